Source: an optimization exercise on an open RTL-to-GDS flow (aim: small area, a short achievable clock period and few clock cycles). Production flows keep margins and buffers that such runs may drop. Where RTL was checked, it was by simulation tests only, not by an equivalence proof against the original. Order is by start time. A run may have started before the one above it ended, and the first run may already hold edits. The series may have gaps, and a smaller design here may also do less where the tests do not look. No functional check of the RTL was part of run 2. Power and IR drop assume default switching activity.

===== flow/run.sh =====
#!/bin/bash
# synth_recipe.tcl (not shown) runs the flow's synth.tcl, then flattens the netlist and writes it again
# the make line also repeats each setting of config.mk as NAME=value (left out here)
make -C /OpenROAD-flow-scripts/flow DESIGN_CONFIG=/design/flow/config.mk WORK_HOME=/design/flow/orfs CLKGATE_MAP_FILE= SYNTH_SCRIPT=/design/flow/synth_recipe.tcl finish

===== flow/config.mk =====
export PLATFORM = sky130hd
export DESIGN_NAME = MU0
export DESIGN_NICKNAME = MU0
export VERILOG_FILES = /design/flow/design.v
export SDC_FILE = /design/flow/constraint.sdc
export NUM_CORES = 8
export LEC_CHECK = 0
export CAP_MARGIN = 20
export CORE_MARGIN = 2
export CORE_UTILIZATION = 40
export SLEW_MARGIN = 20

===== flow/constraint.sdc =====
create_clock -name core_clock -period 9.0 [get_ports {Clk}]
set_input_delay 1.8000 -clock core_clock [delete_from_list [all_inputs] [get_ports {Clk}]]
set_output_delay 1.8000 -clock core_clock [all_outputs]
set_load 0.01 [all_outputs]

===== flow/design.v =====
`timescale 1ns / 10ps
module BUF (output O, input I);
assign O = I;
endmodule
module INV (output O, input I);
assign O = ~I;
endmodule
module GND (output G);
assign G = 1'b0;
endmodule
module AND2 (output O, input I0, I1);
assign O = I0 & I1;
endmodule
module AND2B1 (output O, input I0, I1);
assign O = ~I0 & I1;
endmodule
module AND3 (output O, input I0, I1, I2);
assign O = I0 & I1 & I2;
endmodule
module AND3B1 (output O, input I0, I1, I2);
assign O = ~I0 & I1 & I2;
endmodule
module AND3B2 (output O, input I0, I1, I2);
assign O = ~I0 & ~I1 & I2;
endmodule
module AND4 (output O, input I0, I1, I2, I3);
assign O = I0 & I1 & I2 & I3;
endmodule
module AND4B1 (output O, input I0, I1, I2, I3);
assign O = ~I0 & I1 & I2 & I3;
endmodule
module AND4B2 (output O, input I0, I1, I2, I3);
assign O = ~I0 & ~I1 & I2 & I3;
endmodule
module AND4B3 (output O, input I0, I1, I2, I3);
assign O = ~I0 & ~I1 & ~I2 & I3;
endmodule
module OR2 (output O, input I0, I1);
assign O = I0 | I1;
endmodule
module OR2B1 (output O, input I0, I1);
assign O = ~I0 | I1;
endmodule
module OR3 (output O, input I0, I1, I2);
assign O = I0 | I1 | I2;
endmodule
module OR4 (output O, input I0, I1, I2, I3);
assign O = I0 | I1 | I2 | I3;
endmodule
module NOR4 (output O, input I0, I1, I2, I3);
assign O = ~(I0 | I1 | I2 | I3);
endmodule
module XOR2 (output O, input I0, I1);
assign O = I0 ^ I1;
endmodule
module FDC (output reg Q, input C, CLR, D);
always @(posedge C or posedge CLR)
  if (CLR) Q <= 1'b0;
  else     Q <= D;
endmodule
module FDCE (output reg Q, input C, CE, CLR, D);
always @(posedge C or posedge CLR)
  if (CLR)     Q <= 1'b0;
  else if (CE) Q <= D;
endmodule
`timescale 1ns / 10ps 
module mux_3_1 ( Q, A, B, C, sel );
output  Q;
input  A, B, C;
input [1:0]  sel;
AND3B1  I2 ( .O(net10), .I2(B), .I1(sel[0]), .I0(sel[1]));
AND3B1  I1 ( .O(net11), .I2(C), .I1(sel[1]), .I0(sel[0]));
AND3B2  I3 ( .O(net12), .I2(A), .I1(sel[1]), .I0(sel[0]));
AND3  I0 ( .O(net13), .I2(sel[1]), .I1(sel[0]), .I0(C));
OR4  I4 ( .O(Q), .I3(net12), .I2(net10), .I1(net11), .I0(net13));
endmodule
`timescale 1ns / 10ps 
module decoder_3_8 ( Q_0, Q_1, Q_2, Q_3, Q_4, Q_5, Q_6, Q_7,
     En, F );
input  En;
output  Q_0, Q_1, Q_2, Q_3, Q_4, Q_5, Q_6, Q_7;
wire [0:7]  Q;
assign {Q_0, Q_1, Q_2, Q_3, Q_4, Q_5, Q_6, Q_7} = Q;
input [2:0]  F;
AND4B3  I4 ( .I0(F[2]), .I1(F[1]), .I2(F[0]), .I3(En), .O(Q[0]));
AND4B1  I1 ( .I0(F[0]), .I1(F[2]), .I2(F[1]), .I3(En), .O(Q[6]));
AND4B1  I2 ( .I0(F[1]), .I1(F[2]), .I2(F[0]), .I3(En), .O(Q[5]));
AND4B1  I7 ( .I0(F[2]), .I1(F[1]), .I2(F[0]), .I3(En), .O(Q[3]));
AND4  I0 ( .I0(F[2]), .I1(F[1]), .I2(F[0]), .I3(En), .O(Q[7]));
AND4B2  I3 ( .I0(F[1]), .I1(F[0]), .I2(F[2]), .I3(En), .O(Q[4]));
AND4B2  I5 ( .I0(F[2]), .I1(F[1]), .I2(F[0]), .I3(En), .O(Q[1]));
AND4B2  I6 ( .I0(F[2]), .I1(F[0]), .I2(F[1]), .I3(En), .O(Q[2]));
endmodule
`timescale 1ns / 10ps 
module MU0_control ( Acc_En, Halted, IR_En, M, PC_En, Rd, Wr, X_sel,
     Y_sel, addr_sel, fetch, Clk, F, N, Reset, Z );
output  Acc_En, Halted, IR_En, PC_En, Rd, Wr, X_sel, Y_sel, addr_sel,
     fetch;
input  Clk, N, Reset, Z;
output [1:0]  M;
input [3:0]  F;
decoder_3_8 I2 ( lda, sta, add, sub, jmp, jge, jne, stp, addr_sel,
     F[2:0]);
BUF  I10 ( .I(F[2]), .O(Y_sel));
BUF  I8 ( .I(stp), .O(Halted));
FDC  I0 ( .C(Clk), .CLR(Reset), .Q(addr_sel), .D(net110));
AND2  I12 ( .I0(net120), .I1(addr_sel), .O(M[0]));
AND2  I9 ( .I0(net103), .I1(addr_sel), .O(Acc_En));
AND2  I4 ( .I0(sta), .I1(addr_sel), .O(Wr));
INV  I3 ( .I(addr_sel), .O(X_sel));
INV  I11 ( .I(addr_sel), .O(IR_En));
INV  I5 ( .I(addr_sel), .O(fetch));
AND2B1  I15 ( .I0(Z), .I1(jne), .O(net123));
AND2B1  I17 ( .I0(N), .I1(jge), .O(net126));
OR4  I16 ( .I0(net123), .I1(net126), .I2(jmp), .I3(fetch), .O(PC_En));
OR2B1  I14 ( .I0(addr_sel), .I1(sub), .O(M[1]));
OR2B1  I1 ( .I0(addr_sel), .I1(stp), .O(net110));
OR2B1  I6 ( .I0(addr_sel), .I1(net103), .O(Rd));
OR2  I13 ( .I0(sub), .I1(add), .O(net120));
OR3  I7 ( .I0(add), .I1(sub), .I2(lda), .O(net103));
endmodule
`timescale 1ns / 10ps 
module fulladder ( cout, s, a, b, cin );
output  cout, s;
input  a, b, cin;
XOR2  I5 ( .O(s), .I1(cin), .I0(net12));
XOR2  I3 ( .O(net12), .I1(b), .I0(a));
AND2  I7 ( .O(net15), .I1(b), .I0(a));
AND2  I6 ( .O(net14), .I1(cin), .I0(net12));
OR2  I8 ( .O(cout), .I1(net14), .I0(net15));
endmodule
`timescale 1ns / 10ps 
module adder_4bit ( cout, s, a, b, cin );
output  cout;
input  cin;
output [3:0]  s;
input [3:0]  a;
input [3:0]  b;
fulladder I3 ( cout, s[3], a[3], b[3], net03);
fulladder I2 ( net03, s[2], a[2], b[2], net04);
fulladder I1 ( net04, s[1], a[1], b[1], net8);
fulladder I0 ( net8, s[0], a[0], b[0], cin);
endmodule
`timescale 1ns / 10ps 
module adder_16bit ( cout, s, a, b, cin );
output  cout;
input  cin;
output [15:0]  s;
input [15:0]  b;
input [15:0]  a;
adder_4bit I3 ( cout, s[15:12], a[15:12], b[15:12], net8);
adder_4bit I2 ( net8, s[11:8], a[11:8], b[11:8], net9);
adder_4bit I1 ( net9, s[7:4], a[7:4], b[7:4], net10);
adder_4bit I0 ( net10, s[3:0], a[3:0], b[3:0], cin);
endmodule
`timescale 1ns / 10ps 
module MU0_ALU ( Q, M, X, Y );
output [15:0]  Q;
input [15:0]  Y;
input [15:0]  X;
input [1:0]  M;
wire  [0:15]  net6;
wire  [0:15]  net15;
wire  [0:15]  net9;
wire  [0:15]  net18;
AND2B1  I3[15:0] ( .O(net9[0:15]), .I0(Y[15:0]), .I1(net12));
adder_16bit I8 ( net018, Q[15:0], net18[0:15], net6[0:15], M[1]);
OR2  I4[15:0] ( .O(net6[0:15]), .I0(net15[0:15]), .I1(net9[0:15]));
OR2  I5 ( .I0(M[1]), .I1(M[0]), .O(net3));
AND2  I1[15:0] ( .O(net18[0:15]), .I0(net3), .I1(X[15:0]));
AND2  I2[15:0] ( .O(net15[0:15]), .I0(net1), .I1(Y[15:0]));
AND2  I7 ( .I0(M[1]), .I1(M[0]), .O(net12));
INV  I6 ( .I(M[1]), .O(net1));
endmodule
`timescale 1ns / 10ps 
module MU0_conditions ( N, Z, Acc );
output  N, Z;
input [15:0]  Acc;
OR4  I0 ( .I0(Acc[15]), .I1(Acc[14]), .I2(Acc[13]), .I3(Acc[12]),
     .O(net26));
OR4  I1 ( .I0(Acc[11]), .I1(Acc[10]), .I2(Acc[9]), .I3(Acc[8]),
     .O(net21));
OR4  I2 ( .I0(Acc[7]), .I1(Acc[6]), .I2(Acc[5]), .I3(Acc[4]),
     .O(net16));
OR4  I3 ( .I0(Acc[3]), .I1(Acc[2]), .I2(Acc[1]), .I3(Acc[0]),
     .O(net11));
BUF  I5 ( .I(Acc[15]), .O(N));
NOR4  I4 ( .I0(net26), .I1(net21), .I2(net16), .I3(net11), .O(Z));
endmodule
`timescale 1ns / 10ps
module mux_2to1_12bit ( output reg [11:0] q,
			input [11:0] a,
			input [11:0] b,
			input sel );
always @ (*)
begin
    case(sel)
        1'b0:    q = a;
	1'b1:    q = b;
        default: q = 12'bX;
    endcase
end
endmodule
`timescale 1ns / 10ps
module mux_2to1_16bit ( output reg [15:0] q,
			input [15:0] a,
			input [15:0] b,
			input sel);
always @ (*)
begin
    case (sel)
        1'b0: q = a;
        1'b1: q = b;
	default: q = 16'bX;
    endcase
end
endmodule
`timescale 1ns / 10ps 
module MU0_datapath ( Acc, Addr, Dout, F, N, PC, Z, Acc_En, Clk, Din,
     IR_En, M, PC_En, Reset, X_sel, Y_sel, addr_sel );
output  N, Z;
input  Acc_En, Clk, IR_En, PC_En, Reset, X_sel, Y_sel, addr_sel;
output [15:0]  Dout;
output [11:0]  Addr;
output [3:0]  F;
output [15:0]  PC;
output [15:0]  Acc;
input [15:0]  Din;
input [1:0]  M;
wire  [15:0]  Y;
wire  [15:0]  ALU;
wire  [15:0]  IR;
BUF  I8[3:0] ( .O(F[3:0]), .I(IR[15:12]));
MU0_ALU I0 ( ALU[15:0], M[1:0], Dout[15:0], Y[15:0]);
MU0_conditions I7 ( N, Z, Acc[15:0]);
mux_2to1_12bit I12 ( Addr[11:0], PC[11:0], IR[11:0], addr_sel);
GND  I11[3:0] ( .G(PC[15:12]));
mux_2to1_16bit I14 ( Y[15:0], Din[15:0], IR[15:0], Y_sel);
mux_2to1_16bit I13 ( Dout[15:0], Acc[15:0], PC[15:0], X_sel);
FDCE  I15[15:0] ( .Q(IR[15:0]), .C(Clk), .CE(IR_En), .CLR(Reset),
     .D(Din[15:0]));
FDCE  I16[11:0] ( .Q(PC[11:0]), .C(Clk), .CE(PC_En), .CLR(Reset),
     .D(ALU[11:0]));
FDCE  I18[15:0] ( .Q(Acc[15:0]), .C(Clk), .CE(Acc_En), .CLR(Reset),
     .D(ALU[15:0]));
endmodule
`timescale 1ns / 10ps 
module MU0 ( Addr, Dout, Halted, Rd, Wr, cc, fetch, regC, Clk, Din,
     Reset, srcC );
output  Halted, Rd, Wr, fetch;
input  Clk, Reset;
output [11:0]  Addr;
output [1:0]  cc;
output [15:0]  Dout;
output [15:0]  regC;
input [15:0]  Din;
input [1:0]  srcC;
wire  [15:0]  flags;
wire  [0:15]  net028;
wire  [0:1]  net34;
wire  [0:3]  net35;
wire  [0:15]  net027;
mux_3_1 I9[15:0] ( regC[15:0], net028[0:15], net027[0:15], flags[15:0],
     srcC[1:0]);
MU0_control I0 ( net26, Halted, net25, net34[0:1], net24, Rd, Wr,
     net28, net27, net29, fetch, Clk, net35[0:3], cc[1], Reset, cc[0]);
MU0_datapath I1 ( net028[0:15], Addr[11:0], Dout[15:0], net35[0:3],
     cc[1], net027[0:15], cc[0], net26, Clk, Din[15:0], net25,
     net34[0:1], net24, Reset, net28, net27, net29);
GND  I6[15:2] ( .G(flags[15:2]));
BUF  I8 ( .O(flags[0]), .I(cc[0]));
BUF  I7 ( .O(flags[1]), .I(cc[1]));
endmodule

==> key figures, run 1 <==
Status
  • Status: timing/DRC/antenna clean

Run
  • Maxcap violations: 0

Setup path
  • Crit path launch type: input pin
  • Worst setup EP type: flop
  • Worst-path fanout max: 3
  • Setup Crit Path Kind: in2reg
  • Data arrival, critical path: 8950 ps
  • Req. time, crit path: just over 9000 ps

Routing
  • DR vias: 2,473
  • DRC: 0
  • DR vias/cell: 5.02
  • DRT Pass-1 Iters: 4
  • Final wirelength: between 7 and 8 mm
  • Wire per inst: 16.1 um
  • Antenna Violating Nets Remaining: 0
  • Iteration-0 DRC Markers: about 110

Power
  • Clock share of power: 0.087
  • Sequential share of power: 0.225
  • Pwr dens: 470 mW/mm^2
  • VDD IR max: ~0.19 mV
  • Switching power: 0.000797 W
  • Leak pwr: between 1.5 and 2 nW
  • Design internal power: 0.00104 W
  • Total power: 0.00184 W
  • Sw Share: 0.433
  • Logic gate share of total power: 0.687

Logic synthesis
  • Top FF cell, synth: dfrtp_1
  • Post-synth top area cell: dfrtp_1
  • Synth top area share: 0.337
  • Sequential area share after synthesis: 0.337
  • Synth Register Bits: between 40 and 50
  • Synth Area in Compound Gates: 0.102
  • Most frequent cells after synthesis: 69 x nand2_1, 44 x dfrtp_1, 35 x buf_4
  • Syn_nets: 397
  • Post-synthesis adder-cell area fraction: 0.0919
  • Yosys cell types: 31
  • Post-Synth Simple-Gate Area: 0.156
  • Syn Std Cell Area: 0.00327 mm^2
  • Synthesis Warnings: 44
  • Top cells by area, synth: dfrtp_1 34%, fa_1 9.2%, buf_4 8.0%
  • Async SR Flop Fraction: 1.00
  • Count of flip-flops with a built-in enable after synthesis: 0
  • Synth Area in XOR/XNOR: 0.0375
  • Mux contribution to synthesized area: 0.146
  • Main combinational cell family by area after synthesis: simple AND/OR/NAND/NOR gates
  • Cell count after synthesis: between 300 and 400
  • Avg Inst Size Synth: 9.02 um^2
  • Count leader, synth: nand2_1

Final layout
  • Synth-to-layout area growth: 19.8%
  • Fillers: between 700 and 800
  • Share of layout cells above drive strength 1: 0.130
  • Post-layout util: 0.501
  • ANT cells: 0
  • Final nets: ~430

Timing
  • Layout Skew: between 10 and 15 ps
  • Tcrit/Tclk final: 0.971
  • Setup TNS: 0 ps
  • Max-slew violations: 0
  • Setup violators final: 0
  • Minimum clock period: about 8700 ps
  • Tightest Pin Transition: ~900 ps
  • Fmax: about 110 MHz
  • Hold Fails Final Rpt: 0
  • Max_slew headroom: 0.400

Worst hold path
  • Hold crit path type: reg2reg

Global route
  • Grt ovf: 0
  • Largest net degree at the start of global routing: 50
  • Gr usage total: 0.191
  • Initial antenna violation count: 0
  • First-pass GRT wire length: ~13 mm
  • Via count of the first global-routing pass: around 2,500

Floorplanning
  • Die area: slightly below 0.009 mm^2
  • Core ar.: 0.00781 mm^2
  • Die width: around 94 um
  • I/O pins: 70
  • Initial Util: 0.418
  • Std cell rows: 32
  • Die Ht: between 90 and 100 um

Clock network
  • Worst-Skew Late Latency: slightly above 300 ps
  • Clock Sinks: 44
  • Cts bufs inserted: 5
  • Root Driver: clkbuf_8
  • Htree depth: 2
  • Register clock-pin slew on the reported worst setup and hold paths: around 100 ps
  • CTS tree: done
  • Clock Tree Buf Depth: 2

Placed design
  • Buffers on Ports: between 60 and 70
  • Placer Congestion: 0.829
  • DP HPWL: between 5 and 6 mm
## cell usage in the layout (no fill, tap or decap), types with 13 or more instances in the layout
cell type	netlist	layout
mux2_2	18	18
nand2_1	69	69
clkdlybuf4s50_1	0	69
fa_1	15	13
mux2i_1	14	14
inv_1	19	19
nor2_1	27	27
xnor2_1	14	13
a21oi_1	16	16
dfrtp_1	44	44
o21ai_0	23	22
## state kept, by name, summed over array words and instances (netlist names)
register / cells
I1.I15.Q: 15
I1.I18.Q: 16
I0.I0.Q: 1
I1.I16.Q: 12
## final timing paths
kind | start | end | slack [ps] | depth (start not counted)
min in group asynchronous | Reset | I1.I16[6].Q | 1940 | 3
worst min register to register | I1.I15[10].Q | I1.I15[10].Q | 510 | 2
worst max-delay path | Din[0] | I1.I18[15].Q | 260 | 25
max in group asynchronous | Reset | I1.I15[13].Q | 6670 | 3
worst min-delay path | I1.I15[10].Q | I1.I15[10].Q | 510 | 2
worst max register to register | I1.I15[13].Q | I1.I18[15].Q | 1460 | 22
## critical path, stage by stage
cell	delay (ps)
clkdlybuf4s50_1	450
inv_1	50
xnor2_1	130
o21ai_0	90
nand2_1	110
fa_1	170
inv_1	50
fa_2	360
fa_1	400
fa_1	390
fa_1	390
fa_1	390
fa_1	390
fa_1	390
fa_1	400
fa_1	390
fa_1	420
fa_2	370
fa_1	390
fa_1	390
fa_1	410
xnor2_2	190
buf_4	150
nand2_1	60
o221ai_1	220
## what timing repair did
action	in CTS	in global routing
hold buffers	0	0
resized for setup	0	4
endpoints found under the setup margin	0	1
hold endpoints to repair	0	0
setup buffers	0	0
## layer usage
metal / wire length [um] / part of all wire / global-route usage
met1: 3910 / 0.49 / 0.297
met2: 3570 / 0.45 / 0.280
met3: 348 / 0.044 / 0.0271
met4: 105 / 0.013 / 0.0471
met5: 0 / 0 / 0
## cell type report
class / count / area (um^2) / share of cell area
flip-flops and latches: 44 / 1100 / 0.281
clock buffers: 5 / 68.8 / 0.0176
clock inverters: 3 / 46.3 / 0.0118
multi-input cells: 244 / 1760 / 0.449
inverters: 19 / 71.3 / 0.0182
well taps: 102 / 128 / 0.0326
repair buffers: 76 / 743 / 0.190
## cell families (layout without fill, tap and decap cells)
group                      count (synthesis)  in the layout
and+or+nand+nor                          119            119
buffers and inverters                     74            103
AOI/OAI and AO/OA                         55             55
DFF                                       44             44
muxes                                     41             41
adders and majority gates                 15             15
xor gates and xnor gates                  14             14
## through the flow
step           setup slack (ps)  hold WS, ps  area, um^2  instances
6_report                    264          513        3920        493
5_1_grt                   -8.02          547        3920        493
4_1_cts                     140          517        3900        493
3_5_place_dp               -173          492        3790        485
3_3_place_gp              -86.3          485        3790        485
2_1_floorplan               650          469        3270        362
## power groups by stage
stage / clock [W] / combinational (W) / sequential [W]
2_1_floorplan: 0 / 0.000922 / 0.000372
3_3_place_gp: 0 / 0.00122 / 0.000414
3_5_place_dp: 0 / 0.00125 / 0.000418
4_1_cts: 0.000164 / 0.00126 / 0.000414
5_1_grt: 0.000169 / 0.00139 / 0.000433
6_report: 0.000161 / 0.00127 / 0.000415
Testbench counts, summed over its fixed seeds: cycles 54,166.
==> run 2: changes to the inputs <==
==> flow/design.v (replaced) <==
`timescale 1ns / 10ps
module MU0 ( Addr, Dout, Halted, Rd, Wr, cc, fetch, regC, Clk, Din,
     Reset, srcC );
output  Halted, Rd, Wr, fetch;
input  Clk, Reset;
output [11:0]  Addr;
output [1:0]  cc;
output [15:0]  Dout;
output [15:0]  regC;
input [15:0]  Din;
input [1:0]  srcC;
reg  [15:0] acc;      
reg  [11:0] a;        
reg  [11:0] p;        
reg         ex_rd;    
reg         ex_wr;    
reg         ex_sub;   
reg         ex_lda;   
reg         halt;
wire n = acc[15];
wire z = ~|acc;
wire fet = ~(ex_rd | ex_wr | halt);
wire [2:0] op = Din[14:12];
wire mem_op = ~op[2];
wire taken = op[2] & ~(op[1] & op[0]) &
             (~(op[1] | op[0]) | (op[0] & ~n) | (op[1] & ~z));
wire load_s = fet & (mem_op | taken);
wire [11:0] a_inc = a + {11'd0, ~halt};
always @(posedge Clk or posedge Reset)
  if (Reset) begin
    a <= 12'd0;
    ex_rd <= 1'b0;
    ex_wr <= 1'b0;
    ex_sub <= 1'b0;
    ex_lda <= 1'b0;
    halt <= 1'b0;
  end else begin
    a <= load_s ? Din[11:0] : (ex_rd | ex_wr) ? p : a_inc;
    ex_rd <= fet & mem_op & ~(~op[1] & op[0]);
    ex_wr <= fet & mem_op & ~op[1] & op[0];
    ex_sub <= fet & mem_op & op[1] & op[0];
    ex_lda <= fet & mem_op & ~op[1] & ~op[0];
    halt <= halt | (fet & (&op));
  end
always @(posedge Clk)
  p <= a_inc;
wire [15:0] x = ex_lda ? 16'd0 : acc;
wire [15:0] y = (Din ^ {16{ex_sub}}) & {16{ex_rd}};
always @(posedge Clk or posedge Reset)
  if (Reset) acc <= 16'd0;
  else       acc <= x + y + {15'd0, ex_sub};
assign Addr = a;
assign Dout = acc;
assign Rd = ~ex_wr;
assign Wr = ex_wr;
assign fetch = fet;
assign Halted = halt;
assign cc = {n, z};
assign regC = srcC[1] ? {14'd0, n, z} : srcC[0] ? {4'd0, a} : acc;
endmodule
==> run 2 against run 1 <==
  * Core utilization grew 2.7 points
  * Still clean on timing, DRC and antenna
  * Clock-buffer cell count unchanged
  * Clock skew about the same
  * Synthesized area shrank 6.8%
  * Highest routed layer unchanged
  * Die area down 6.5%
  * Total power shrank 45%
  * Non-clock buffer count decreased by 6
  * Cell area shrank 1.1%
  * Synthesized cell count decreased by 7.5%
==> key figures, run 2 <==
Final layout
  • Post-layout util: 0.528
  • Largest register FFs: 16
  • Most flop-heavy register: acc
  • Highest-count cells in the layout ignoring fill and taps: 69 x clkdlybuf4s50_1, 33 x nand2_1, 33 x dfrtp_1, 30 x xor2_1, 23 x mux2i_1
  • Commonest non-fill, non-tap cell in the layout: clkdlybuf4s50_1
  • Synth-to-layout area growth: 27.1%
  • Share of layout cells above drive strength 1: 0.0453
  • Final nets: 434
  • Biggest regs: acc x16, a x12, p x12
  • ANT cells: 0

Routing
  • Wire per inst: between 15 and 20 um
  • Antenna Violating Nets Remaining: 0
  • DRT Pass-1 Iters: 4
  • DRC: 0
  • DR vias/cell: around 5.1
  • DR vias: about 2,500
  • Final wirelength: roughly 8 mm
  • Iteration-0 DRC Markers: 92

Global route
  • Via count of the first global-routing pass: between 2,000 and 3,000
  • Gr usage total: 0.206
  • Initial antenna violation count: 0
  • Largest net degree at the start of global routing: 34
  • First-pass GRT wire length: 13.5 mm
  • Grt ovf: 0

Logic synthesis
  • Sequential area share after synthesis: 0.350
  • Syn_nets: ~370
  • Cell count after synthesis: around 340
  • Most frequent cells after synthesis: 33 x dfrtp_1, 33 x nand2_1, 30 x xor2_1
  • Syn Std Cell Area: just over 0.003 mm^2
  • Count of flip-flops with a built-in enable after synthesis: 0
  • Avg Inst Size Synth: approximately 9 um^2
  • Synthesis Warnings: 1
  • Synth top area share: 0.271
  • Top FF cell, synth: dfrtp_1
  • Top cells by area, synth: dfrtp_1 27%, xor2_1 8.6%, dfxtp_1 7.9%
  • Yosys cell types: 46
  • Synth Register Bits: between 40 and 50
  • Post-synth top area cell: dfrtp_1
  • Async SR Flop Fraction: 0.733

Timing
  • Layout Skew: between 10 and 15 ps
  • RSZ-0062 raised after global routing: false
  • Setup TNS: 0 ps
  • Minimum clock period: between 5000 and 6000 ps
  • Hold_ws: ~510 ps
  • Hold Fails Final Rpt: 0
  • Max-slew violations: 0
  • Fmax: ~180 MHz
  • Tcrit/Tclk final: 0.630
  • Max_slew headroom: 0.420
  • Setup violators final: 0
  • Tightest Pin Transition: 869 ps

Setup path
  • Crit path launch type: input pin
  • Req. time, crit path: slightly above 7000 ps
  • Worst-path fanout max: 13
  • Setup Crit Path Kind: in2out
  • Data arrival, critical path: just under 4000 ps
  • Worst setup EP type: output port

Clock network
  • Clock Sinks: 45
  • CTS tree: done
  • Clock Tree Buf Depth: 2
  • Register clock-pin slew on the reported worst setup and hold paths: approximately 90 ps
  • Cts bufs inserted: 5
  • Root Driver: clkbuf_8
  • Post-cts sizing count: 0
  • Worst-Skew Late Latency: 310 ps
  • Setup repair bufs after CTS: 0
  • CTS Hold Bufs: 0
  • Htree depth: 2

Placed design
  • Buffers on Ports: 69
  • Placer Congestion: approximately 0.86
  • DP HPWL: about 6.3 mm

Power
  • Total power: around 0.001 W
  • Pwr dens: between 200 and 300 mW/mm^2
  • VDD IR max: between 0.1 and 0.15 mV
  • Leak pwr: ~1.8 nW

Floorplanning
  • Core ar.: roughly 0.0073 mm^2
  • Die area: about 0.0083 mm^2
  • Die width: between 90 and 100 um
  • Initial Util: 0.415
  • Die Ht: ~90 um
  • I/O pins: 70
  • Std cell rows: 31

Worst hold path
  • Hold crit path type: reg2reg

Run
  • Maxcap violations: 0

Status
  • Status: timing/DRC/antenna clean
==> run 2: cell types whose count changed in the layout (fill, tap and decap cells not counted), sizes merged, moves of 13 or more <==
cell and delta:
nand2 -36, mux2 -27, fa -13, ha +16
xor2 +30
==> run 2: cell type report <==
type | count | area [um^2]
timing repair buffer | 70 | 698
clock buffer | 5 | 68.8
clock inverter | 3 | 25.0
multi-input combinational | 264 | 1850
fill | 695 | 3460
sequential | 45 | 1070
inverter | 10 | 37.5
tap | 99 | 124
==> run 2: per-stage QoR <==
step / setup slack [ps] / instance area (um^2) / instances
after detailed placement: 3380 / 3780 / 488
after CTS: 3380 / 3870 / 496
after global placement: 3410 / 3780 / 488
final: 3330 / 3870 / 496
after global routing: 3320 / 3870 / 496
after floorplan: 4670 / 3050 / 335
==> run 2: kinds of logic after synthesis <==
| kind of cell | Yosys count | share of synthesized area |
|---|---|---|
| flops | 45 | 0.350 |
| mux | 23 | 0.0756 |
| buf+inv | 26 | 0.0419 |
| simple gates | 128 | 0.225 |
| xor+xnor | 40 | 0.115 |
| compound gates | 55 | 0.113 |
| fa+ha+maj | 18 | 0.0789 |
==> run 2: critical path: stages <==
cell	delay, ps
clkdlybuf4s50_1	810
nor2_1	540
and2_1	190
clkdlybuf4s50_1	530
==> run 2: final timing paths <==
kind                       depth (start not counted)  slack [ps]     from        to
min in group asynchronous                          3        1890    Reset      a[2]
hold reg to reg                                    2         510     p[9]      a[9]
hold / removal                                     2         510     p[9]      a[9]
max in group asynchronous                          3        6780    Reset   acc[10]
setup / recovery                                   4        3330  srcC[0]  regC[13]
setup reg to reg                                   9        5810   ex_sub   acc[12]
==> run 2: layer usage <==
layer / vias up / global-route usage / part of all wire
li1: 1265 / - / -
met2: 57 / 0.335 / 0.47
met1: 1214 / 0.280 / 0.47
met3: 11 / 0.0332 / 0.033
met5: - / 0 / 0
met4: 0 / 0.0694 / 0.023
==> run 2: power by group <==
part           internal (W)  switching (W)
clock             0.0000562      0.0000793
sequential         0.000291       0.000107
combinational      0.000264       0.000209
==> run 3: changes to the inputs <==
==> flow/design.v (replaced) <==
`timescale 1ns / 10ps
module MU0 ( Addr, Dout, Halted, Rd, Wr, cc, fetch, regC, Clk, Din,
     Reset, srcC );
output  Halted, Rd, Wr, fetch;
input  Clk, Reset;
output [11:0]  Addr;
output [1:0]  cc;
output [15:0]  Dout;
output [15:0]  regC;
input [15:0]  Din;
input [1:0]  srcC;
reg  [15:0] ir;       
reg  [15:0] acc;      
reg  [11:0] pc;       
reg         dec;      
reg         pend;     
reg         sub;      
reg         lda;      
reg         halt;
wire n = acc[15];
wire z = ~|acc;
wire [2:0] op = ir[14:12];
wire mem_op = ~op[2];
wire is_sta = mem_op & ~op[1] & op[0];
wire is_jmp = op[2] & ~(op[1] & op[0]);
wire is_stp = &op;
wire taken = is_jmp & (~(op[1] | op[0]) | (op[0] & ~n) | (op[1] & ~z));
wire halted = halt | (dec & is_stp);
wire fet = ~halt & (~dec | is_jmp);
wire use_s = dec & (mem_op | taken);
assign Addr = use_s ? ir[11:0] : pc;
wire [11:0] ic;
assign ic[0] = Addr[0];
genvar j;
generate for (j = 1; j < 12; j = j + 1) begin : inc
  assign ic[j] = ic[j-1] & Addr[j];
end endgenerate
always @(posedge Clk)
  ir <= Din;
always @(posedge Clk or posedge Reset)
  if (Reset) begin
    pc <= 12'd0;
    dec <= 1'b0;
    pend <= 1'b0;
    sub <= 1'b0;
    lda <= 1'b0;
    halt <= 1'b0;
  end else begin
    if (fet) pc <= Addr ^ {ic[10:0], 1'b1};
    dec <= fet;
    pend <= dec & mem_op & ~is_sta;
    sub <= dec & mem_op & op[1] & op[0];
    lda <= dec & mem_op & ~op[1] & ~op[0];
    halt <= halted;
  end
wire [15:0] x = acc & {16{~lda}};
wire [15:0] y = (ir ^ {16{sub}}) & {16{pend}};
wire [16:0] c;
wire [15:0] g = x & y;
wire [15:0] p = x ^ y;
assign c[0] = sub;
genvar i;
generate for (i = 0; i < 16; i = i + 1) begin : add
  assign c[i+1] = g[i] | (p[i] & c[i]);
end endgenerate
always @(posedge Clk or posedge Reset)
  if (Reset) acc <= 16'd0;
  else       acc <= p ^ c[15:0];
assign Dout = acc;
assign Wr = dec & is_sta;
assign Rd = ~Wr;
assign fetch = fet;
assign Halted = halted;
assign cc = {n, z};
assign regC = srcC[1] ? {14'd0, n, z} : srcC[0] ? {4'd0, pc} : acc;
endmodule
==> flow/flow/run.sh (new file) <==
#!/bin/bash
# Layout flow: the standard flow (standard.sh) with
#  - synthesis mapped by flow/abc.script (area-oriented ABC mapping) and no
#    full/half-adder cell extraction,
#  - sky130_fd_sc_hd__buf_1 as the port buffer cell, sized up by repair,
#  - repair_timing aiming at a setup margin of SETUP_MARGIN ns.
# The whole make output goes to flow.log in the work folder; ORFS's own
# per-step logs are under orfs/logs/.
set -euo pipefail
W=$(pwd)
F=$W/flow
export MY_ABC_SCRIPT=$F/abc.script
export MY_ABC_DONTUSE="sky130_fd_sc_hd__maj3_1 sky130_fd_sc_hd__maj3_2 sky130_fd_sc_hd__maj3_4"
bash "$W/standard.sh" \
  SYNTH_SCRIPT="$F/synth.tcl" \
  ADDER_MAP_FILE= \
  SETUP_SLACK_MARGIN=4.5 \
  "BUFFER_PORTS_ARGS=-buffer_cell sky130_fd_sc_hd__buf_1" \
  finish > "$W/flow.log" 2>&1
==> flow/flow/abc.script (new file) <==
strash
dch
map -D 3000
topo
stime -c
==> flow/flow/synth.tcl (new file) <==
proc synth {args} { yosys synth -nofsm -noshare {*}$args }
proc abc {args} {
  set i [lsearch $args -script]
  if {$i >= 0} { set args [lreplace $args $i [expr {$i+1}] -script $::env(MY_ABC_SCRIPT)] }
  if {[info exists ::env(MY_ABC_DONTUSE)]} {
    foreach c $::env(MY_ABC_DONTUSE) { lappend args -dont_use $c }
  }
  yosys abc {*}$args
}
source $::env(SCRIPTS_DIR)/synth.tcl
# left out here: clear keep_hierarchy, flatten, clean up, hide names made inside functions, write 1_2_yosys.v
==> flow/standard.sh (new file) <==
#!/bin/bash
# synth_recipe.tcl (not shown) runs the flow's synth.tcl, then flattens the netlist and writes it again
# the make line also repeats each setting of config.mk as NAME=value (left out here)
make -C /OpenROAD-flow-scripts/flow DESIGN_CONFIG=/design/flow/config.mk WORK_HOME=/design/flow/orfs CLKGATE_MAP_FILE= SYNTH_SCRIPT=/design/flow/synth_recipe.tcl "${@:-finish}"
removed: flow/run.sh
==> run 3 against run 2 <==
  * Still clean on timing, DRC and antenna
  * Clock skew fell by 5.5 ps
  * Die area fell by 12%
  * Total power shrank 3.7%
  * Wire length down 15%
  * Synthesized area shrank 13%
  * Sequential share of layout area increased by 8.1 points
  * Clock-buffer cell count is 3 higher
  * Sequential power decreased by 7.5%
  * Via count decreased by 0.16%
  * Maximum frequency increased by 27%
  * Critical endpoint is now regC[0]
  * Highest routed layer unchanged
==> key figures, run 3 <==
Status
  • Status: timing/DRC/antenna clean

Setup path
  • Worst setup EP type: output port
  • Crit path launch type: input pin
  • Worst-path fanout max: 17
  • Req. time, crit path: just over 7000 ps
  • R2R cell count: 26
  • Data arrival, critical path: between 2000 and 3000 ps
  • R2R Path Start: lda
  • Setup Crit Path Kind: in2out
  • CP startpoint: srcC[0]
  • R2R Path End: acc[15]
  • R2R setup slack: 4880 ps

Placed design
  • Inst Count DP: about 510
  • Buffers on Ports: a little under 70
  • DP HPWL: roughly 5.2 mm
  • Placer Congestion: approximately 0.84

Power
  • Logic gate share of total power: 0.482
  • Total power: just under 0.001 W
  • Pwr dens: roughly 300 mW/mm^2
  • Sequential share of power: 0.379
  • Leak pwr: 1.25 nW
  • Clock share of power: 0.138
  • VDD IR max: between 0.1 and 0.15 mV
  • Design internal power: roughly 0.00052 W
  • Sw Share: 0.462
  • Switching power: around 0.00045 W

Routing
  • Final wirelength: around 7.0 mm
  • Antenna Violating Nets Remaining: 0
  • Wire per inst: roughly 13 um
  • DR vias: between 2,000 and 3,000
  • DRT Pass-1 Iters: 4
  • DRC: 0
  • DR vias/cell: 4.89
  • Iteration-0 DRC Markers: 78

Worst hold path
  • Hold crit path type: reg2reg
  • Worst Hold End: sub
  • Hold path cells: 1
  • HP Start: ir[14]

Clock network
  • CTS tree: done
  • Root Driver: clkbuf_8
  • Register clock-pin slew on the reported worst setup and hold paths: roughly 90 ps
  • Worst-Skew Late Latency: around 300 ps
  • Clock Sinks: 49
  • Clock Tree Buf Depth: 2
  • CTS Hold Bufs: 0
  • Cts bufs inserted: 5
  • Htree depth: 2

Final layout
  • Synth-to-layout area growth: 21.8%
  • Share of layout cells above drive strength 1: 0.0926
  • Final nets: ~460
  • Biggest regs: acc x16, ir x16, pc x12
  • Commonest non-fill, non-tap cell in the layout: buf_1
  • Highest-count cells in the layout ignoring fill and taps: 66 x buf_1, 62 x clkinv_1, 48 x nor2_1, 39 x nand2_1, 36 x o21ai_0
  • ANT cells: 0
  • Fillers: between 600 and 700
  • Post-Layout Cell Count: 520

Timing
  • Hold_ws: 446 ps
  • Fmax: roughly 220 MHz
  • Layout Skew: roughly 7.4 ps
  • Max-slew violations: 0
  • Setup violators final: 0
  • RSZ-0062 raised after global routing: false
  • Tcrit/Tclk final: 0.495
  • Tightest Pin Transition: about 460 ps
  • Hold Fails Final Rpt: 0
  • Setup TNS: 0 ps
  • Max_slew headroom: 0.696
  • Minimum clock period: 4460 ps

Floorplanning
  • Std cell rows: 29
  • Die Ht: about 86 um
  • Core ar.: 0.00639 mm^2
  • Die area: approximately 0.0073 mm^2
  • Die width: 85.5 um
  • I/O pins: 70
  • Initial Util: 0.416

Logic synthesis
  • Count of flip-flops with a built-in enable after synthesis: 0
  • Synth Register Bits: 49
  • Cell count after synthesis: approximately 360
  • Synthesis Warnings: 1
  • Syn_nets: 382
  • Post-synth top area cell: dfrtp_1
  • Top cells by area, synth: dfrtp_1 31%, dfxtp_1 12%, o21ai_0 9.8%
  • Top FF cell, synth: dfrtp_1
  • Avg Inst Size Synth: 7.34 um^2
  • Count leader, synth: clkinv_1
  • Synth top area share: 0.311
  • Sequential area share after synthesis: 0.431
  • Syn Std Cell Area: about 0.0027 mm^2
  • Most frequent cells after synthesis: 65 x clkinv_1, 52 x nor2_1, 52 x o21ai_0
  • Async SR Flop Fraction: 0.673
  • Yosys cell types: 21

Global route
  • Gr usage total: 0.193
  • Grt ovf: 0
  • Largest net degree at the start of global routing: 34
  • First-pass GRT wire length: around 11 mm
  • Via count of the first global-routing pass: 2,255
  • Initial antenna violation count: 0

Run
  • Maxcap violations: 0
==> run 3: critical path, cell delays in order <==
cell and delay (ps):
buf_6 160, clkinv_4 120, o21ai_1 190, a21oi_1 80
a21oi_2 150, clkbuf_2 160
==> run 3: timing repair <==
action / 4_1_cts / 5_1_grt
pin swaps: 0 / 5
resized for setup: 23 / 28
setup buffers: 0 / 5
setup endpoints to repair: 26 / 17
==> run 3: layout make-up <==
class	count	area, um^2	share of cell area
Tap cell	77	96.3	0.0298
Multi-Input combinational cell	245	1320	0.407
Timing Repair Buffer	76	322	0.0993
Inverter	65	256	0.0792
Clock buffer	8	90.1	0.0278
Sequential cell	49	1150	0.357
==> run 3: kinds of logic after synthesis <==
group | share of synthesized area
AND/OR/NAND/NOR | 0.181
AO/OA/AOI/OAI | 0.202
buffers and inverters | 0.100
flip-flops | 0.431
XOR/XNOR | 0.0856
==> run 3: layer usage <==
layer  up-vias  track usage  share of wire  wire (um)
li1       1352            -              -          -
met3         5       0.0423          0.060        420
met2        52        0.290           0.44       3080
met5         -            0              0          0
met1      1134        0.285           0.49       3420
met4         0       0.0433         0.0076         53
==> run 3: how the worst max path moves through the flow <==
stage                   end  cells after the start
floorplan           regC[0]                      4
global placement    regC[0]                      6
detailed placement  regC[0]                      6
CTS                 regC[0]                      6
global route        acc[15]                     29
finish              regC[0]                      6
==> run 3: power groups by stage <==
| stage | combinational (W) | clock, W | sequential, W |
|---|---|---|---|
| after global placement | 0.000436 | 0 | 0.000365 |
| final | 0.000468 | 0.000134 | 0.000368 |
| after detailed placement | 0.000445 | 0 | 0.000364 |
| after CTS | 0.000453 | 0.000140 | 0.000363 |
| after floorplan | 0.000310 | 0 | 0.000359 |
| after global routing | 0.000534 | 0.000148 | 0.000377 |
==> run 3: per-stage QoR <==
stage          instance area (um^2)  setup slack, ps  utilization
2_1_floorplan                  2660             4780            -
3_3_place_gp                   3010             3750        0.472
3_5_place_dp                   3010             3660        0.472
4_1_cts                        3140             4480        0.491
5_1_grt                        3240             4460        0.507
6_report                       3240             4540        0.507
Testbench counts for the RTL of run 3, summed over its fixed seeds: cycles 48,860.
==> run 4: changes to the inputs <==
--- a/flow/design.v
+++ b/flow/design.v
@@ -17,8 +17,8 @@
 reg         sub;      
 reg         lda;      
 reg         halt;
+reg         z;        
 wire n = acc[15];
-wire z = ~|acc;
 wire [2:0] op = ir[14:12];
 wire mem_op = ~op[2];
 wire is_sta = mem_op & ~op[1] & op[0];
@@ -35,8 +35,9 @@
 generate for (j = 1; j < 12; j = j + 1) begin : inc
   assign ic[j] = ic[j-1] & Addr[j];
 end endgenerate
+wire inv_d = dec & mem_op & op[1] & op[0];
 always @(posedge Clk)
-  ir <= Din;
+  ir <= Din ^ {16{inv_d}};
 always @(posedge Clk or posedge Reset)
   if (Reset) begin
     pc <= 12'd0;
@@ -49,12 +50,12 @@
     if (fet) pc <= Addr ^ {ic[10:0], 1'b1};
     dec <= fet;
     pend <= dec & mem_op & ~is_sta;
-    sub <= dec & mem_op & op[1] & op[0];
+    sub <= inv_d;
     lda <= dec & mem_op & ~op[1] & ~op[0];
     halt <= halted;
   end
 wire [15:0] x = acc & {16{~lda}};
-wire [15:0] y = (ir ^ {16{sub}}) & {16{pend}};
+wire [15:0] y = ir & {16{pend}};
 wire [16:0] c;
 wire [15:0] g = x & y;
 wire [15:0] p = x ^ y;
@@ -63,14 +64,28 @@
 generate for (i = 0; i < 16; i = i + 1) begin : add
   assign c[i+1] = g[i] | (p[i] & c[i]);
 end endgenerate
+wire [15:0] sum = p ^ c[15:0];
+wire zero = ~|sum;
 always @(posedge Clk or posedge Reset)
   if (Reset) acc <= 16'd0;
-  else       acc <= p ^ c[15:0];
+  else       acc <= sum;
+always @(posedge Clk or posedge Reset)
+  if (Reset) z <= 1'b1;
+  else       z <= zero;
 assign Dout = acc;
 assign Wr = dec & is_sta;
 assign Rd = ~Wr;
 assign fetch = fet;
 assign Halted = halted;
 assign cc = {n, z};
-assign regC = srcC[1] ? {14'd0, n, z} : srcC[0] ? {4'd0, pc} : acc;
+MU0_regc rc (.regC(regC), .acc(acc), .pc(pc), .n(n), .z(z), .srcC(srcC));
 endmodule
+module MU0_regc (regC, acc, pc, n, z, srcC);
+output [15:0] regC;
+input  [15:0] acc;
+input  [11:0] pc;
+input         n, z;
+input  [1:0]  srcC;
+wire [15:0] m = srcC[0] ? {4'd0, pc} : acc;
+assign regC = srcC[1] ? {14'd0, n, z} : m;
+endmodule
==> flow/flow/run.sh (replaced) <==
#!/bin/bash
# Layout flow: the standard flow (standard.sh) with
#  - synthesis mapped by flow/abc.script (area-oriented ABC mapping), no
#    full/half-adder cell extraction, and the regC multiplexer (MU0_regc)
#    mapped on its own before the design is flattened,
#  - sky130_fd_sc_hd__buf_1 as the port buffer cell, sized up by repair,
#  - repair_timing aiming at a setup margin of SETUP_MARGIN ns.
# The whole make output goes to flow.log in the work folder; ORFS's own
# per-step logs are under orfs/logs/.
set -euo pipefail
W=$(pwd)
F=$W/flow
export MY_ABC_SCRIPT=$F/abc.script
export MY_ABC_DONTUSE="sky130_fd_sc_hd__maj3_1 sky130_fd_sc_hd__maj3_2 sky130_fd_sc_hd__maj3_4"
bash "$W/standard.sh" \
  SYNTH_SCRIPT="$F/synth.tcl" \
  ADDER_MAP_FILE= \
  SYNTH_KEEP_MODULES=MU0_regc \
  SETUP_SLACK_MARGIN=4.7 \
  "BUFFER_PORTS_ARGS=-buffer_cell sky130_fd_sc_hd__buf_1" \
  finish > "$W/flow.log" 2>&1
==> flow/flow/abc.script (replaced) <==
strash
&get -n
&dch -f
&nf -D 3000
&put
topo
stime -c
==> run 4 against run 3 <==
  * Still clean
  * Synthesized area shrank 2.5%
  * Total power grew 12%
  * Worst setup slack gained 190 ps
  * Maximum frequency grew 4.4%
  * Cell area shrank 2.7%
==> key figures, run 4 <==
Status
  • Status: timing/DRC/antenna clean

Clock network
  • Clock Tree Buf Depth: 2
  • Root Driver: clkbuf_8
  • Worst-Skew Late Latency: slightly above 300 ps
  • Cts bufs inserted: 5
  • CTS tree: done
  • Htree depth: 2
  • Register clock-pin slew on the reported worst setup and hold paths: around 90 ps
  • Clock Sinks: 50

Logic synthesis
  • Async SR Flop Fraction: 0.680
  • Mux contribution to synthesized area: 0.0960
  • Post-Synth Simple-Gate Area: 0.164
  • Top cells by area, synth: dfrtp_1 32%, dfxtp_1 12%, xnor2_1 9.5%
  • Syn Std Cell Area: 0.00259 mm^2
  • Avg Inst Size Synth: just under 10 um^2
  • Post-synthesis adder-cell area fraction: 0
  • Synth Area in XOR/XNOR: 0.145
  • Synthesis Warnings: 1
  • Post-synth top area cell: dfrtp_1
  • Synth Area in Compound Gates: 0.119
  • Yosys cell types: 29
  • Sequential area share after synthesis: 0.452
  • Main combinational cell family by area after synthesis: simple AND/OR/NAND/NOR gates
  • Synth top area share: 0.319
  • Syn_nets: 288
  • Most frequent cells after synthesis: 33 x dfrtp_1, 33 x nor2_1, 28 x xnor2_1
  • Cell count after synthesis: about 270
  • Count of flip-flops with a built-in enable after synthesis: 0
  • Synth Register Bits: 50
  • Top FF cell, synth: dfrtp_1

Placed design
  • Inst Count DP: a little over 400
  • Placer Congestion: 0.797
  • Setup WS pre-CTS: ~4000 ps
  • DP HPWL: ~4.4 mm
  • Placed Area: a little under 0.003 mm^2
  • Buffers on Ports: a little under 70

Routing
  • Highest metal used: met4
  • DR vias: about 2,200
  • Final wirelength: 6.13 mm
  • WL met2: ~2.9 mm
  • DRT Pass-1 Iters: 4
  • Met3 wire length: a little over 300 um
  • Antenna Violating Nets Remaining: 0
  • DR vias/cell: 5.12
  • DRC: 0
  • Iteration-0 DRC Markers: 74
  • M1 WL: between 2 and 3 mm
  • Wire per inst: between 10 and 15 um

Timing
  • Max_slew headroom: 0.594
  • Max-slew violations: 0
  • Minimum clock period: roughly 4300 ps
  • Setup TNS: 0 ps
  • Fmax: 234 MHz
  • Hold Fails Final Rpt: 0
  • Tightest Pin Transition: just over 600 ps
  • Tcrit/Tclk final: 0.474
  • Layout Skew: roughly 6.7 ps
  • Final Worst Setup Slack: roughly 4700 ps
  • RSZ-0062 raised after global routing: true
  • Setup violators final: 0

Power
  • Clock share of power: 0.175
  • Design internal power: 0.000627 W
  • Switching power: 0.000458 W
  • Sw Share: 0.422
  • Logic gate share of total power: 0.469
  • VDD IR max: 0.139 mV
  • Pwr dens: around 340 mW/mm^2
  • Sequential share of power: 0.356
  • Leak pwr: approximately 1.2 nW

Final layout
  • Multi-input gate area: around 0.0014 mm^2
  • Commonest non-fill, non-tap cell in the layout: buf_1
  • Biggest regs: acc x16, ir x16, pc x12
  • Synth-to-layout area growth: 21.5%
  • Share of layout cells above drive strength 1: 0.0688
  • Cell area after layout: ~0.0031 mm^2
  • Register area: roughly 0.0012 mm^2
  • Highest-count cells in the layout ignoring fill and taps: 67 x buf_1, 32 x nor2_1, 31 x dfrtp_1, 28 x xnor2_1, 21 x a21oi_1
  • Final nets: roughly 370
  • ANT cells: 0
  • Post-layout util: 0.499
  • Fillers: 650
  • Post-Layout Cell Count: approximately 430

Setup path
  • Req. time, crit path: approximately 7200 ps
  • Highest-delay cell along the critical path: o21ai_0
  • Worst setup EP type: output port
  • Crit path launch type: input pin
  • CP top delay family: buffers and inverters
  • Cell chain of the critical path: buf_6 > mux2i_1 > o21ai_0 > buf_1
  • Data arrival, critical path: roughly 2500 ps
  • CP peak stage delay: around 200 ps
  • Setup Crit Path Kind: in2out
  • Worst Path Buf+Inv: 2
  • Worst-path fanout max: 13

Floorplanning
  • Core ar.: ~0.0063 mm^2
  • Std cell rows: 29
  • Initial Util: 0.411
  • Die width: approximately 85 um
  • Die area: 0.00714 mm^2
  • Die Ht: 84.5 um
  • I/O pins: 70

Global route
  • Via count of the first global-routing pass: between 2,000 and 2,500
  • First-pass GRT wire length: about 9.9 mm
  • Initial antenna violation count: 0
  • Largest net degree at the start of global routing: 35
  • Grt ovf: 0
  • Gr usage total: 0.176

Run
  • Maxcap violations: 0

Worst hold path
  • Hold crit path type: reg2reg
[run 4: cell types whose count changed after synthesis, moves of 7 or more]
cell and delta:
clkinv_1 -55, o21ai_0 -41, xnor2_1 +24, nand2_1 -21
nor2_1 -19, mux2i_1 +17, a21oi_1 -14, nor3_1 -11
a22o_1 +7, mux2_1 +7, xor2_1 -7
[run 4: routing by layer]
layer | global-route usage | vias to the layer above
li1 | - | 1102
met1 | 0.231 | 1018
met2 | 0.286 | 53
met3 | 0.0374 | 10
met4 | 0.0678 | 0
met5 | 0 | -
[run 4: cells by family after synthesis]
kind of cell,Yosys count
AOI/OAI and AO/OA,51
xor gates and xnor gates,43
buffers and inverters,13
DFF,50
muxes,24
and+or+nand+nor,87
[run 4: metrics by stage]
| step | hold WS, ps | total power [W] |
|---|---|---|
| 2_1_floorplan | 460 | 0.000739 |
| 3_3_place_gp | 499 | 0.000886 |
| 6_report | 521 | 0.00108 |
| 3_5_place_dp | 504 | 0.000893 |
| 5_1_grt | 541 | 0.00117 |
| 4_1_cts | 526 | 0.00109 |
[run 4: path summary, 6_finish.rpt]
path                         start  endpoint  slack, ps  depth (start not counted)
hold reg to reg               halt      halt        520                          1
hold / removal                halt      halt        520                          1
max in group asynchronous    Reset      pend       7110                          3
min in group asynchronous    Reset   acc[12]       1550                          3
setup reg to reg               lda         z       5030                         16
setup / recovery           srcC[0]   regC[1]       4730                          4
[run 4: timing repair]
| item | 4_1_cts | 5_1_grt |
|---|---|---|
| gates cloned | 0 | 1 |
| endpoints found under the setup margin | 19 | 9 |
| setup buffers | 1 | 1 |
| resized for setup | 15 | 8 |
| hold buffers | 0 | 0 |
| pin swaps | 0 | 1 |
[run 4: power groups by stage]
stage	logic [W]	clock network, W	registers, W
finish	0.000509	0.000190	0.000386
global placement	0.000495	0	0.000391
CTS	0.000510	0.000193	0.000386
detailed placement	0.000501	0	0.000393
global route	0.000571	0.000204	0.000398
floorplan	0.000356	0	0.000383
[run 4: per-module statistics from Yosys, one instance, submodules excluded]
module	flip-flops and latches	cell area, um^2
MU0_regc	0	204
MU0	50	2390
[run 4: final cells by class]
cell class | instances | area share
clock buffers | 5 | 0.0219
clock inverters | 3 | 0.0219
inverters | 10 | 0.0135
multi-input cells | 205 | 0.437
flip-flops and latches | 50 | 0.374
well taps | 77 | 0.0306
repair buffers | 75 | 0.100
repair inverters | 1 | 0.00159
Testbench counts for the RTL of run 4, summed over its fixed seeds: cycles 48,860.
==> run 5: changes to the inputs <==
--- a/flow/design.v
+++ b/flow/design.v
@@ -44,16 +44,17 @@
     dec <= 1'b0;
     pend <= 1'b0;
     sub <= 1'b0;
-    lda <= 1'b0;
     halt <= 1'b0;
   end else begin
     if (fet) pc <= Addr ^ {ic[10:0], 1'b1};
     dec <= fet;
     pend <= dec & mem_op & ~is_sta;
     sub <= inv_d;
-    lda <= dec & mem_op & ~op[1] & ~op[0];
     halt <= halted;
   end
+always @(posedge Clk or posedge Reset)
+  if (Reset) lda <= 1'b1;
+  else       lda <= dec & mem_op & ~op[1] & ~op[0];
 wire [15:0] x = acc & {16{~lda}};
 wire [15:0] y = ir & {16{pend}};
 wire [16:0] c;
@@ -66,12 +67,10 @@
 end endgenerate
 wire [15:0] sum = p ^ c[15:0];
 wire zero = ~|sum;
-always @(posedge Clk or posedge Reset)
-  if (Reset) acc <= 16'd0;
-  else       acc <= sum;
-always @(posedge Clk or posedge Reset)
-  if (Reset) z <= 1'b1;
-  else       z <= zero;
+always @(posedge Clk) begin
+  acc <= sum;
+  z <= zero;
+end
 assign Dout = acc;
 assign Wr = dec & is_sta;
 assign Rd = ~Wr;
--- a/flow/flow/run.sh
+++ b/flow/flow/run.sh
@@ -4,7 +4,8 @@
 #    full/half-adder cell extraction, and the regC multiplexer (MU0_regc)
 #    mapped on its own before the design is flattened,
 #  - sky130_fd_sc_hd__buf_1 as the port buffer cell, sized up by repair,
-#  - repair_timing aiming at a setup margin of SETUP_MARGIN ns.
+#  - repair_timing aiming at a setup slack of 4.75 ns (a period of 4.25 ns),
+#  - 60% core utilization.
 # The whole make output goes to flow.log in the work folder; ORFS's own
 # per-step logs are under orfs/logs/.
 set -euo pipefail
@@ -16,6 +17,7 @@
   SYNTH_SCRIPT="$F/synth.tcl" \
   ADDER_MAP_FILE= \
   SYNTH_KEEP_MODULES=MU0_regc \
-  SETUP_SLACK_MARGIN=4.7 \
+  CORE_UTILIZATION=60 \
+  SETUP_SLACK_MARGIN=4.75 \
   "BUFFER_PORTS_ARGS=-buffer_cell sky130_fd_sc_hd__buf_1" \
   finish > "$W/flow.log" 2>&1
==> run 5 against run 4 <==
  * Via count increased by 3.0%
  * Wire length down 4.2%
  * Global-route usage up 8.5 points
  * Synthesized area fell by 3.3%
  * Critical endpoint is now regC[13]
  * Largest power group unchanged
==> key figures, run 5 <==
Global route
  • Gr usage total: 0.261
  • Via count of the first global-routing pass: roughly 1,900
  • Largest net degree at the start of global routing: 27
  • Grt ovf: 0
  • First-pass GRT wire length: a little under 9 mm
  • Initial antenna violation count: 0

Clock network
  • Cts bufs inserted: 5
  • Clock Tree Buf Depth: 2
  • CTS tree: done
  • Clock Sinks: 50
  • Register clock-pin slew on the reported worst setup and hold paths: around 100 ps
  • Htree depth: 2
  • Worst-Skew Late Latency: 310 ps
  • CTS Hold Bufs: 0
  • Root Driver: clkbuf_8

Floorplanning
  • Die area: 0.00471 mm^2
  • Initial Util: 0.627
  • Std cell rows: 23
  • Die width: between 60 and 70 um
  • Core ar.: ~0.004 mm^2
  • Die Ht: ~70 um
  • I/O pins: 70

Power
  • Design internal power: about 0.00064 W
  • Clock share of power: 0.177
  • Sw Share: 0.419
  • VDD IR max: 0.174 mV
  • Logic gate share of total power: 0.476
  • Pwr dens: about 360 mW/mm^2
  • Leak pwr: between 1 and 1.5 nW
  • Total power: around 0.0011 W
  • Sequential share of power: 0.348
  • Switching power: roughly 0.00046 W

Timing
  • Setup TNS: 0 ps
  • Layout Skew: ~12 ps
  • Max-slew violations: 0
  • Hold Fails Final Rpt: 0
  • Setup violators final: 0
  • Max_slew headroom: 0.544
  • Fmax: about 240 MHz
  • Tcrit/Tclk final: 0.468
  • Final Worst Setup Slack: 4790 ps
  • Minimum clock period: roughly 4200 ps
  • Tightest Pin Transition: 679 ps
  • RSZ-0062 raised after global routing: false

Placed design
  • DP HPWL: around 3.9 mm
  • Setup WS pre-CTS: 4150 ps
  • Placer Congestion: about 0.86
  • Buffers on Ports: 69

Logic synthesis
  • Most frequent cells after synthesis: 33 x dfxtp_1, 33 x nor2_1, 27 x xnor2_1
  • Top cells by area, synth: dfxtp_1 26%, dfrtp_1 16%, xnor2_1 9.4%
  • Avg Inst Size Synth: a little over 9 um^2
  • Async SR Flop Fraction: 0.340
  • Sequential area share after synthesis: 0.434
  • Synth Register Bits: 50
  • Syn_nets: 288
  • Post-synth top area cell: dfxtp_1
  • Yosys cell types: 29
  • Top FF cell, synth: dfxtp_1
  • Cell count after synthesis: 268
  • Syn Std Cell Area: 0.00251 mm^2
  • Count of flip-flops with a built-in enable after synthesis: 0
  • Synth top area share: 0.264
  • Synthesis Warnings: 1

Setup path
  • CP top delay family: buffers and inverters
  • Worst Path Buf+Inv: 2
  • WP depth: 4
  • Setup Crit Path Kind: in2out
  • Cell chain of the critical path: buf_4 > nor2_4 > and2_0 > buf_1
  • R2R cell count: 16
  • Worst setup EP type: output port
  • Req. time, crit path: around 7000 ps
  • Data arrival, critical path: between 2000 and 2500 ps
  • Worst-path fanout max: 15
  • Crit path launch type: input pin
  • CP peak stage delay: about 180 ps
  • Highest-delay cell along the critical path: buf_4

Final layout
  • Biggest regs: acc x16, ir x16, pc x12
  • Highest-count cells in the layout ignoring fill and taps: 65 x buf_1, 33 x dfxtp_1, 32 x nor2_1, 27 x xnor2_1, 19 x nand2_1
  • Final nets: 370
  • ANT cells: 0
  • Post-layout util: 0.774
  • Synth-to-layout area growth: 23.5%
  • Commonest non-fill, non-tap cell in the layout: buf_1
  • Fillers: 282
  • Share of layout cells above drive strength 1: 0.0997

Routing
  • Final wirelength: between 5 and 6 mm
  • Wire per inst: approximately 15 um
  • Antenna Violating Nets Remaining: 0
  • DRC: 0
  • DR vias/cell: approximately 5.6
  • DRT Pass-1 Iters: 5
  • DR vias: between 2,000 and 2,500
  • Iteration-0 DRC Markers: approximately 140

Status
  • Status: timing/DRC/antenna clean

Run
  • Maxcap violations: 0

Worst hold path
  • Hold path cells: 1
  • Hold crit path type: reg2reg
-- run 5: cell count changes after synthesis, sizes merged --
cell   change
dfrtp     -17
and3       -1
xor2       +1
xnor2      -1
dfxtp     +17
nand3      +1
-- run 5: power by group through the flow --
stage / clock network, W / logic, W / registers [W]
after detailed placement: 0 / 0.000494 / 0.000388
after global routing: 0.000207 / 0.000588 / 0.000393
after global placement: 0 / 0.000485 / 0.000386
after CTS: 0.000198 / 0.000510 / 0.000381
final: 0.000195 / 0.000525 / 0.000383
after floorplan: 0 / 0.000353 / 0.000385
-- run 5: cell families after synthesis --
| logic type | count (synthesis) | share of synthesized area |
|---|---|---|
| xor+xnor | 43 | 0.150 |
| simple gates | 87 | 0.169 |
| mux | 24 | 0.0994 |
| buf+inv | 13 | 0.0240 |
| compound gates | 51 | 0.123 |
| flops | 50 | 0.434 |
-- run 5: final timing paths --
path | from | endpoint | slack, ps
worst max-delay path | srcC[1] | regC[13] | 4790
worst min-delay path | sub | acc[0] | 530
worst max register to register | lda | z | 5050
worst min register to register | sub | acc[0] | 530
max in group asynchronous | Reset | pend | 7160
min in group asynchronous | Reset | pc[2] | 1470
-- run 5: what timing repair did --
item	4_1_cts	5_1_grt
gates resized for setup	18	15
setup endpoints to repair	20	7
hold endpoints to repair	0	0
setup buffers	6	1
pin swaps	6	2
-- run 5: layout make-up --
class,instances,area (um^2),share of cell area
Clock buffer,6,82.6,0.0267
Clock inverter,2,60.1,0.0194
Tap cell,50,62.6,0.0202
Multi-Input combinational cell,205,1410,0.454
Sequential cell,50,1090,0.352
Timing Repair Buffer,78,344,0.111
Inverter,10,50.0,0.0162
-- run 5: metrics by stage --
step                cell area (um^2)  instances  hold slack, ps
detailed placement              2830        386             491
CTS                             3050        400             510
global route                    3100        401             559
global placement                2830        386             487
finish                          3100        401             532
floorplan                       2510        268             465
-- run 5: Yosys stat by module (local to each module, per instance) --
module / cells / area (um^2)
MU0_regc: 31 / 204
MU0: 237 / 2300
-- run 5: metal layers --
metal  part of all wire  routed length, um  global-route usage  up-vias
met4             0.0095                 56              0.0900        0
li1                   -                  -                   -     1097
met3              0.061                360              0.0617        7
met5                  0                  0                   0        -
met1               0.44               2610               0.334     1064
met2               0.49               2850               0.429       80
Testbench counts for the RTL of run 5, summed over its fixed seeds: cycles 48,860.
==> run 6: changes to the inputs <==
--- a/flow/flow/run.sh
+++ b/flow/flow/run.sh
@@ -5,7 +5,8 @@
 #    mapped on its own before the design is flattened,
 #  - sky130_fd_sc_hd__buf_1 as the port buffer cell, sized up by repair,
 #  - repair_timing aiming at a setup slack of 4.75 ns (a period of 4.25 ns),
-#  - 60% core utilization.
+#  - 60% core utilization,
+#  - clock tree synthesis without dummy load cells.
 # The whole make output goes to flow.log in the work folder; ORFS's own
 # per-step logs are under orfs/logs/.
 set -euo pipefail
@@ -18,6 +19,7 @@
   ADDER_MAP_FILE= \
   SYNTH_KEEP_MODULES=MU0_regc \
   CORE_UTILIZATION=60 \
+  "CTS_ARGS=-sink_clustering_enable -repair_clock_nets -dont_use_dummy_load" \
   SETUP_SLACK_MARGIN=4.75 \
   "BUFFER_PORTS_ARGS=-buffer_cell sky130_fd_sc_hd__buf_1" \
   finish > "$W/flow.log" 2>&1
==> run 6 against run 5 <==
  * Still clean
  * Cell area down 2.7%
  * Combinational power is 0.8% lower
  * Via count shrank 1.2%
  * Synthesized area unchanged
  * Clock-buffer cell count decreased by 1
  * Sequential share of layout area up 1.0 points
  * Hold slack got worse by 1.2 ps
  * Maximum frequency increased by 0.26%
  * Sequential power about the same
  * First-iteration DRC count is 13% lower
  * Largest cell class unchanged
==> key figures, run 6 <==
Global route
  • Grt ovf: 0
  • Via count of the first global-routing pass: between 1,500 and 2,000
  • Largest net degree at the start of global routing: 27
  • Initial antenna violation count: 0
  • First-pass GRT wire length: roughly 8.6 mm
  • Gr usage total: 0.252

Routing
  • DRT Pass-1 Iters: 4
  • DRC: 0
  • Iteration-0 DRC Markers: between 100 and 150
  • DR vias: ~2,200
  • Final wirelength: ~5.6 mm
  • DR vias/cell: around 5.6
  • Antenna Violating Nets Remaining: 0
  • Wire per inst: 14.2 um

Logic synthesis
  • Top cells by area, synth: dfxtp_1 26%, dfrtp_1 16%, xnor2_1 9.4%
  • Most frequent cells after synthesis: 33 x dfxtp_1, 33 x nor2_1, 27 x xnor2_1
  • Cell count after synthesis: roughly 270
  • Syn Std Cell Area: ~0.0025 mm^2
  • Syn_nets: 288
  • Avg Inst Size Synth: slightly above 9 um^2
  • Synthesis Warnings: 1
  • Yosys cell types: 29
  • Synth Register Bits: 50
  • Async SR Flop Fraction: 0.340
  • Top FF cell, synth: dfxtp_1
  • Count of flip-flops with a built-in enable after synthesis: 0
  • Synth top area share: 0.264
  • Sequential area share after synthesis: 0.434
  • Post-synth top area cell: dfxtp_1

Timing
  • Hold Fails Final Rpt: 0
  • Tightest Pin Transition: between 600 and 700 ps
  • Fmax: about 240 MHz
  • Minimum clock period: roughly 4200 ps
  • RSZ-0062 raised after global routing: true
  • Setup TNS: 0 ps
  • Setup violators final: 0
  • Max-slew violations: 0
  • Tcrit/Tclk final: 0.467
  • Max_slew headroom: 0.546
  • Layout Skew: around 17 ps

Final layout
  • Post-layout util: 0.753
  • Share of layout cells above drive strength 1: 0.0865
  • Commonest non-fill, non-tap cell in the layout: buf_1
  • Final nets: approximately 370
  • Highest-count cells in the layout ignoring fill and taps: 65 x buf_1, 33 x dfxtp_1, 32 x nor2_1, 27 x xnor2_1, 19 x nand2_1
  • Biggest regs: acc x16, ir x16, pc x12
  • ANT cells: 0
  • Synth-to-layout area growth: 20.1%

Clock network
  • CTS Hold Bufs: 0
  • Htree depth: 2
  • Clock Tree Buf Depth: 2
  • CTS tree: done
  • Register clock-pin slew on the reported worst setup and hold paths: around 80 ps
  • Worst-Skew Late Latency: 300 ps
  • Clock Sinks: 50
  • Cts bufs inserted: 5
  • Root Driver: clkbuf_8

Setup path
  • Worst Path Buf+Inv: 2
  • Cell chain of the critical path: buf_4 > nor2_4 > and2_0 > buf_1
  • CP top delay family: buffers and inverters
  • Worst-path fanout max: 15
  • CP peak stage delay: approximately 180 ps
  • Data arrival, critical path: between 2000 and 2500 ps
  • Setup Crit Path Kind: in2out
  • Worst setup EP type: output port
  • Highest-delay cell along the critical path: buf_4
  • Crit path launch type: input pin
  • Req. time, crit path: between 7000 and 8000 ps

Floorplanning
  • Core ar.: 0.00400 mm^2
  • Die width: between 60 and 70 um
  • Die area: 0.00471 mm^2
  • Initial Util: 0.627
  • I/O pins: 70
  • Die Ht: approximately 69 um
  • Std cell rows: 23

Worst hold path
  • Hold crit path type: reg2reg

Power
  • Leak pwr: 1.18 nW
  • Pwr dens: 339 mW/mm^2
  • VDD IR max: 0.176 mV

Placed design
  • Buffers on Ports: 69
  • Placer Congestion: between 0.8 and 0.9
  • DP HPWL: roughly 3.9 mm

Run
  • Maxcap violations: 0

Status
  • Status: timing/DRC/antenna clean
==> run 6: layer usage <==
layer	track usage	wire length, um	vias to the layer above
met2	0.422	2710	84
met1	0.320	2510	1039
met3	0.0568	353	7
met4	0.0825	64	0
met5	0	0	-
li1	-	-	1092
==> run 6: layout make-up <==
class,instances,area [um^2]
multi-input combinational,205,1400
sequential,50,1090
fill,301,990
timing repair buffer,77,337
clock buffer,5,68.8
tap,50,62.6
inverter,10,50.0
==> run 6: worst paths after layout <==
kind                          from        to  slack [ps]  depth (start not counted)
setup reg to reg               lda         z        5080                         16
min in group asynchronous    Reset      pend        1470                          2
max in group asynchronous    Reset      pend        7160                          2
hold reg to reg              pc[2]     pc[2]         530                          1
hold / removal               pc[2]     pc[2]         530                          1
setup / recovery           srcC[1]  regC[12]        4800                          4
==> run 6: modules after synthesis, one instance, submodules excluded <==
module	area, um^2	flip-flops and latches	cells	times used
MU0	2300	50	237	1
MU0_regc	204	0	31	1
==> run 6: metrics by stage <==
stage / setup WS, ps / power [W] / instances / hold slack (ps) / cell area, um^2
4_1_cts: 4710 / 0.00101 / 396 / 520 / 2970
3_5_place_dp: 4150 / 0.000882 / 386 / 491 / 2830
6_report: 4800 / 0.00102 / 397 / 531 / 3010
2_1_floorplan: 4770 / 0.000738 / 268 / 465 / 2510
5_1_grt: 4710 / 0.00111 / 397 / 558 / 3010
3_3_place_gp: 4170 / 0.000871 / 386 / 487 / 2830
==> run 6: logic make-up (layout without fill, tap and decap cells) <==
family | Yosys count | in the layout | share of synthesized area
compound gates | 51 | 51 | 0.123
xor+xnor | 43 | 43 | 0.150
buf+inv | 13 | 92 | 0.0240
flops | 50 | 50 | 0.434
mux | 24 | 24 | 0.0994
simple gates | 87 | 87 | 0.169
==> run 6: report_power, final <==
group	switching (W)	internal, W	total (W)
combinational	0.000307	0.000214	0.000521
sequential	0.0000761	0.000307	0.000383
clock	0.0000671	0.0000503	0.000117
total	0.000450	0.000572	0.00102
==> run 6: what timing repair did <==
item / in CTS / in global routing
resized for setup: 16 / 15
pin swaps: 6 / 4
setup buffers: 5 / 1
endpoints found under the setup margin: 20 / 8
==> run 7: changes to the inputs <==
--- a/flow/flow/run.sh
+++ b/flow/flow/run.sh
@@ -4,7 +4,8 @@
 #    full/half-adder cell extraction, and the regC multiplexer (MU0_regc)
 #    mapped on its own before the design is flattened,
 #  - sky130_fd_sc_hd__buf_1 as the port buffer cell, sized up by repair,
-#  - repair_timing aiming at a setup slack of 4.75 ns (a period of 4.25 ns),
+#  - repair_timing aiming at a setup slack of 4.8 ns (a period of 4.2 ns),
+#    by resizing cells only,
 #  - 60% core utilization,
 #  - clock tree synthesis without dummy load cells.
 # The whole make output goes to flow.log in the work folder; ORFS's own
@@ -20,6 +21,7 @@
   SYNTH_KEEP_MODULES=MU0_regc \
   CORE_UTILIZATION=60 \
   "CTS_ARGS=-sink_clustering_enable -repair_clock_nets -dont_use_dummy_load" \
-  SETUP_SLACK_MARGIN=4.75 \
+  SETUP_SLACK_MARGIN=4.8 \
+  SETUP_MOVE_SEQUENCE=sizeup \
   "BUFFER_PORTS_ARGS=-buffer_cell sky130_fd_sc_hd__buf_1" \
   finish > "$W/flow.log" 2>&1
==> run 7 against run 6 <==
  * Combinational power fell by 3%
  * Highest routed layer unchanged
  * Sequential power hardly changed
  * Sequential cell count is the same
  * Critical endpoint unchanged
  * First-iteration DRC count fell by 39%
  * Synthesized area stayed put
  * Critical path type unchanged
==> key figures, run 7 <==
Logic synthesis
  • Synthesis Warnings: 1
  • Top cells by area, synth: dfxtp_1 26%, dfrtp_1 16%, xnor2_1 9.4%
  • Synth Register Bits: 50
  • Async SR Flop Fraction: 0.340
  • Cell count after synthesis: ~270
  • Most frequent cells after synthesis: 33 x dfxtp_1, 33 x nor2_1, 27 x xnor2_1
  • Count of flip-flops with a built-in enable after synthesis: 0
  • Post-synth top area cell: dfxtp_1
  • Syn Std Cell Area: 0.00251 mm^2
  • Syn_nets: 288
  • Sequential area share after synthesis: 0.434
  • Synth top area share: 0.264
  • Avg Inst Size Synth: between 9 and 10 um^2
  • Top FF cell, synth: dfxtp_1
  • Yosys cell types: 29

Timing
  • Minimum clock period: between 4000 and 5000 ps
  • Tcrit/Tclk final: 0.461
  • Fmax: between 200 and 250 MHz
  • Tightest Pin Transition: slightly below 700 ps
  • Hold Fails Final Rpt: 0
  • Final Worst Setup Slack: around 4800 ps
  • Setup TNS: 0 ps
  • Setup violators final: 0
  • Max_slew headroom: 0.544
  • Layout Skew: 20.3 ps
  • RSZ-0062 raised after global routing: false
  • Max-slew violations: 0

Worst hold path
  • HP Start: sub
  • Hold path cells: 1
  • Worst Hold End: acc[0]
  • Hold crit path type: reg2reg

Floorplanning
  • Die Ht: slightly below 70 um
  • Std cell rows: 23
  • Die area: about 0.0047 mm^2
  • I/O pins: 70
  • Core ar.: roughly 0.0040 mm^2
  • Die width: around 69 um
  • Initial Util: 0.627

Final layout
  • Share of layout cells above drive strength 1: 0.0880
  • Biggest regs: acc x16, ir x16, pc x12
  • Post-Layout Cell Count: approximately 400
  • Commonest non-fill, non-tap cell in the layout: buf_1
  • Highest-count cells in the layout ignoring fill and taps: 61 x buf_1, 33 x dfxtp_1, 32 x nor2_1, 27 x xnor2_1, 19 x nand2_1
  • ANT cells: 0
  • Synth-to-layout area growth: 19.2%
  • Final nets: 363

Clock network
  • Htree depth: 2
  • Cts bufs inserted: 5
  • Register clock-pin slew on the reported worst setup and hold paths: ~100 ps
  • Clock Sinks: 50
  • Worst-Skew Late Latency: about 310 ps
  • Clock Tree Buf Depth: 2
  • Root Driver: clkbuf_8
  • Setup repair bufs after CTS: 0
  • CTS tree: done
  • CTS Hold Bufs: 0

Routing
  • DRC: 0
  • Final wirelength: around 5.5 mm
  • Antenna Violating Nets Remaining: 0
  • DR vias: about 2,100
  • DRT Pass-1 Iters: 4
  • Wire per inst: approximately 14 um
  • DR vias/cell: roughly 5.5
  • Iteration-0 DRC Markers: 72

Placed design
  • Placer Congestion: between 0.7 and 0.8
  • Buffers on Ports: 69
  • DP HPWL: about 3.8 mm
  • Setup WS pre-CTS: 4070 ps
  • Inst Count DP: 386

Power
  • VDD IR max: approximately 0.18 mV
  • Pwr dens: between 300 and 400 mW/mm^2
  • Leak pwr: ~1.2 nW

Global route
  • Grt ovf: 0
  • Largest net degree at the start of global routing: 32
  • Via count of the first global-routing pass: 1,837
  • Initial antenna violation count: 0
  • First-pass GRT wire length: 8.35 mm
  • Gr usage total: 0.244

Setup path
  • R2R Path Start: lda
  • Crit path launch type: input pin
  • Setup Crit Path Kind: in2out
  • R2R setup slack: around 5100 ps
  • Req. time, crit path: 7200 ps
  • Worst-path fanout max: 15
  • Worst setup EP type: output port
  • R2R Path End: z
  • R2R cell count: 16
  • Data arrival, critical path: about 2400 ps

Run
  • Maxcap violations: 0

Status
  • Status: timing/DRC/antenna clean
-- run 7: cell counts after synthesis --
No cell type changed its count.
-- run 7: logic make-up (layout without fill, tap and decap cells) --
family,after synthesis,count (layout),synth area share
xor+xnor,43,43,0.150
simple gates,87,87,0.169
compound gates,51,51,0.123
buf+inv,13,86,0.0240
flops,50,50,0.434
mux,24,24,0.0994
-- run 7: timing repair --
action | in CTS | in global routing
endpoints found under the setup margin | 20 | 11
gates cloned | 0 | 0
resized for setup | 30 | 11
-- run 7: stage by stage --
stage / area [um^2] / hold slack, ps / power [W] / utilization
3_5_place_dp: 2830 / 502 / 0.000877 / 0.707
6_report: 2990 / 510 / 0.00101 / 0.747
2_1_floorplan: 2510 / 465 / 0.000738 / -
3_3_place_gp: 2830 / 485 / 0.000866 / 0.707
4_1_cts: 2960 / 520 / 0.00101 / 0.741
5_1_grt: 2990 / 531 / 0.00110 / 0.747
-- run 7: per-layer routing --
metal,GRT usage,share of wire,vias up
li1,-,-,1084
met1,0.315,0.45,975
met2,0.397,0.47,68
met5,0,0,-
met4,0.115,0.014,0
met3,0.0406,0.057,7
-- run 7: how the worst max path moves through the flow --
stage	start	to	slack, ps	cells past startpoint
6_report	srcC[1]	regC[12]	4850	4
4_1_cts	srcC[1]	regC[12]	4790	4
2_1_floorplan	ir[12]	Addr[0]	4860	6
3_5_place_dp	srcC[0]	regC[12]	4070	4
3_3_place_gp	srcC[0]	regC[12]	4150	4
5_1_grt	srcC[0]	regC[0]	4780	4
-- run 7: final cells by class --
type / instances / area [um^2]
clock buffers: 5 / 68.8
well taps: 50 / 62.6
flip-flops and latches: 50 / 1090
multi-input cells: 205 / 1410
inverters: 10 / 50.0
fillers: 334 / 1010
repair buffers: 71 / 305
-- run 7: where the power goes --
part | internal (W) | switching (W)
combinational | 0.000211 | 0.000295
clock | 0.0000503 | 0.0000687
sequential | 0.000307 | 0.0000795
total | 0.000568 | 0.000443
-- run 7: modules after synthesis (local to each module, per instance) --
| module | times used | flops+latches |
|---|---|---|
| MU0_regc | 1 | 0 |
| MU0 | 1 | 50 |
-- run 7: critical path, stage by stage --
cell	delay, ps
buf_6	140
nor2_4	140
and2_0	140
buf_2	130
==> run 8: changes to the inputs <==
--- a/flow/design.v
+++ b/flow/design.v
@@ -44,17 +44,16 @@
     dec <= 1'b0;
     pend <= 1'b0;
     sub <= 1'b0;
+    lda <= 1'b0;
     halt <= 1'b0;
   end else begin
     if (fet) pc <= Addr ^ {ic[10:0], 1'b1};
     dec <= fet;
     pend <= dec & mem_op & ~is_sta;
     sub <= inv_d;
+    lda <= dec & mem_op & ~op[1] & ~op[0];
     halt <= halted;
   end
-always @(posedge Clk or posedge Reset)
-  if (Reset) lda <= 1'b1;
-  else       lda <= dec & mem_op & ~op[1] & ~op[0];
 wire [15:0] x = acc & {16{~lda}};
 wire [15:0] y = ir & {16{pend}};
 wire [16:0] c;
@@ -67,10 +66,12 @@
 end endgenerate
 wire [15:0] sum = p ^ c[15:0];
 wire zero = ~|sum;
-always @(posedge Clk) begin
-  acc <= sum;
-  z <= zero;
-end
+always @(posedge Clk or posedge Reset)
+  if (Reset) acc <= 16'd0;
+  else       acc <= sum;
+always @(posedge Clk or posedge Reset)
+  if (Reset) z <= 1'b1;
+  else       z <= zero;
 assign Dout = acc;
 assign Wr = dec & is_sta;
 assign Rd = ~Wr;
==> run 8 against run 7 <==
  * Cell area is 2.2% higher
  * Critical path depth stayed put
  * Maximum frequency is 0.10% higher
  * Clock power hardly changed
  * Cell count is 0.51% higher
  * Core utilization hardly changed
  * Worst setup slack better by 4.3 ps
  * Synthesized cell count stayed put
==> key figures, run 8 <==
Routing
  • DRT Pass-1 Iters: 4
  • DR vias: 2,196
  • Final wirelength: about 5.7 mm
  • Highest metal used: met4
  • Met3 wire length: 339 um
  • M1 WL: 2.61 mm
  • WL met2: between 2 and 3 mm
  • DR vias/cell: roughly 5.6
  • Iteration-0 DRC Markers: between 100 and 150
  • DRC: 0
  • Antenna Violating Nets Remaining: 0
  • Wire per inst: approximately 14 um

Timing
  • Fmax: around 240 MHz
  • Tightest Pin Transition: 526 ps
  • Layout Skew: approximately 16 ps
  • Hold Fails Final Rpt: 0
  • Max_slew headroom: 0.647
  • Minimum clock period: 4150 ps
  • Setup violators final: 0
  • RSZ-0062 raised after global routing: false
  • Tcrit/Tclk final: 0.461
  • Setup TNS: 0 ps
  • Max-slew violations: 0

Setup path
  • Worst setup EP type: output port
  • Data arrival, critical path: about 2400 ps
  • Cell chain of the critical path: buf_12 > mux2i_1 > o21ai_0 > buf_1
  • CP peak stage delay: 160 ps
  • Crit path launch type: input pin
  • Worst-path fanout max: 13
  • Req. time, crit path: around 7200 ps
  • Setup Crit Path Kind: in2out
  • CP top delay family: buffers and inverters
  • Worst Path Buf+Inv: 2
  • Highest-delay cell along the critical path: buf_1

Logic synthesis
  • Post-synth top area cell: dfrtp_1
  • Most frequent cells after synthesis: 33 x dfrtp_1, 33 x nor2_1, 28 x xnor2_1
  • Synth Register Bits: 50
  • Async SR Flop Fraction: 0.680
  • Cell count after synthesis: 268
  • Syn Std Cell Area: 0.00259 mm^2
  • Synthesis Warnings: 1
  • Top FF cell, synth: dfrtp_1
  • Top cells by area, synth: dfrtp_1 32%, dfxtp_1 12%, xnor2_1 9.5%
  • Avg Inst Size Synth: approximately 9.7 um^2
  • Syn_nets: around 290
  • Synth top area share: 0.319
  • Count of flip-flops with a built-in enable after synthesis: 0
  • Yosys cell types: 29
  • Sequential area share after synthesis: 0.452

Clock network
  • Clock Tree Buf Depth: 2
  • Cts bufs inserted: 5
  • CTS tree: done
  • Setup repair bufs after CTS: 0
  • Register clock-pin slew on the reported worst setup and hold paths: about 80 ps
  • Htree depth: 2
  • Worst-Skew Late Latency: just over 300 ps
  • Root Driver: clkbuf_8
  • Clock Sinks: 50
  • Post-cts sizing count: 23
  • CTS Hold Bufs: 0

Global route
  • Initial antenna violation count: 0
  • Largest net degree at the start of global routing: 35
  • Gr usage total: 0.241
  • First-pass GRT wire length: around 9.4 mm
  • Via count of the first global-routing pass: ~2,000
  • Grt ovf: 0

Power
  • Design internal power: roughly 0.00057 W
  • Sequential share of power: 0.380
  • Clock share of power: 0.118
  • Leak pwr: 1.23 nW
  • Switching power: 0.000443 W
  • Sw Share: 0.439
  • VDD IR max: between 0.15 and 0.2 mV
  • Logic gate share of total power: 0.501
  • Pwr dens: approximately 330 mW/mm^2
  • Total power: 0.00101 W

Final layout
  • Final nets: 365
  • Fillers: approximately 310
  • Commonest non-fill, non-tap cell in the layout: buf_1
  • Post-layout util: 0.747
  • Synth-to-layout area growth: 17.8%
  • ANT cells: 0
  • Biggest regs: acc x16, ir x16, pc x12
  • Share of layout cells above drive strength 1: 0.0729
  • Cell area after layout: roughly 0.0031 mm^2
  • Highest-count cells in the layout ignoring fill and taps: 62 x buf_1, 32 x nor2_1, 31 x dfrtp_1, 28 x xnor2_1, 20 x a21oi_1

Placed design
  • Placed Area: ~0.003 mm^2
  • DP HPWL: just under 4 mm
  • Buffers on Ports: 69
  • Placer Congestion: 0.794

Floorplanning
  • Die width: 69.7 um
  • Core ar.: between 0.004 and 0.005 mm^2
  • Std cell rows: 23
  • Die Ht: approximately 70 um
  • I/O pins: 70
  • Initial Util: 0.634
  • Die area: 0.00486 mm^2

Worst hold path
  • Hold crit path type: reg2reg

Run
  • Maxcap violations: 0

Status
  • Status: timing/DRC/antenna clean
run 8: cell types whose count changed in the layout (fill, tap and decap cells not counted), moves of 2 or more:
cell     before  now
dfrtp_1      15   31
a21oi_1      16   20
buf_4         2    4
a21oi_2       7    3
dfxtp_1      33   16
run 8: worst register-to-register path, stage by stage, from the launching register on:
cell and delay, ps:
dfrtp_4 620, a22o_1 260, a21boi_1 250, o21ai_2 120
a21oi_2 160, o21ai_1 140, a21oi_2 180, o21ai_1 120
a21oi_1 210, o21ai_1 130, a21oi_1 210, o21ai_1 130
a21oi_1 210, o21ai_1 130, a21oi_1 200, xor2_1 100
or4_1 500, nor3_1 160
run 8: final cells by class:
type	count	area, um^2	area share
timing repair buffer	73	319	0.105
clock buffer	5	68.8	0.0225
inverter	10	42.5	0.0139
sequential	50	1180	0.386
multi-input combinational	205	1380	0.453
tap	50	62.6	0.0205
run 8: per-layer routing:
metal | vias up | global-route usage
met2 | 80 | 0.375
met3 | 12 | 0.0581
met4 | 0 | 0.0726
li1 | 1088 | -
met1 | 1016 | 0.336
met5 | - | 0
run 8: final timing paths:
kind                               from       to  slack [ps]  cells past startpoint
worst max-delay path            srcC[0]  regC[1]        4850                      4
worst max register to register     pend        z        5080                     17
worst min-delay path               halt     halt         510                      1
worst min register to register     halt     halt         510                      1
min in group asynchronous         Reset    pc[7]        1540                      3
max in group asynchronous         Reset     pend        7100                      3
run 8: power groups by stage:
stage	clock, W	sequential (W)	combinational, W
after detailed placement	0	0.000384	0.000499
final	0.000120	0.000384	0.000506
after CTS	0.000120	0.000382	0.000505
after floorplan	0	0.000383	0.000356
after global routing	0.000129	0.000397	0.000566
after global placement	0	0.000384	0.000489
run 8: kinds of logic (layout without fill, tap and decap cells):
kind of cell / Yosys count / count (layout) / share of synthesized area
mux: 24 / 24 / 0.0960
flops: 50 / 50 / 0.452
simple gates: 87 / 87 / 0.164
compound gates: 51 / 51 / 0.119
xor+xnor: 43 / 43 / 0.145
buf+inv: 13 / 88 / 0.0232
run 8: Yosys stat by module, one instance, submodules excluded:
module,times used,cells
MU0,1,237
MU0_regc,1,31
run 8: stage by stage:
step / hold slack, ps / setup slack [ps] / instances
finish: 513 / 4850 / 393
global route: 561 / 4800 / 393
CTS: 512 / 4800 / 393
detailed placement: 475 / 4100 / 388
global placement: 478 / 4150 / 388
floorplan: 460 / 4810 / 268
Testbench counts for the RTL of run 8, summed over its fixed seeds: cycles 48,860.

==> afterwards: timing with drivers on the ports <==
In the flow no input, the clock included, has a driving cell. The finished layouts below were timed again as built, in two steps. Step 1 assumes that a clkbuf_16 drives the clock port and a buf_2 every other input. Step 2 also shifts input and output timing later by t, the mid clock arrival at the registers, as if the neighbouring blocks saw the same clock. a / b / c = ideal / step 1 / step 2; a / b = the first two.
run	t, ns	setup slack, ns	worst register clock-pin slew, ns
run 1	0.334	0.264 / 0.268 / -0.066	0.10 / 0.10
run 2	0.337	3.330 / 3.306 / 3.306	0.10 / 0.10
run 3	0.323	4.541 / 4.502 / 4.502	0.09 / 0.09
run 4	0.339	4.730 / 4.680 / 4.680	0.09 / 0.09
run 5	0.331	4.786 / 4.763 / 4.763	0.10 / 0.10
run 6	0.320	4.797 / 4.769 / 4.769	0.09 / 0.09
run 7	0.333	4.849 / 4.794 / 4.794	0.10 / 0.10
run 8	0.326	4.853 / 4.792 / 4.792	0.10 / 0.10
Met with ideal ports but missed after step 2: setup timing in run 1. For run 1, which loses most, drivers alone change the setup slack by +0.004 ns; drivers and shift together by -0.330 ns.
